What follows belongs to an exercise in optimizing a design on an open flow for small area; a production flow would make more cautious choices. Only simulation tests tie the RTL to the original design; equivalence was not proved. The runs stand in the order in which they began. Some may have run side by side, so a run need not build on the results above it, and the first need not be the original design. Not every run is shown, and edits may drop behaviour that the tests do not exercise.

**design/flow/run.sh**
```bash
#!/bin/bash
# synth_recipe.tcl (not shown) runs the flow's synth.tcl, then flattens the netlist and writes it again
# the make line also repeats each setting of config.mk as NAME=value (left out here)
make -C /OpenROAD-flow-scripts/flow DESIGN_CONFIG=/design/flow/config.mk WORK_HOME=/design/flow/orfs CLKGATE_MAP_FILE= SYNTH_SCRIPT=/design/flow/synth_recipe.tcl finish
```
**design/flow/config.mk**
```make
export PLATFORM = sky130hd
export DESIGN_NAME = usb2_ulpi
export DESIGN_NICKNAME = usb2_ulpi
export VERILOG_FILES = /design/flow/design.v
export SDC_FILE = /design/flow/constraint.sdc
export NUM_CORES = 4
export LEC_CHECK = 0
export CAP_MARGIN = 20
export CORE_MARGIN = 2
export CORE_UTILIZATION = 40
export PLACE_DENSITY = 0.6
export SLEW_MARGIN = 20
```
**design/flow/constraint.sdc**
```tcl
create_clock -name core_clock -period 10.0 [get_ports {phy_clk}]
set_input_delay 2.0000 -clock core_clock [delete_from_list [all_inputs] [get_ports {phy_clk}]]
set_output_delay 2.0000 -clock core_clock [all_outputs]
set_load 0.01 [all_outputs]
```
**design/flow/design.v**
```verilog
module usb2_ulpi (
input	wire			reset_n,
output	wire			reset_local,
input	wire			opt_disable_all,
input	wire			opt_enable_hs,
input	wire			opt_ignore_vbus,
output	wire			stat_connected,
output	reg				stat_fs,
output	reg				stat_hs,
input	wire			phy_clk,
input	wire	[7:0]	phy_d_in,
output	wire	[7:0]	phy_d_out_mux,
output	wire			phy_d_oe,
input	wire			phy_dir,
output	wire			phy_stp,
input	wire			phy_nxt,
output	wire			pkt_out_act,
output	wire	[7:0]	pkt_out_byte,
output	wire			pkt_out_latch,
output	wire			pkt_in_cts,
output	wire			pkt_in_nxt,
input	wire	[7:0]	pkt_in_byte,
input	wire			pkt_in_latch,
input	wire			pkt_in_stp,
output	wire			se0_reset,
output	wire	[1:0]	dbg_linestate
);
	reg				reset_1, reset_2;
	reg				reset_ulpi;
	assign			reset_local = reset_n & reset_ulpi;
	reg				opt_enable_hs_1, opt_enable_hs_2;
	reg				opt_ignore_vbus_1, opt_ignore_vbus_2;
	reg				phy_dir_1;
	reg		[7:0]	phy_d_out;
	reg		[7:0]	phy_d_next;
	reg				phy_d_sel;
	assign	phy_d_out_mux 	= phy_d_sel ? pkt_in_byte : phy_d_out;
	assign	phy_d_oe = !phy_dir_1;
	reg				phy_stp_out;
	assign			phy_stp			= phy_stp_out ^ pkt_in_stp;
	reg		[7:0]	in_rx_cmd;
	reg				know_recv_packet;				 
	reg		[1:0]	last_line_state;
	wire	[1:0]	line_state	= in_rx_cmd[1:0];
	wire	[1:0]	vbus_state	= in_rx_cmd[3:2];
	wire	[1:0]	rx_event	= in_rx_cmd[5:4];
	wire			vbus_valid	= (vbus_state == 2'b11);
	reg				vbus_valid_1; 
	assign			stat_connected = vbus_valid;	 
	wire			rx_active	= (rx_event[0]);
	reg		[2:0]	tx_cmd_code;					 
	reg		[7:0]	tx_reg_addr;					 
	reg		[7:0]	tx_reg_data_rd;					 
	reg		[7:0]	tx_reg_data_wr;					 
	reg		[3:0]	tx_pid;							 
	parameter [2:0]	TX_CMD_XMIT_NOPID	= 3'b001,	 
					TX_CMD_XMIT_PID		= 3'b101,	
					TX_CMD_REGWR_IMM	= 3'b010,
					TX_CMD_REGWR_EXT	= 3'b110,
					TX_CMD_REGRD_IMM	= 3'b011,
					TX_CMD_REGRD_EXT	= 3'b111;
	assign	pkt_out_latch 	= pkt_out_act & phy_dir & phy_nxt;
	assign	pkt_out_byte 	= pkt_out_latch ? phy_d_in : 8'h0;
	assign	pkt_out_act 	= (rx_active | know_recv_packet) & phy_dir;
	assign	pkt_in_cts		= ~phy_dir & can_send;
	assign	pkt_in_nxt		= phy_nxt && (state == ST_PKT_1 || state == ST_PKT_2);
	reg				pkt_in_latch_defer;
	reg				can_send;
	reg		[3:0]	can_send_delay;
	reg		[6:0]	state;
	reg		[6:0]	state_next;
	parameter [6:0]	ST_RST_0			= 7'd0,
					ST_RST_1			= 7'd1,
					ST_RST_2			= 7'd2,
					ST_RST_3			= 7'd3,
					ST_RST_4			= 7'd4,
					ST_IDLE				= 7'd10,
					ST_RX_0				= 7'd20,
					ST_TXCMD_0			= 7'd30,
					ST_TXCMD_1			= 7'd31,
					ST_TXCMD_2			= 7'd32,
					ST_TXCMD_3			= 7'd33,
					ST_PKT_0			= 7'd40,
					ST_PKT_1			= 7'd41,
					ST_PKT_2			= 7'd42,
					ST_CHIRP_0			= 7'd50,
					ST_CHIRP_1			= 7'd51,
					ST_CHIRP_2			= 7'd52,
					ST_CHIRP_3			= 7'd53,
					ST_CHIRP_4			= 7'd54,
					ST_CHIRP_5			= 7'd55;
	reg		[7:0]	dc;
	reg		[11:0]	dc_wrap;
	wire			se0_bus_reset 	= (dc_wrap == 710); 
	assign			se0_reset		= se0_bus_reset;
	assign 			dbg_linestate = line_state;
always @(posedge phy_clk) begin
	{reset_2, reset_1} <= {reset_1, reset_n};
	{opt_enable_hs_2, opt_enable_hs_1} <= {opt_enable_hs_1, opt_enable_hs};
	{opt_ignore_vbus_2, opt_ignore_vbus_1} <= {opt_ignore_vbus_1, opt_ignore_vbus};
	vbus_valid_1 <= vbus_valid;
	phy_dir_1 <= phy_dir;
	dc <= dc + 1'b1;
	if(can_send) begin 
		if(can_send_delay < stat_hs ? 4'hF : 4'h0) 
			can_send_delay <= can_send_delay + 1'b1;
	end else begin
		can_send_delay <= 0;
	end
	phy_stp_out <= 1'b0;
	phy_d_out <= phy_d_next;
	if(pkt_in_latch) pkt_in_latch_defer <= 1;
	case(state)
	ST_RST_0: begin
		phy_d_out <= 8'h0;
		phy_d_next <= 8'h0;
		phy_stp_out <= 1'b0;
		phy_dir_1 <= 1'b1;
		stat_fs <= 1'b0;
		stat_hs <= 1'b0;
		can_send <= 1'b0;
		vbus_valid_1 <= 1'b0;
		dc <= 0;
		dc_wrap <= 0;
		pkt_in_latch_defer <= 0;
		if(opt_disable_all) 
			state <= ST_RST_0;
		else
			state <= ST_RST_1;
	end
	ST_RST_1: begin
		reset_ulpi <= 1;
		tx_cmd_code <= 		TX_CMD_REGWR_IMM;
		tx_reg_addr <= 		6'h4;
		tx_reg_data_wr <= {	2'b01, 		 
							1'b1, 		 
							2'b00, 		 
							1'b1,		 
							2'b01		 
		};
		if(dc == 255) dc_wrap <= dc_wrap + 1'b1;
		if(~phy_dir & dc_wrap == 2000) begin
			state <= ST_TXCMD_0;	
			state_next <= ST_RST_2;
		end
	end
	ST_RST_2: begin
		if(dc == 255) state <= ST_RST_0;
		if(phy_dir) state <= ST_RST_3;
	end
	ST_RST_3: begin
		if(phy_dir) state <= ST_RX_0;
		state_next <= ST_RST_4;
	end
	ST_RST_4: begin
		tx_cmd_code <= 		TX_CMD_REGWR_IMM;
		tx_reg_addr <= 		6'hA;
		tx_reg_data_wr <= 	8'h0;
		state <= ST_TXCMD_0;
		state_next <= ST_IDLE;
	end
	ST_IDLE: begin
		if(line_state == 2'b00) begin
			if(dc == 255) dc_wrap <= dc_wrap + 1'b1;
		end else begin
			dc_wrap <= 0;
		end
		know_recv_packet <= 0;
		if(phy_dir & ~phy_dir_1) begin
			can_send <= 0;
			know_recv_packet <= phy_nxt;
			dc <= 0;
			state <= ST_RX_0;
			state_next <= ST_IDLE;
		end else begin
			can_send <= 1;
			if(pkt_in_latch | pkt_in_latch_defer) begin	
				state <= ST_PKT_0;
			end else
			if(se0_bus_reset & opt_enable_hs_2) begin
				state <= ST_CHIRP_0;
			end
		end
	end
	ST_RX_0: begin
		if(~phy_nxt) in_rx_cmd <= phy_d_in;
		if(~phy_dir) begin
			state <= state_next;
		end
	end
	ST_TXCMD_0: begin
		if(~tx_cmd_code[2]) begin
			if(~tx_cmd_code[1]) 
				phy_d_next <= {tx_cmd_code[1:0], 6'b0};					 
			else 				
				phy_d_next <= {tx_cmd_code[1:0], tx_reg_addr[5:0]};		 
		end else begin
			if(~tx_cmd_code[1]) 
				phy_d_next <= {tx_cmd_code[1:0], 2'b0, tx_pid[3:0]};	 
			else 				
				phy_d_next <= {tx_cmd_code[1:0], 6'b101111};			 
		end
		if(phy_nxt) begin
			if(tx_cmd_code[0]) begin
				phy_d_out <= 0;
				state <= ST_TXCMD_2;
			end else begin
				phy_d_out <= tx_reg_data_wr;
				phy_d_next <= 0;
				state <= ST_TXCMD_1;	 
			end
		end
		if(~tx_cmd_code[1]) begin
			state <= state_next;
		end
	end
	ST_TXCMD_1: begin
		phy_stp_out <= 1'b1;
		state <= state_next;
	end
	ST_TXCMD_2: begin
		if(phy_dir) state <= ST_TXCMD_3;
	end 
	ST_TXCMD_3: begin
		tx_reg_data_rd <= phy_d_in;
		state <= state_next;
	end
	ST_PKT_0: begin
		tx_cmd_code <= TX_CMD_XMIT_PID;
		tx_pid <= pkt_in_byte[3:0];
		can_send <= 0;
		state <= ST_TXCMD_0;
		state_next <= ST_PKT_1;
	end
	ST_PKT_1: begin
		if(phy_nxt) begin
			state <= ST_PKT_2;
			phy_d_sel <= 1;
		end
	end
	ST_PKT_2: begin
		if(pkt_in_stp) begin
			phy_d_sel <= 0;
			phy_d_out <= 0;
			phy_d_next <= 0;
			pkt_in_latch_defer <= 0;
			state <= ST_IDLE;
		end
	end
	ST_CHIRP_0: begin
		tx_cmd_code <= 		TX_CMD_REGWR_IMM;
		tx_reg_addr <= 		6'h4;
		tx_reg_data_wr <= {	2'b01, 		 
							1'b0, 		 
							2'b10, 		 
							1'b0,		 
							2'b00		 
		};
		state <= ST_TXCMD_0;	
		state_next <= ST_CHIRP_1;
	end
	ST_CHIRP_1: begin
		tx_cmd_code <= 		TX_CMD_XMIT_NOPID;
		tx_reg_addr <= 		6'h4;
		dc_wrap <= 0;
		state <= ST_TXCMD_0;	
		state_next <= ST_CHIRP_2;
	end
	ST_CHIRP_2: begin
		if(phy_nxt) begin
			phy_d_out <= 8'h0;
			phy_d_next <= 8'h0;
			if(dc == 255) dc_wrap <= dc_wrap + 1'b1;
			if(dc_wrap == 600) begin
				phy_stp_out <= 1'b1;
				state <= ST_CHIRP_3;
			end
		end
	end
	ST_CHIRP_3: begin
		if(phy_dir & ~phy_dir_1) begin
			state <= ST_RX_0;
			state_next <= ST_CHIRP_4;
		end
	end
	ST_CHIRP_4: begin
		tx_cmd_code <= 		TX_CMD_REGWR_IMM;
		tx_reg_addr <= 		6'h4;
		tx_reg_data_wr <= {	2'b01, 		 
							1'b0, 		 
							2'b00, 		 
							1'b0,		 
							2'b00		 
		};
		if(~phy_dir && phy_d_in == 8'h0) state <= ST_TXCMD_0;	
		state_next <= ST_CHIRP_5;
	end
	ST_CHIRP_5: begin
		stat_hs <= 1'b1;
		state <= ST_IDLE;
	end
	default: state <= ST_RST_0;
	endcase
	if(~reset_2) begin
		state <= ST_RST_0;
		reset_ulpi <= 1'b0;
		in_rx_cmd <= 8'h0;
		know_recv_packet <= 1'b0;
		tx_cmd_code <= 3'h0;
		tx_reg_addr <= 8'h0;
		tx_reg_data_rd <= 8'h0;
		tx_reg_data_wr <= 8'h0;
		tx_pid <= 4'h0;
		phy_d_sel <= 1'b0;
		state_next <= ST_RST_0;
		can_send_delay <= 4'h0;
		last_line_state <= 2'b00;
	end
	if(~opt_ignore_vbus_2) begin
		if(~vbus_valid & vbus_valid_1) begin
			reset_ulpi <= 0;
			state <= ST_RST_0;
		end
	end
end
endmodule
```
==> impl_summary.txt, run 1 <==
----------------------------------------------------
[Clock network]
  Clock net sink count ... 81
  Source-to-sink clock delay at the later pin of the worst-skew pair ... 350 ps
  Max H-tree Level ... 3
  TritonCTS clock tree ... done
  Post-cts gate resize count ... 0
  Clk pin slew, worst setup/hold paths ... 60 ps
  Clock tree root driver cell ... clkbuf_16
  Maximum buffer depth of the clock tree ... 2
  Number of buffers inserted by post-CTS setup repair ... 0
  Cts hold-fix bufs ... 0
  Inserted Clock Buffers ... 9

[STA]
  Post-route setup TNS ... 0 ps
  Final setup viols ... 0
  Clock period minus worst slack ... 5770 ps
  Pins over their slew limit ... 0
  Fin. Hold Viols ... 0
  Worst clock skew ... 11.2 ps
  Slew at the pin closest to its max-slew limit ... 906 ps
  Hold_ws ... 328 ps
  Setup repair after global routing missed its margin ... false
  Relative slew slack ... 0.393
  Fmax achieved ... 173 MHz
  Period utilization ... 0.577

[Job]
  Number of max-cap violations ... 0

[Placed design]
  Number of buffers added on ports ... 52
  # placed instances ... 691
  Total cell area at the placement stage ... 0.00530 sq mm
  Gpl congestion ... 0.962
  DP Wirelength ... 10100 um

[Setup path]
  Setup CP Type ... input pin to output pin
  Highest cell delay on the worst timing path ... 540 ps
  CP Data Required Time ... 8000 ps
  Crit path launch type ... input pin
  Slowest cell on the critical path ... clkdlybuf4s50_1
  Arrival time of data at the critical path endpoint ... 3770 ps
  Critical Path End Type ... output pin
  Crit path top cell by count ... clkdlybuf4s50_1
  Max FO, Critical Path ... 17
  Worst path cell trace ... clkdlybuf4s50_1 > buf_4 > o21a_1 > and3_1 > clkdlybuf4s50_1

[Yosys]
  Synthesized cell area ... 0.00476 sq mm
  Library cell occupying the most area in the post-synthesis netlist ... dfxtp_1
  Mean instance size in the synthesized netlist ... 9.02 sq um
  Synth Flop Type ... dfxtp_1
  Count of distinct cell types in the synthesized netlist ... 73
  Proportion of synthesized chip area in sequential cells ... 0.387
  Area share of the largest cell type after synthesis ... 0.248
  Cell count after synthesis ... 527
  Register bit total from synthesis ... 81
  Synthesis warning total ... 1
  Post-synthesis async set-or-reset flop share ... 0
  Number of flops mapped to enable cells by yosys ... 22
  Cell types with the largest area share after synthesis ... dfxtp_1 (25%), edfxtp_1 (14%), nor2_1 (3.9%)

[Global route]
  Leftover overflow at the end of global routing ... 0
  Via count of the first global-routing pass ... 4148
  All-Layer GR Usage ... 0.228
  Initial antenna violation count ... 0
  Wire length of the first global-routing pass ... 22600 um
  Largest net degree at the start of global routing ... 32

[Layout]
  Count of filler cells inserted in the layout ... 1107
  Cell area after layout ... 0.00559 sq mm
  Area used by multi-input combinational logic ... 0.00267 sq mm
  Area used by sequential logic in the layout ... 0.00184 sq mm
  Final std cells w/o fill ... 707
  Share of layout cells above drive strength 1 ... 0.0904
  Post-layout nets ... 588
  Total inserted antenna cells ... 0
  Synthesis-to-layout area growth ... 17.6%

[Die]
  Initial Utilization ... 0.413
  Die span in x ... 113 um
  Floorplan core area ... 0.0115 sq mm
  Ports placed on the boundary ... 54
  Placement row count ... 39
  Die outline height ... 113 um
  DIE AREA ... 0.0128 sq mm

[Route]
  Detailed-router iteration count before antenna repair ... 15
  Number of vias per cell after detailed routing ... 6.08
  1st-iter DRT viols ... 329
  Final wirelength ... 14300 um
  Final routed DRC violation total ... 0
  DR vias ... 4300
  Antenna-violating nets left ... 0
  Routed len/inst ... 20.2 um

[Min path]
  Hold Crit Class ... flop to flop

[Run status]
  Status ... timing/DRC/antenna clean

----------------------------------------------------
-- stage by stage --
| stage | utilization | worst slack (ps) |
|---|---|---|
| 6_report | 0.486 | 4230 |
| 5_1_grt | 0.486 | 4120 |
| 4_1_cts | 0.486 | 4230 |
| 3_5_place_dp | 0.460 | 4230 |
| 3_3_place_gp | 0.460 | 4250 |
| 2_1_floorplan | - | 5050 |
-- metal layers --
layer / wire (um) / track usage / part of all wire / vias to the layer above
met3: 1060 / 0.0536 / 0.074 / 46
met5: 0 / 0 / 0 / -
met2: 6460 / 0.357 / 0.45 / 210
met4: 598 / 0.113 / 0.042 / 0
li1: - / - / - / 2004
met1: 6190 / 0.297 / 0.43 / 2040
-- layout make-up --
cell class                      count  share of cell area
Inverter                           11             0.00738
Sequential cell                    81               0.329
Clock inverter                      6              0.0119
Tap cell                          143              0.0320
Timing Repair Buffer               58               0.101
Clock buffer                       10              0.0409
Multi-Input combinational cell    398               0.477
-- registers in the layout (all words and copies together) (netlist names), 2 cells and up --
name            flops
dc                  8
dc_wrap            12
in_rx_cmd           5
phy_d_next          8
phy_d_out           8
state               7
state_next          6
tx_cmd_code         3
tx_pid              4
tx_reg_addr         2
tx_reg_data_wr      3
-- cell usage in the layout (no fill, tap or decap), drive strengths merged, types with 4 or more instances in the layout --
master | synthesis | layout
nor4 | 6 | 6
a22o | 5 | 5
o211ai | 8 | 8
a21boi | 11 | 11
and3 | 17 | 17
mux2i | 15 | 15
xor2 | 10 | 10
a21o | 4 | 4
a211oi | 5 | 5
clkbuf | 15 | 10
nor3 | 24 | 24
ha | 4 | 4
mux2 | 9 | 9
nor2b | 15 | 15
xnor2 | 8 | 8
o21ai | 22 | 22
nand2b | 10 | 10
inv | 11 | 13
o41a | 6 | 6
nand3 | 25 | 25
or2 | 4 | 4
buf | 23 | 6
clkdlybuf4s50 | 0 | 52
o22ai | 5 | 5
a211o | 4 | 4
and2 | 7 | 7
dfxtp | 59 | 59
edfxtp | 22 | 22
nand4 | 8 | 8
nand2 | 43 | 43
nor2 | 49 | 49
or3 | 7 | 7
a21oi | 13 | 13
-- synthesized netlist by cell type, types with 5 or more instances --
cell type / count
dfxtp_1: 59
nor2_1: 49
nand2_1: 43
nand3_1: 25
edfxtp_1: 22
o21ai_0: 22
nor3_1: 20
and3_1: 17
mux2i_1: 15
nor2b_1: 15
buf_2: 13
clkbuf_1: 13
a21oi_1: 12
a21boi_0: 11
inv_1: 11
nand2b_1: 10
xor2_1: 10
mux2_2: 9
nand4_1: 8
o211ai_1: 8
xnor2_1: 8
and2_1: 6
buf_4: 6
o41a_1: 6
a22o_1: 5
nor4_1: 5
or3_1: 5
-- cells by family after synthesis --
logic type                 share of synthesized area
and+or+nand+nor                                0.280
buffers and inverters                         0.0521
xor gates and xnor gates                      0.0331
muxes                                         0.0529
AOI/OAI and AO/OA                              0.183
adders and majority gates                     0.0105
DFF                                            0.387
other                                       0.000789
-- final timing paths --
path / cells past startpoint / end / from / slack [ps]
setup / recovery: 5 / pkt_out_byte[7] / phy_dir / 4230
hold reg to reg: 0 / opt_ignore_vbus_2$_DFF_P_ / opt_ignore_vbus_1$_DFF_P_ / 330
setup reg to reg: 5 / phy_d_out[4]$_DFF_P_ / state[4]$_DFF_P_ / 7000
hold / removal: 0 / opt_ignore_vbus_2$_DFF_P_ / opt_ignore_vbus_1$_DFF_P_ / 330
-- critical path: cells and delay by family --
family / cells / cell delay (ps)
simple gates: 1 / 200
compound gates: 1 / 330
buf+inv: 3 / 1230
Power of run 1 is not shown: the default activity estimate is doubtful for this run.
==> run 2: changes to the inputs <==
==> design/flow/design.v (replaced) <==
module usb2_ulpi (
input	wire			reset_n,
output	wire			reset_local,
input	wire			opt_disable_all,
input	wire			opt_enable_hs,
input	wire			opt_ignore_vbus,
output	wire			stat_connected,
output	wire			stat_fs,
output	reg				stat_hs,
input	wire			phy_clk,
input	wire	[7:0]	phy_d_in,
output	wire	[7:0]	phy_d_out_mux,
output	wire			phy_d_oe,
input	wire			phy_dir,
output	wire			phy_stp,
input	wire			phy_nxt,
output	wire			pkt_out_act,
output	wire	[7:0]	pkt_out_byte,
output	wire			pkt_out_latch,
output	wire			pkt_in_cts,
output	wire			pkt_in_nxt,
input	wire	[7:0]	pkt_in_byte,
input	wire			pkt_in_latch,
input	wire			pkt_in_stp,
output	wire			se0_reset,
output	wire	[1:0]	dbg_linestate
);
	localparam		DCW = 8;			 
	localparam		WW = 12;			 
	localparam		N_DEB = 2000;		 
	localparam		N_SE0 = 710;		 
	localparam		N_CHIRP = 600;		 
	localparam [4:0]
		S_RST_0		= 5'd0,
		S_RST_1		= 5'd1,
		S_RST_2		= 5'd2,
		S_RST_3		= 5'd3,
		S_RST_4		= 5'd4,
		S_IDLE		= 5'd5,
		S_PKT_0		= 5'd6,
		S_PKT_1		= 5'd7,
		S_PKT_2		= 5'd8,
		S_CHIRP_0	= 5'd9,
		S_CHIRP_1	= 5'd10,
		S_CHIRP_2	= 5'd11,
		S_CHIRP_3	= 5'd12,
		S_CHIRP_4	= 5'd13,
		S_CHIRP_5	= 5'd14,
		S_X_PID		= 5'd15,	 
		S_X_NOPID	= 5'd16,	 
		S_RX_R4		= 5'd17,	 
		S_RX_I		= 5'd18,	 
		S_RX_C4		= 5'd19,	 
		S_W_RST		= 5'd24,	 
		S_W_A		= 5'd25,	 
		S_W_C0		= 5'd26,	 
		S_W_C4		= 5'd27,	 
		S_S_RST		= 5'd28,	 
		S_S_A		= 5'd29,
		S_S_C0		= 5'd30,
		S_S_C4		= 5'd31;
	localparam [2:0]
		K_00		= 3'd0,
		K_84		= 3'd1,
		K_8A		= 3'd2,
		K_40		= 3'd3,
		K_4P		= 3'd4,
		K_65		= 3'd5,
		K_50		= 3'd6;
	reg				reset_1, reset_2;
	reg				reset_ulpi;
	reg				opt_enable_hs_1, opt_enable_hs_2;
	reg				opt_ignore_vbus_1, opt_ignore_vbus_2;
	reg				phy_dir_1;
	reg		[2:0]	phy_d_k;
	reg				phy_d_f;
	reg				phy_d_sel;
	reg				phy_stp_out;
	reg		[1:0]	line_state;
	reg				vbus_valid;
	reg				rx_active;
	reg				vbus_valid_1;
	reg				know_recv_packet;
	reg		[3:0]	tx_pid;
	reg				pkt_in_latch_defer;
	reg				can_send;
	reg		[4:0]	state;
	reg		[DCW-1:0]	dc;
	reg		[WW-1:0]	dc_wrap;
	wire			dc_max = &dc;
	wire			dir_rise = phy_dir & ~phy_dir_1;
	wire			st_w = (state[4:2] == 3'b110);
	wire			st_s = (state[4:2] == 3'b111);
	wire			st_pkt = (state == S_PKT_1) | (state == S_PKT_2);
	assign	reset_local		= reset_n & reset_ulpi;
	assign	stat_connected	= vbus_valid;
	assign	stat_fs			= 1'b0;
	assign	dbg_linestate	= line_state;
	assign	se0_reset		= (dc_wrap == N_SE0);
	assign	phy_d_oe		= !phy_dir_1;
	assign	phy_stp			= phy_stp_out ^ pkt_in_stp;
	assign	pkt_out_act		= (rx_active | know_recv_packet) & phy_dir;
	assign	pkt_out_latch	= pkt_out_act & phy_nxt;
	assign	pkt_out_byte	= pkt_out_latch ? phy_d_in : 8'h0;
	assign	pkt_in_cts		= ~phy_dir & can_send;
	assign	pkt_in_nxt		= phy_nxt & st_pkt;
	reg		[7:0]	phy_d_out;
	always @(*) begin
		case (phy_d_k)
		K_84:		phy_d_out = 8'h84;
		K_8A:		phy_d_out = 8'h8A;
		K_40:		phy_d_out = 8'h40;
		K_4P:		phy_d_out = {4'h4, tx_pid};
		K_65:		phy_d_out = 8'h65;
		K_50:		phy_d_out = 8'h50;
		default:	phy_d_out = 8'h00;
		endcase
	end
	assign	phy_d_out_mux	= phy_d_sel ? pkt_in_byte : phy_d_out;
	reg		[2:0]	k_next;
	always @(*) begin
		k_next = K_00;
		case (state)
		S_W_RST:	k_next = phy_nxt ? K_65 : phy_d_f ? K_84 : K_00;
		S_W_A:		k_next = phy_nxt ? K_00 : phy_d_f ? K_8A : K_00;
		S_W_C0:		k_next = phy_nxt ? K_50 : phy_d_f ? K_84 : K_00;
		S_W_C4:		k_next = phy_nxt ? K_40 : phy_d_f ? K_84 : K_00;
		S_PKT_1:	k_next = K_4P;
		S_PKT_2:	k_next = pkt_in_stp ? K_00 : K_4P;
		S_CHIRP_2:	k_next = (phy_nxt | phy_d_f) ? K_00 : K_40;
		default:	k_next = K_00;
		endcase
	end
	reg		[4:0]	st_next;
	always @(*) begin
		st_next = state;
		case (state)
		S_RST_0:	st_next = opt_disable_all ? S_RST_0 : S_RST_1;
		S_RST_1:	if (~phy_dir & (dc_wrap == N_DEB)) st_next = S_W_RST;
		S_RST_2:	if (phy_dir) st_next = S_RST_3; else if (dc_max) st_next = S_RST_0;
		S_RST_3:	if (phy_dir) st_next = S_RX_R4;
		S_RST_4:	st_next = S_W_A;
		S_IDLE: begin
			if (dir_rise) st_next = S_RX_I;
			else if (pkt_in_latch | pkt_in_latch_defer) st_next = S_PKT_0;
			else if (se0_reset & opt_enable_hs_2) st_next = S_CHIRP_0;
		end
		S_RX_R4:	if (~phy_dir) st_next = S_RST_4;
		S_RX_I:		if (~phy_dir) st_next = S_IDLE;
		S_RX_C4:	if (~phy_dir) st_next = S_CHIRP_4;
		S_W_RST, S_W_A, S_W_C0, S_W_C4:
					if (phy_nxt) st_next = {3'b111, state[1:0]};
		S_S_RST:	st_next = S_RST_2;
		S_S_A:		st_next = S_IDLE;
		S_S_C0:		st_next = S_CHIRP_1;
		S_S_C4:		st_next = S_CHIRP_5;
		S_PKT_0:	st_next = S_X_PID;
		S_X_PID:	st_next = S_PKT_1;
		S_PKT_1:	if (phy_nxt) st_next = S_PKT_2;
		S_PKT_2:	if (pkt_in_stp) st_next = S_IDLE;
		S_CHIRP_0:	st_next = S_W_C0;
		S_CHIRP_1:	st_next = S_X_NOPID;
		S_X_NOPID:	st_next = S_CHIRP_2;
		S_CHIRP_2:	if (phy_nxt & (dc_wrap == N_CHIRP)) st_next = S_CHIRP_3;
		S_CHIRP_3:	if (dir_rise) st_next = S_RX_C4;
		S_CHIRP_4:	if (~phy_dir & (phy_d_in == 8'h0)) st_next = S_W_C4;
		S_CHIRP_5:	st_next = S_IDLE;
		default:	st_next = S_RST_0;
		endcase
	end
	wire	st_rst0 = (state == S_RST_0);
	wire	st_idle = (state == S_IDLE);
	wire	st_rx = (state == S_RX_R4) | (state == S_RX_I) | (state == S_RX_C4);
	wire	vbus_drop = ~opt_ignore_vbus_2 & ~vbus_valid & vbus_valid_1;
always @(posedge phy_clk) begin
	{reset_2, reset_1} <= {reset_1, reset_n};
	{opt_enable_hs_2, opt_enable_hs_1} <= {opt_enable_hs_1, opt_enable_hs};
	{opt_ignore_vbus_2, opt_ignore_vbus_1} <= {opt_ignore_vbus_1, opt_ignore_vbus};
	vbus_valid_1 <= vbus_valid & ~st_rst0;
	phy_dir_1 <= phy_dir | st_rst0;
	if (st_rst0 | (st_idle & dir_rise))
		dc <= 0;
	else
		dc <= dc + 1'b1;
	phy_stp_out <= st_s | ((state == S_CHIRP_2) & phy_nxt & (dc_wrap == N_CHIRP));
	phy_d_k <= st_rst0 ? K_00 : k_next;
	phy_d_f <= st_w | ((state == S_CHIRP_2) & (phy_d_f | phy_nxt));
	if (st_rst0 | ((state == S_PKT_2) & pkt_in_stp))
		pkt_in_latch_defer <= 1'b0;
	else if (pkt_in_latch)
		pkt_in_latch_defer <= 1'b1;
	if (st_rst0 | (state == S_PKT_0))
		can_send <= 1'b0;
	else if (st_idle)
		can_send <= ~dir_rise;
	if (st_rst0)
		stat_hs <= 1'b0;
	else if (state == S_CHIRP_5)
		stat_hs <= 1'b1;
	if (state == S_PKT_0)
		tx_pid <= pkt_in_byte[3:0];
	if (st_rst0 | (state == S_CHIRP_1) | (st_idle & (line_state != 2'b00)))
		dc_wrap <= 0;
	else if (dc_max & ((state == S_RST_1) | st_idle | ((state == S_CHIRP_2) & phy_nxt)))
		dc_wrap <= dc_wrap + 1'b1;
	state <= st_next;
	if (~reset_2) begin
		state <= S_RST_0;
		reset_ulpi <= 1'b0;
		line_state <= 2'b00;
		vbus_valid <= 1'b0;
		rx_active <= 1'b0;
		know_recv_packet <= 1'b0;
		phy_d_sel <= 1'b0;
	end else begin
		if (state == S_RST_1) reset_ulpi <= 1'b1;
		if (st_rx & ~phy_nxt) begin
			line_state <= phy_d_in[1:0];
			vbus_valid <= &phy_d_in[3:2];
			rx_active <= phy_d_in[4];
		end
		if (st_idle) know_recv_packet <= dir_rise & phy_nxt;
		if ((state == S_PKT_1) & phy_nxt) phy_d_sel <= 1'b1;
		else if ((state == S_PKT_2) & pkt_in_stp) phy_d_sel <= 1'b0;
	end
	if (vbus_drop) begin
		reset_ulpi <= 1'b0;
		state <= S_RST_0;
	end
end
endmodule
==> impl_summary.txt, run 2 <==
----------------------------------------------------
[Run status]
  Status ... timing/DRC/antenna clean (unchanged)

[Die]
  Die span in x ... 89.7 um (was 113 um)
  Ports placed on the boundary ... 54 (unchanged)
  Placement row count ... 31 (was 39)
  Initial Utilization ... 0.409 (was 0.413)
  Floorplan core area ... 0.00718 sq mm (was 0.0115 sq mm)
  DIE AREA ... 0.00804 sq mm (was 0.0128 sq mm)
  Die outline height ... 89.7 um (was 113 um)

[Placed design]
  Gpl congestion ... 0.866 (was 0.962)
  DP Wirelength ... 5440 um (was 10100 um)
  Number of buffers added on ports ... 52 (unchanged)

[Clock network]
  Maximum buffer depth of the clock tree ... 2 (unchanged)
  Post-cts gate resize count ... 0 (unchanged)
  Clock net sink count ... 52 (was 81)
  Max H-tree Level ... 2 (was 3)
  TritonCTS clock tree ... done (unchanged)
  Inserted Clock Buffers ... 5 (was 9)
  Clock tree root driver cell ... clkbuf_8 (was clkbuf_16)
  Source-to-sink clock delay at the later pin of the worst-skew pair ... 310 ps (was 350 ps)
  Clk pin slew, worst setup/hold paths ... 100 ps (was 60 ps)
  Cts hold-fix bufs ... 0 (unchanged)
  Number of buffers inserted by post-CTS setup repair ... 0 (unchanged)

[STA]
  Relative slew slack ... 0.344 (was 0.393)
  Post-route setup TNS ... 0 ps (unchanged)
  Fmax achieved ... 172 MHz (was 173 MHz)
  Hold_ws ... 335 ps (was 328 ps)
  Fin. Hold Viols ... 0 (unchanged)
  Setup repair after global routing missed its margin ... false (unchanged)
  Final setup viols ... 0 (unchanged)
  Pins over their slew limit ... 0 (unchanged)
  Clock period minus worst slack ... 5820 ps (was 5770 ps)
  Slew at the pin closest to its max-slew limit ... 976 ps (was 906 ps)
  Period utilization ... 0.582 (was 0.577)
  Worst clock skew ... 4.53 ps (was 11.2 ps)

[Yosys]
  Register bit total from synthesis ... 52 (was 81)
  Synthesized cell area ... 0.00294 sq mm (was 0.00476 sq mm)
  Synth Flop Type ... dfxtp_1 (unchanged)
  Cell types with the largest area share after synthesis ... dfxtp_1 (33%), nor2_1 (5.8%), edfxtp_1 (4.1%) (was dfxtp_1 (25%), edfxtp_1 (14%), nor2_1 (3.9%))
  Cell count after synthesis ... 366 (was 527)
  Post-synthesis async set-or-reset flop share ... 0 (unchanged)
  Number of flops mapped to enable cells by yosys ... 4 (was 22)
  Proportion of synthesized chip area in sequential cells ... 0.368 (was 0.387)
  Dominant cell by count in the synthesized netlist ... dfxtp_1 (unchanged)
  Mean instance size in the synthesized netlist ... 8.02 sq um (was 9.02 sq um)
  Library cell occupying the most area in the post-synthesis netlist ... dfxtp_1 (unchanged)
  Synthesis warning total ... 1 (unchanged)
  Count of distinct cell types in the synthesized netlist ... 57 (was 73)
  Leading post-synthesis cells by instance count ... dfxtp_1 (48), nor2_1 (45), nand2_1 (31), a21oi_1 (23), clkbuf_1 (17) (was dfxtp_1 (59), nor2_1 (49), nand2_1 (43), nand3_1 (25))
  Area share of the largest cell type after synthesis ... 0.327 (was 0.248)

[Route]
  Detailed-router iteration count before antenna repair ... 4 (was 15)
  Number of vias per cell after detailed routing ... 5.34 (was 6.08)
  DR vias ... 2702 (was 4300)
  Final wirelength ... 7380 um (was 14300 um)
  Final routed DRC violation total ... 0 (unchanged)
  1st-iter DRT viols ... 236 (was 329)
  Routed len/inst ... 14.6 um (was 20.2 um)
  Antenna-violating nets left ... 0 (unchanged)

[Layout]
  Commonest non-fill, non-tap cells in the layout ... clkdlybuf4s50_1 (52), dfxtp_1 (48), nor2_1 (45) (was dfxtp_1 (59), clkdlybuf4s50_1 (52), nor2_1 (49))
  Reg with most FFs ... dc_wrap (unchanged)
  Most frequent standard cell in the layout excluding fill and tap cells ... clkdlybuf4s50_1 (was dfxtp_1)
  Max FFs per register ... 12 (unchanged)
  Synthesis-to-layout area growth ... 23.0% (was 17.6%)
  Post-layout nets ... 435 (was 588)
  Regs by FF count ... dc_wrap x12, dc x8, state x5
  Total inserted antenna cells ... 0 (unchanged)
  Share of layout cells above drive strength 1 ... 0.0418 (was 0.0904)

[Setup path]
  Crit path launch type ... input pin (unchanged)
  Arrival time of data at the critical path endpoint ... 3820 ps (was 3770 ps)
  CP Data Required Time ... 8000 ps (about the same)
  Setup CP Type ... input pin to output pin (unchanged)
  Critical Path End Type ... output pin (unchanged)
  Max FO, Critical Path ... 22 (was 17)

[Global route]
  Largest net degree at the start of global routing ... 32 (unchanged)
  All-Layer GR Usage ... 0.189 (was 0.228)
  Leftover overflow at the end of global routing ... 0 (unchanged)
  Met3 track demand over resource ... 0.0274 (was 0.0536)
  Initial antenna violation count ... 0 (unchanged)
  Via count of the first global-routing pass ... 2394 (was 4148)
  Top Usage Layer GRT ... met2 (unchanged)
  GR Util met1 ... 0.274 (was 0.297)
  Global Route met2 Usage ... 0.290 (was 0.357)
  Wire length of the first global-routing pass ... 11900 um (was 22600 um)

[Min path]
  Hold Crit Class ... flop to flop (unchanged)

[Job]
  Number of max-cap violations ... 0 (unchanged)

----------------------------------------------------
-- run 2: cell types whose count changed in the layout (fill, tap and decap cells not counted), sizes merged, moves of 6 or more --
cell and delta:
mux2 -9, o41a -6, nand2 -12, nand3 -11, nor3 -11, edfxtp -18, dfxtp -11, mux2i -8
a21boi -9, a21oi +10
-- run 2: through the flow --
stage / utilization / worst slack (ps) / std cells / area, sq um
2_1_floorplan: - / 5200 / 366 / 2940
3_3_place_gp: 0.490 / 4200 / 498 / 3510
3_5_place_dp: 0.490 / 4130 / 498 / 3510
4_1_cts: 0.503 / 4120 / 506 / 3610
5_1_grt: 0.503 / 4050 / 506 / 3610
6_report: 0.503 / 4180 / 506 / 3610
-- run 2: final cells by class --
| cell class | instances | area [sq um] |
|---|---|---|
| clock inverters | 3 | 27.5 |
| well taps | 99 | 124 |
| flip-flops and latches | 52 | 1080 |
| fillers | 716 | 3560 |
| repair buffers | 55 | 543 |
| clock buffers | 5 | 68.8 |
| inverters | 11 | 41.3 |
| multi-input cells | 281 | 1730 |
-- run 2: worst max-delay path: stages --
cell,delay [ps]
clkdlybuf4s50_1,950
a21boi_0,290
clkdlybuf4s50_1,570
-- run 2: final timing paths --
check | start | endpoint | slack (ps) | cells past startpoint
max | phy_nxt | pkt_in_nxt | 4180 | 3
min | opt_ignore_vbus_1$_DFF_P_ | opt_ignore_vbus_2$_DFF_P_ | 340 | 0
max reg2reg | state[4]$_SDFFE_PP0P_ | state[0]$_SDFFE_PP0P_ | 7450 | 6
min reg2reg | opt_ignore_vbus_1$_DFF_P_ | opt_ignore_vbus_2$_DFF_P_ | 340 | 0
-- run 2: routing by layer --
layer,vias to the layer above,share of wire
met2,70,0.45
met5,-,0
met3,9,0.052
met1,1237,0.48
met4,0,0.012
li1,1386,-
-- run 2: kinds of logic (layout without fill, tap and decap cells) --
| logic type | count (synthesis) | after routing | share of synthesized area |
|---|---|---|---|
| AND/OR/NAND/NOR | 170 | 170 | 0.306 |
| AO/OA/AOI/OAI | 81 | 81 | 0.186 |
| flip-flops | 52 | 52 | 0.368 |
| buffers and inverters | 33 | 74 | 0.0443 |
| XOR/XNOR | 18 | 18 | 0.0537 |
| multiplexers | 7 | 7 | 0.0239 |
| adder cells (fa/ha/maj) | 4 | 4 | 0.0170 |
| other | 1 | 1 | 0.00128 |
Power of run 2 is not shown: the default activity estimate is doubtful for this run.
==> run 3: changes to the inputs <==
==> design/flow/flow/run.sh (new file) <==
#!/bin/bash
# Standard ORFS layout, with buf_1 as the port buffer cell.
set -euo pipefail
bash standard.sh "BUFFER_PORTS_ARGS=-buffer_cell sky130_fd_sc_hd__buf_1" finish > standard_flow.log 2>&1
==> design/flow/standard.sh (new file) <==
#!/bin/bash
# synth_recipe.tcl (not shown) runs the flow's synth.tcl, then flattens the netlist and writes it again
# the make line also repeats each setting of config.mk as NAME=value (left out here)
make -C /OpenROAD-flow-scripts/flow DESIGN_CONFIG=/design/flow/config.mk WORK_HOME=/design/flow/orfs CLKGATE_MAP_FILE= SYNTH_SCRIPT=/design/flow/synth_recipe.tcl "${@:-finish}"
removed: design/flow/run.sh
==> impl_summary.txt, run 3 <==
----------------------------------------------------
[Die]
  Floorplan core area ... 0.00718 sq mm (unchanged)
  Initial Utilization ... 0.409 (unchanged)
  Ports placed on the boundary ... 54 (unchanged)
  DIE AREA ... 0.00804 sq mm (unchanged)
  Placement row count ... 31 (unchanged)
  Die outline height ... 89.7 um (unchanged)
  Die span in x ... 89.7 um (unchanged)

[Min path]
  Hold Crit Class ... flop to flop (unchanged)
  Launch point of the worst hold path ... opt_enable_hs_1$_DFF_P_ (was opt_ignore_vbus_1$_DFF_P_)
  Worst min-delay path endpoint ... opt_enable_hs_2$_DFF_P_ (was opt_ignore_vbus_2$_DFF_P_)
  Hold Path Cell Cnt ... 0 (unchanged)

[Placed design]
  Gpl congestion ... 0.887 (was 0.866)
  Number of buffers added on ports ... 52 (unchanged)
  Setup WS pre-CTS ... 4910 ps (was 4130 ps)
  DP Wirelength ... 5150 um (was 5440 um)

[Yosys]
  Dominant cell by count in the synthesized netlist ... dfxtp_1 (unchanged)
  Synthesized cell area ... 0.00294 sq mm (unchanged)
  Post-synthesis async set-or-reset flop share ... 0 (unchanged)
  Synth Flop Type ... dfxtp_1 (unchanged)
  Number of flops mapped to enable cells by yosys ... 4 (unchanged)
  Cell count after synthesis ... 366 (unchanged)
  Leading post-synthesis cells by instance count ... dfxtp_1 (48), nor2_1 (45), nand2_1 (31), a21oi_1 (23), clkbuf_1 (17) (unchanged)
  Cell types with the largest area share after synthesis ... dfxtp_1 (33%), nor2_1 (5.8%), edfxtp_1 (4.1%) (unchanged)
  Synthesis warning total ... 1 (unchanged)
  Mean instance size in the synthesized netlist ... 8.02 sq um (unchanged)
  Proportion of synthesized chip area in sequential cells ... 0.368 (unchanged)
  Library cell occupying the most area in the post-synthesis netlist ... dfxtp_1 (unchanged)
  Area share of the largest cell type after synthesis ... 0.327 (unchanged)
  Count of distinct cell types in the synthesized netlist ... 57 (unchanged)
  Register bit total from synthesis ... 52 (unchanged)

[Route]
  Final wirelength ... 7200 um (was 7380 um)
  Detailed-router iteration count before antenna repair ... 5 (was 4)
  Number of vias per cell after detailed routing ... 5.38 (was 5.34)
  Final routed DRC violation total ... 0 (unchanged)
  Antenna-violating nets left ... 0 (unchanged)
  1st-iter DRT viols ... 312 (was 236)
  Routed len/inst ... 14.1 um (was 14.6 um)
  DR vias ... 2736 (was 2702)

[Setup path]
  Crit path launch type ... input pin (unchanged)
  Critical Path End Type ... output pin (unchanged)
  Reg2reg path depth ... 5 (was 6)
  Arrival time of data at the critical path endpoint ... 3070 ps (was 3820 ps)
  R2r startpoint ... state[0]$_SDFFE_PP0P_ (was state[4]$_SDFFE_PP0P_)
  Capturing point of the worst reg2reg path ... dc_wrap[1]$_SDFFE_PP0P_ (was state[0]$_SDFFE_PP0P_)
  Setup CP Type ... input pin to output pin (unchanged)
  Max FO, Critical Path ... 10 (was 22)
  CP Data Required Time ... 8000 ps (about the same)
  Setup slack, reg-to-reg ... 7560 ps (was 7450 ps)

[Layout]
  Share of layout cells above drive strength 1 ... 0.0463 (was 0.0418)
  Commonest non-fill, non-tap cells in the layout ... buf_1 (52), dfxtp_1 (48), nor2_1 (45) (was clkdlybuf4s50_1 (52), dfxtp_1 (48), nor2_1 (45))
  Post-layout nets ... 438 (was 435)
  Regs by FF count ... dc_wrap x12, dc x8, state x5 (unchanged)
  Total inserted antenna cells ... 0 (unchanged)
  Synthesis-to-layout area growth ... 12.3% (was 23.0%)
  Reg with most FFs ... dc_wrap (unchanged)
  Max FFs per register ... 12 (unchanged)
  Most frequent standard cell in the layout excluding fill and tap cells ... buf_1 (was clkdlybuf4s50_1)

[Clock network]
  Maximum buffer depth of the clock tree ... 2 (unchanged)
  Inserted Clock Buffers ... 5 (unchanged)
  Clock tree root driver cell ... clkbuf_8 (unchanged)
  Number of buffers inserted by post-CTS setup repair ... 0 (unchanged)
  TritonCTS clock tree ... done (unchanged)
  Post-cts gate resize count ... 0 (unchanged)
  Cts hold-fix bufs ... 0 (unchanged)
  Clk pin slew, worst setup/hold paths ... 90 ps (was 100 ps)
  Source-to-sink clock delay at the later pin of the worst-skew pair ... 320 ps (was 310 ps)
  Max H-tree Level ... 2 (unchanged)
  Clock net sink count ... 52 (unchanged)

[STA]
  Period utilization ... 0.507 (was 0.582)
  Slew at the pin closest to its max-slew limit ... 782 ps (was 976 ps)
  Clock period minus worst slack ... 5070 ps (was 5820 ps)
  Final setup viols ... 0 (unchanged)
  Fmax achieved ... 197 MHz (was 172 MHz)
  Pins over their slew limit ... 0 (unchanged)
  Relative slew slack ... 0.465 (was 0.344)
  Worst clock skew ... 11.3 ps (was 4.53 ps)
  Fin. Hold Viols ... 0 (unchanged)
  Post-route setup TNS ... 0 ps (unchanged)
  Setup repair after global routing missed its margin ... false (unchanged)
  Final worst slack ... 4930 ps (was 4180 ps)

[Global route]
  Leftover overflow at the end of global routing ... 0 (unchanged)
  Largest net degree at the start of global routing ... 32 (unchanged)
  All-Layer GR Usage ... 0.184 (was 0.189)
  Initial antenna violation count ... 0 (unchanged)
  Wire length of the first global-routing pass ... 11600 um (was 11900 um)
  Via count of the first global-routing pass ... 2366 (was 2394)

[Run status]
  Status ... timing/DRC/antenna clean (unchanged)

[Job]
  Number of max-cap violations ... 0 (unchanged)

----------------------------------------------------
run 3: layout make-up:
class / instances / area [sq um]
clock buffer: 6 / 72.6
sequential: 52 / 1080
timing repair buffer: 58 / 238
fill: 719 / 3880
clock inverter: 2 / 16.3
tap: 99 / 124
inverter: 11 / 41.3
multi-input combinational: 281 / 1730
run 3: cell families after synthesis:
kind of cell / synth area share
multiplexers: 0.0239
AND/OR/NAND/NOR: 0.306
flip-flops: 0.368
adder cells (fa/ha/maj): 0.0170
XOR/XNOR: 0.0537
other: 0.00128
AO/OA/AOI/OAI: 0.186
buffers and inverters: 0.0443
run 3: metal layers:
layer | vias up | global-route usage | wire length, um
li1 | 1389 | - | -
met1 | 1241 | 0.267 | 3510
met2 | 97 | 0.273 | 3190
met3 | 9 | 0.0356 | 390
met4 | 0 | 0.0583 | 101
met5 | - | 0 | 0
run 3: metrics by stage:
stage / instance area, sq um / std cells / hold WS (ps) / utilization
5_1_grt: 3300 / 509 / 343 / 0.460
6_report: 3300 / 509 / 328 / 0.460
3_3_place_gp: 3200 / 500 / 311 / 0.447
4_1_cts: 3290 / 508 / 335 / 0.459
2_1_floorplan: 2940 / 366 / 310 / -
3_5_place_dp: 3200 / 500 / 318 / 0.447
run 3: how the worst max path moves through the flow:
stage | start | end | slack, ps | cells after the start
after global routing | phy_dir | pkt_out_byte[6] | 4760 | 4
after detailed placement | phy_dir | pkt_out_byte[6] | 4910 | 4
after CTS | phy_dir | pkt_out_byte[6] | 4900 | 4
after floorplan | phy_nxt | pkt_in_nxt | 5200 | 3
after global placement | phy_dir | pkt_out_byte[6] | 4970 | 4
final | phy_dir | pkt_out_byte[6] | 4930 | 4
run 3: critical path: stages:
cell	delay, ps
buf_1	390
o21a_1	340
and3_1	190
buf_1	160
Power of run 3 is not shown: the default activity estimate is doubtful for this run.
==> run 4: changes to the inputs <==
--- a/design/flow/design.v
+++ b/design/flow/design.v
@@ -26,6 +26,7 @@
 output	wire	[1:0]	dbg_linestate
 );
 	localparam		DCW = 8;			 
+	localparam [DCW-1:0] DC_TAPS = 8'b10111000;	 
 	localparam		WW = 12;			 
 	localparam		N_DEB = 2000;		 
 	localparam		N_SE0 = 710;		 
@@ -87,7 +88,18 @@
 	reg		[4:0]	state;
 	reg		[DCW-1:0]	dc;
 	reg		[WW-1:0]	dc_wrap;
-	wire			dc_max = &dc;
+	wire			dc_z = ~|dc[DCW-2:0];
+	wire			dc_fb = ^(dc & DC_TAPS) ^ dc_z;
+	wire			dc_max = dc[DCW-1] & dc_z;
+	wire	[WW:0]	wr_c;
+	wire			wr_en;
+	assign	wr_c[0] = wr_en;
+	genvar gi;
+	generate
+		for (gi = 0; gi < WW; gi = gi + 1) begin : g_wr
+			assign wr_c[gi+1] = wr_c[gi] & dc_wrap[gi];
+		end
+	endgenerate
 	wire			dir_rise = phy_dir & ~phy_dir_1;
 	wire			st_w = (state[4:2] == 3'b110);
 	wire			st_s = (state[4:2] == 3'b111);
@@ -171,6 +183,7 @@
 	wire	st_rst0 = (state == S_RST_0);
 	wire	st_idle = (state == S_IDLE);
 	wire	st_rx = (state == S_RX_R4) | (state == S_RX_I) | (state == S_RX_C4);
+	assign	wr_en = dc_max & ((state == S_RST_1) | st_idle | ((state == S_CHIRP_2) & phy_nxt));
 	wire	vbus_drop = ~opt_ignore_vbus_2 & ~vbus_valid & vbus_valid_1;
 always @(posedge phy_clk) begin
 	{reset_2, reset_1} <= {reset_1, reset_n};
@@ -181,7 +194,7 @@
 	if (st_rst0 | (st_idle & dir_rise))
 		dc <= 0;
 	else
-		dc <= dc + 1'b1;
+		dc <= {dc[DCW-2:0], dc_fb};
 	phy_stp_out <= st_s | ((state == S_CHIRP_2) & phy_nxt & (dc_wrap == N_CHIRP));
 	phy_d_k <= st_rst0 ? K_00 : k_next;
 	phy_d_f <= st_w | ((state == S_CHIRP_2) & (phy_d_f | phy_nxt));
@@ -201,8 +214,8 @@
 		tx_pid <= pkt_in_byte[3:0];
 	if (st_rst0 | (state == S_CHIRP_1) | (st_idle & (line_state != 2'b00)))
 		dc_wrap <= 0;
-	else if (dc_max & ((state == S_RST_1) | st_idle | ((state == S_CHIRP_2) & phy_nxt)))
-		dc_wrap <= dc_wrap + 1'b1;
+	else
+		dc_wrap <= dc_wrap ^ wr_c[WW-1:0];
 	state <= st_next;
 	if (~reset_2) begin
 		state <= S_RST_0;
--- a/design/flow/config.mk
+++ b/design/flow/config.mk
@@ -8,5 +8,6 @@
 export CAP_MARGIN = 20
 export CORE_MARGIN = 2
 export CORE_UTILIZATION = 40
+export CTS_BUF_LIST = sky130_fd_sc_hd__clkbuf_8
 export PLACE_DENSITY = 0.6
 export SLEW_MARGIN = 20
==> impl_summary.txt, run 4 <==
----------------------------------------------------
[Run status]
  Status ... timing/DRC/antenna clean (unchanged)

[Yosys]
  Dominant cell by count in the synthesized netlist ... dfxtp_1 (unchanged)
  Cell count after synthesis ... 328 (was 366)
  Post-synthesis async set-or-reset flop share ... 0 (unchanged)
  Number of flops mapped to enable cells by yosys ... 4 (unchanged)
  Leading post-synthesis cells by instance count ... dfxtp_1 (48), nand2_1 (27), nor2_1 (27), nor2b_1 (22), o21ai_0 (16) (was dfxtp_1 (48), nor2_1 (45), nand2_1 (31), a21oi_1 (23), clkbuf_1 (17))
  Count of distinct cell types in the synthesized netlist ... 61 (was 57)
  Library cell occupying the most area in the post-synthesis netlist ... dfxtp_1 (unchanged)
  Cell types with the largest area share after synthesis ... dfxtp_1 (34%), ha_1 (5.3%), nor2b_1 (4.9%) (was dfxtp_1 (33%), nor2_1 (5.8%), edfxtp_1 (4.1%))
  Area share of the largest cell type after synthesis ... 0.340 (was 0.327)
  Synthesis warning total ... 1 (unchanged)
  Mean instance size in the synthesized netlist ... 8.61 sq um (was 8.02 sq um)
  Synthesized cell area ... 0.00282 sq mm (was 0.00294 sq mm)
  Proportion of synthesized chip area in sequential cells ... 0.383 (was 0.368)
  Synth Flop Type ... dfxtp_1 (unchanged)
  Register bit total from synthesis ... 52 (unchanged)

[Clock network]
  Clock net sink count ... 52 (unchanged)
  Post-cts gate resize count ... 0 (unchanged)
  Number of buffers inserted by post-CTS setup repair ... 0 (unchanged)
  Inserted Clock Buffers ... 5 (unchanged)
  Max H-tree Level ... 2 (unchanged)
  Cts hold-fix bufs ... 0 (unchanged)
  Clock tree root driver cell ... clkbuf_8 (unchanged)
  Source-to-sink clock delay at the later pin of the worst-skew pair ... 310 ps (was 320 ps)
  Clk pin slew, worst setup/hold paths ... 90 ps (about the same)
  TritonCTS clock tree ... done (unchanged)
  Maximum buffer depth of the clock tree ... 2 (unchanged)

[Global route]
  All-Layer GR Usage ... 0.179 (was 0.184)
  Via count of the first global-routing pass ... 2270 (was 2366)
  Initial antenna violation count ... 0 (unchanged)
  Wire length of the first global-routing pass ... 10900 um (was 11600 um)
  Leftover overflow at the end of global routing ... 0 (unchanged)
  Largest net degree at the start of global routing ... 28 (was 32)

[Die]
  DIE AREA ... 0.00775 sq mm (was 0.00804 sq mm)
  Ports placed on the boundary ... 54 (unchanged)
  Initial Utilization ... 0.413 (was 0.409)
  Placement row count ... 30 (was 31)
  Floorplan core area ... 0.00683 sq mm (was 0.00718 sq mm)
  Die outline height ... 88.0 um (was 89.7 um)
  Die span in x ... 88.0 um (was 89.7 um)

[Route]
  Number of vias per cell after detailed routing ... 5.30 (was 5.38)
  DR vias ... 2480 (was 2736)
  1st-iter DRT viols ... 242 (was 312)
  Routed len/inst ... 13.8 um (was 14.1 um)
  Antenna-violating nets left ... 0 (unchanged)
  Final routed DRC violation total ... 0 (unchanged)
  Detailed-router iteration count before antenna repair ... 4 (was 5)
  Final wirelength ... 6480 um (was 7200 um)

[Min path]
  Hold Crit Class ... flop to flop (unchanged)

[Setup path]
  CP Data Required Time ... 8000 ps (about the same)
  Setup slack, reg-to-reg ... 6300 ps (was 7560 ps)
  Crit path launch type ... input pin (unchanged)
  Setup CP Type ... input pin to output pin (unchanged)
  Critical Path End Type ... output pin (unchanged)
  Max FO, Critical Path ... 22 (was 10)
  Arrival time of data at the critical path endpoint ... 3010 ps (was 3070 ps)

[STA]
  Fin. Hold Viols ... 0 (unchanged)
  Period utilization ... 0.501 (was 0.507)
  Worst clock skew ... 8.00 ps (was 11.3 ps)
  Relative slew slack ... 0.456 (was 0.465)
  Final setup viols ... 0 (unchanged)
  Slew at the pin closest to its max-slew limit ... 815 ps (was 782 ps)
  Fmax achieved ... 199 MHz (was 197 MHz)
  Pins over their slew limit ... 0 (unchanged)
  Post-route setup TNS ... 0 ps (unchanged)
  Setup repair after global routing missed its margin ... false (unchanged)
  Clock period minus worst slack ... 5010 ps (was 5070 ps)
  Final worst slack ... 4990 ps (was 4930 ps)

[Job]
  Number of max-cap violations ... 0 (unchanged)

[Placed design]
  Setup WS pre-CTS ... 4910 ps (about the same)
  Number of buffers added on ports ... 52 (unchanged)
  Gpl congestion ... 0.894 (was 0.887)
  DP Wirelength ... 4750 um (was 5150 um)

[Layout]
  Share of layout cells above drive strength 1 ... 0.0591 (was 0.0463)
  Total inserted antenna cells ... 0 (unchanged)
  Synthesis-to-layout area growth ... 12.5% (was 12.3%)
  Most frequent standard cell in the layout excluding fill and tap cells ... buf_1 (unchanged)
  Reg with most FFs ... dc_wrap (unchanged)
  Regs by FF count ... dc_wrap x12, dc x8, state x5 (unchanged)
  Post-layout nets ... 408 (was 438)
  Commonest non-fill, non-tap cells in the layout ... buf_1 (52), dfxtp_1 (48), nor2_1 (27), nand2_1 (27), nor2b_1 (22) (was buf_1 (52), dfxtp_1 (48), nor2_1 (45))
  Max FFs per register ... 12 (unchanged)

----------------------------------------------------
[run 4: cell count changes after synthesis, moves of 5 or more]
cell     previous run  this run
xor2_1              9         2
nor2b_1            10        22
inv_1              11         5
and2_1              5        13
nand4_1             8         0
nor4_1              3         8
nor2_1             45        27
a21oi_1            23        15
ha_1                4        12
[run 4: layer usage]
layer	track usage	vias to the layer above	wire length, um
met5	0	-	0
met4	0.0744	0	147
met3	0.0320	11	419
met2	0.282	88	2910
met1	0.243	1125	3000
li1	-	1256	-
[run 4: layout make-up]
cell class,instances,area (sq um)
flip-flops and latches,52,1080
repair buffers,56,225
inverters,6,22.5
multi-input cells,250,1630
clock buffers,6,82.6
well taps,96,120
clock inverters,2,15.0
fillers,710,3660
[run 4: path summary, 6_finish.rpt]
check | startpoint | endpoint | cells after the start
min | opt_ignore_vbus_1$_DFF_P_ | opt_ignore_vbus_2$_DFF_P_ | 0
max | phy_nxt | pkt_in_nxt | 3
min reg2reg | opt_ignore_vbus_1$_DFF_P_ | opt_ignore_vbus_2$_DFF_P_ | 0
max reg2reg | state[0]$_SDFFE_PP0P_ | dc_wrap[10]$_SDFF_PP0_ | 14
[run 4: kinds of logic after synthesis]
family,synth area share
simple gates,0.316
compound gates,0.163
flops,0.383
buf+inv,0.0403
fa+ha+maj,0.0532
xor+xnor,0.0217
mux,0.0217
other cells,0.00133
[run 4: critical path: stages]
cell     delay, ps
buf_1          560
nor3b_1        270
buf_1          170
[run 4: per-stage QoR]
stage / utilization / hold WS [ps] / std cells / instance area, sq um
6_report: 0.465 / 334 / 468 / 3180
5_1_grt: 0.465 / 342 / 468 / 3180
4_1_cts: 0.465 / 335 / 468 / 3180
3_5_place_dp: 0.451 / 312 / 460 / 3080
3_3_place_gp: 0.451 / 311 / 460 / 3080
2_1_floorplan: - / 310 / 328 / 2820
Power of run 4 is not shown: the default activity estimate is doubtful for this run.
==> run 5: changes to the inputs <==
==> design/flow/flow/run.sh (replaced) <==
#!/bin/bash
# Standard ORFS layout (standard.sh), with two changes:
#  - port buffers use the smallest buffer cell (buf_1),
#  - CTS does not add dummy load cells.
set -euo pipefail
bash standard.sh \
  "BUFFER_PORTS_ARGS=-buffer_cell sky130_fd_sc_hd__buf_1" \
  "CTS_ARGS=-sink_clustering_enable -repair_clock_nets -dont_use_dummy_load" \
  finish > standard_flow.log 2>&1
--- a/design/flow/config.mk
+++ b/design/flow/config.mk
@@ -8,6 +8,5 @@
 export CAP_MARGIN = 20
 export CORE_MARGIN = 2
 export CORE_UTILIZATION = 40
-export CTS_BUF_LIST = sky130_fd_sc_hd__clkbuf_8
 export PLACE_DENSITY = 0.6
 export SLEW_MARGIN = 20
==> impl_summary.txt, run 5 <==
----------------------------------------------------
[Route]
  Detailed-router iteration count before antenna repair ... 4 (unchanged)
  Antenna-violating nets left ... 0 (unchanged)
  1st-iter DRT viols ... 228 (was 242)
  Final routed DRC violation total ... 0 (unchanged)
  Final wirelength ... 6460 um (was 6480 um)
  Number of vias per cell after detailed routing ... 5.31 (was 5.30)
  Routed len/inst ... 13.9 um (was 13.8 um)
  DR vias ... 2469 (was 2480)

[Clock network]
  Maximum buffer depth of the clock tree ... 2 (unchanged)
  Max H-tree Level ... 2 (unchanged)
  Source-to-sink clock delay at the later pin of the worst-skew pair ... 310 ps (about the same)
  Clock tree root driver cell ... clkbuf_8 (unchanged)
  TritonCTS clock tree ... done (unchanged)
  Inserted Clock Buffers ... 5 (unchanged)
  Clock net sink count ... 52 (unchanged)
  Cts hold-fix bufs ... 0 (unchanged)
  Number of buffers inserted by post-CTS setup repair ... 0 (unchanged)
  Clk pin slew, worst setup/hold paths ... 70 ps (was 90 ps)
  Post-cts gate resize count ... 0 (unchanged)

[STA]
  Worst clock skew ... 15.4 ps (was 8.00 ps)
  Relative slew slack ... 0.443 (was 0.456)
  Pins over their slew limit ... 0 (unchanged)
  Setup repair after global routing missed its margin ... false (unchanged)
  Period utilization ... 0.502 (was 0.501)
  Final worst slack ... 4980 ps (was 4990 ps)
  Slew at the pin closest to its max-slew limit ... 834 ps (was 815 ps)
  Fin. Hold Viols ... 0 (unchanged)
  Fmax achieved ... 199 MHz (about the same)
  Post-route setup TNS ... 0 ps (unchanged)
  Final setup viols ... 0 (unchanged)
  Clock period minus worst slack ... 5020 ps (was 5010 ps)

[Min path]
  Hold Path Cell Cnt ... 0 (unchanged)
  Launch point of the worst hold path ... opt_ignore_vbus_1$_DFF_P_ (unchanged)
  Hold Crit Class ... flop to flop (unchanged)
  Worst min-delay path endpoint ... opt_ignore_vbus_2$_DFF_P_ (unchanged)

[Die]
  Die span in x ... 88.0 um (unchanged)
  Initial Utilization ... 0.413 (unchanged)
  Placement row count ... 30 (unchanged)
  DIE AREA ... 0.00775 sq mm (unchanged)
  Ports placed on the boundary ... 54 (unchanged)
  Floorplan core area ... 0.00683 sq mm (unchanged)
  Die outline height ... 88.0 um (unchanged)

[Setup path]
  Capturing point of the worst reg2reg path ... dc_wrap[10]$_SDFF_PP0_ (unchanged)
  CP Data Required Time ... 8000 ps (about the same)
  Critical Path End Type ... output pin (unchanged)
  Setup slack, reg-to-reg ... 6300 ps (about the same)
  Crit path launch type ... input pin (unchanged)
  Setup CP Type ... input pin to output pin (unchanged)
  Max FO, Critical Path ... 22 (unchanged)
  Arrival time of data at the critical path endpoint ... 3020 ps (was 3010 ps)
  Reg2reg path depth ... 16 (was 14)
  R2r startpoint ... state[1]$_SDFFE_PP0P_ (was state[0]$_SDFFE_PP0P_)

[Global route]
  Global Route met2 Usage ... 0.286 (was 0.282)
  GR Util met1 ... 0.244 (was 0.243)
  All-Layer GR Usage ... 0.179 (unchanged)
  Initial antenna violation count ... 0 (unchanged)
  Wire length of the first global-routing pass ... 10800 um (was 10900 um)
  Via count of the first global-routing pass ... 2257 (was 2270)
  Top Usage Layer GRT ... met2 (unchanged)
  Leftover overflow at the end of global routing ... 0 (unchanged)
  Met3 track demand over resource ... 0.0311 (was 0.0320)
  Largest net degree at the start of global routing ... 28 (unchanged)

[Layout]
  Max FFs per register ... 12 (unchanged)
  Post-layout nets ... 408 (unchanged)
  Regs by FF count ... dc_wrap x12, dc x8, state x5 (unchanged)
  Final std cells w/o fill ... 465 (was 468)
  Synthesis-to-layout area growth ... 11.4% (was 12.5%)
  Share of layout cells above drive strength 1 ... 0.0515 (was 0.0591)
  Reg with most FFs ... dc_wrap (unchanged)
  Total inserted antenna cells ... 0 (unchanged)
  Most frequent standard cell in the layout excluding fill and tap cells ... buf_1 (unchanged)
  Commonest non-fill, non-tap cells in the layout ... buf_1 (52), dfxtp_1 (48), nor2_1 (27), nand2_1 (27), nor2b_1 (22) (unchanged)

[Yosys]
  Leading post-synthesis cells by instance count ... dfxtp_1 (48), nand2_1 (27), nor2_1 (27), nor2b_1 (22), o21ai_0 (16) (unchanged)
  Synthesized cell area ... 0.00282 sq mm (unchanged)
  Cell types with the largest area share after synthesis ... dfxtp_1 (34%), ha_1 (5.3%), nor2b_1 (4.9%) (unchanged)
  Synth Flop Type ... dfxtp_1 (unchanged)
  Count of distinct cell types in the synthesized netlist ... 61 (unchanged)
  Register bit total from synthesis ... 52 (unchanged)
  Library cell occupying the most area in the post-synthesis netlist ... dfxtp_1 (unchanged)
  Post-synthesis async set-or-reset flop share ... 0 (unchanged)
  Dominant cell by count in the synthesized netlist ... dfxtp_1 (unchanged)
  Area share of the largest cell type after synthesis ... 0.340 (unchanged)
  Proportion of synthesized chip area in sequential cells ... 0.383 (unchanged)
  Number of flops mapped to enable cells by yosys ... 4 (unchanged)
  Synthesis warning total ... 1 (unchanged)
  Mean instance size in the synthesized netlist ... 8.61 sq um (unchanged)
  Cell count after synthesis ... 328 (unchanged)

[Job]
  Number of max-cap violations ... 0 (unchanged)

[Placed design]
  Setup WS pre-CTS ... 4910 ps (unchanged)
  # placed instances ... 460 (unchanged)
  DP Wirelength ... 4750 um (unchanged)
  Gpl congestion ... 0.894 (unchanged)
  Number of buffers added on ports ... 52 (unchanged)

[Run status]
  Status ... timing/DRC/antenna clean (unchanged)

----------------------------------------------------
## run 5: stage by stage
step                hold WS [ps]  utilization  area (sq um)
finish                       330        0.461          3150
floorplan                    310            -          2820
global placement             311        0.451          3080
CTS                          331        0.461          3150
global route                 341        0.461          3150
detailed placement           312        0.451          3080
## run 5: cell families after synthesis
| group | after synthesis | synth area share |
|---|---|---|
| compound gates | 66 | 0.163 |
| xor+xnor | 7 | 0.0217 |
| fa+ha+maj | 12 | 0.0532 |
| buf+inv | 26 | 0.0403 |
| flops | 52 | 0.383 |
| mux | 6 | 0.0217 |
| other cells | 1 | 0.00133 |
| simple gates | 158 | 0.316 |
## run 5: layout make-up
type / instances / area [sq um]
Clock buffer: 5 / 68.8
Fill cell: 711 / 3680
Inverter: 6 / 22.5
Multi-Input combinational cell: 250 / 1630
Sequential cell: 52 / 1080
Tap cell: 96 / 120
Timing Repair Buffer: 56 / 225
## run 5: critical path: stages
cell	delay [ps]
buf_1	570
nor3b_1	270
buf_1	170
## run 5: worst max path at each step
stage / startpoint / to / slack, ps / cells after the start
2_1_floorplan: phy_nxt / pkt_in_nxt / 5200 / 3
3_3_place_gp: phy_nxt / dc_wrap[10]$_SDFF_PP0_ / 4970 / 16
3_5_place_dp: phy_nxt / dc_wrap[10]$_SDFF_PP0_ / 4910 / 16
4_1_cts: phy_nxt / pkt_in_nxt / 4980 / 3
5_1_grt: phy_nxt / pkt_out_byte[7] / 4900 / 3
6_report: phy_nxt / pkt_in_nxt / 4980 / 3
## run 5: routing by layer
layer,up-vias,wire length [um]
met5,-,0
met4,0,126
met3,11,464
met2,103,2850
met1,1114,3020
li1,1241,-
Power of run 5 is not shown: the default activity estimate is doubtful for this run.
==> run 6: changes to the inputs <==
--- a/design/flow/design.v
+++ b/design/flow/design.v
@@ -33,25 +33,25 @@
 	localparam		N_CHIRP = 600;		 
 	localparam [4:0]
 		S_RST_0		= 5'd0,
-		S_RST_1		= 5'd1,
+		S_RST_1		= 5'd18,
 		S_RST_2		= 5'd2,
-		S_RST_3		= 5'd3,
-		S_RST_4		= 5'd4,
-		S_IDLE		= 5'd5,
-		S_PKT_0		= 5'd6,
-		S_PKT_1		= 5'd7,
-		S_PKT_2		= 5'd8,
+		S_RST_3		= 5'd5,
+		S_RST_4		= 5'd12,
+		S_IDLE		= 5'd3,
+		S_PKT_0		= 5'd19,
+		S_PKT_1		= 5'd14,
+		S_PKT_2		= 5'd17,
 		S_CHIRP_0	= 5'd9,
 		S_CHIRP_1	= 5'd10,
 		S_CHIRP_2	= 5'd11,
-		S_CHIRP_3	= 5'd12,
+		S_CHIRP_3	= 5'd4,
 		S_CHIRP_4	= 5'd13,
-		S_CHIRP_5	= 5'd14,
+		S_CHIRP_5	= 5'd7,
 		S_X_PID		= 5'd15,	 
 		S_X_NOPID	= 5'd16,	 
-		S_RX_R4		= 5'd17,	 
-		S_RX_I		= 5'd18,	 
-		S_RX_C4		= 5'd19,	 
+		S_RX_R4		= 5'd8,	 
+		S_RX_I		= 5'd1,	 
+		S_RX_C4		= 5'd6,	 
 		S_W_RST		= 5'd24,	 
 		S_W_A		= 5'd25,	 
 		S_W_C0		= 5'd26,	 
@@ -63,10 +63,10 @@
 	localparam [2:0]
 		K_00		= 3'd0,
 		K_84		= 3'd1,
-		K_8A		= 3'd2,
+		K_8A		= 3'd5,
 		K_40		= 3'd3,
 		K_4P		= 3'd4,
-		K_65		= 3'd5,
+		K_65		= 3'd2,
 		K_50		= 3'd6;
 	reg				reset_1, reset_2;
 	reg				reset_ulpi;
@@ -101,8 +101,8 @@
 		end
 	endgenerate
 	wire			dir_rise = phy_dir & ~phy_dir_1;
-	wire			st_w = (state[4:2] == 3'b110);
-	wire			st_s = (state[4:2] == 3'b111);
+	wire			st_w = (state == S_W_RST) | (state == S_W_A) | (state == S_W_C0) | (state == S_W_C4);
+	wire			st_s = (state == S_S_RST) | (state == S_S_A) | (state == S_S_C0) | (state == S_S_C4);
 	wire			st_pkt = (state == S_PKT_1) | (state == S_PKT_2);
 	assign	reset_local		= reset_n & reset_ulpi;
 	assign	stat_connected	= vbus_valid;
@@ -160,8 +160,10 @@
 		S_RX_R4:	if (~phy_dir) st_next = S_RST_4;
 		S_RX_I:		if (~phy_dir) st_next = S_IDLE;
 		S_RX_C4:	if (~phy_dir) st_next = S_CHIRP_4;
-		S_W_RST, S_W_A, S_W_C0, S_W_C4:
-					if (phy_nxt) st_next = {3'b111, state[1:0]};
+		S_W_RST:	if (phy_nxt) st_next = S_S_RST;
+		S_W_A:		if (phy_nxt) st_next = S_S_A;
+		S_W_C0:		if (phy_nxt) st_next = S_S_C0;
+		S_W_C4:		if (phy_nxt) st_next = S_S_C4;
 		S_S_RST:	st_next = S_RST_2;
 		S_S_A:		st_next = S_IDLE;
 		S_S_C0:		st_next = S_CHIRP_1;
==> design/flow/flow/run.sh (replaced) <==
#!/bin/bash
# Own layout flow:
#  1. the standard synthesis, unchanged (standard.sh synth).
#  2. The combinational logic of that netlist is re-mapped by ABC with an
#     area-oriented script (flow/reabc.abc); the flip-flops are kept as
#     black boxes, so every register keeps its name and cell type.
#  3. The rest of the standard ORFS flow (standard.sh finish), with port
#     buffers of the smallest buffer cell (buf_1) and no CTS dummy loads.
# Each tool's output goes to a log file of its own in this folder.
set -euo pipefail
W=$(pwd)
R=$W/orfs/results/$FLOW_PLATFORM/usb2_ulpi/base
LIB=$FLOW_HOME/platforms/$FLOW_PLATFORM/lib/sky130_fd_sc_hd__tt_025C_1v80.lib
YOSYS=$FLOW_HOME/../tools/install/yosys/bin/yosys
[[ -x $YOSYS ]] || YOSYS=yosys
DONT_USE="sky130_fd_sc_hd__lpflow_bleeder_1 sky130_fd_sc_hd__lpflow_clkbufkapwr_1 sky130_fd_sc_hd__lpflow_clkbufkapwr_16 sky130_fd_sc_hd__lpflow_clkbufkapwr_2 sky130_fd_sc_hd__lpflow_clkbufkapwr_4 sky130_fd_sc_hd__lpflow_clkbufkapwr_8 sky130_fd_sc_hd__lpflow_clkinvkapwr_1 sky130_fd_sc_hd__lpflow_clkinvkapwr_16 sky130_fd_sc_hd__lpflow_clkinvkapwr_2 sky130_fd_sc_hd__lpflow_clkinvkapwr_4 sky130_fd_sc_hd__lpflow_clkinvkapwr_8 sky130_fd_sc_hd__lpflow_decapkapwr_12 sky130_fd_sc_hd__lpflow_decapkapwr_3 sky130_fd_sc_hd__lpflow_decapkapwr_4 sky130_fd_sc_hd__lpflow_decapkapwr_6 sky130_fd_sc_hd__lpflow_decapkapwr_8 sky130_fd_sc_hd__lpflow_inputiso0n_1 sky130_fd_sc_hd__lpflow_inputiso0p_1 sky130_fd_sc_hd__lpflow_inputiso1n_1 sky130_fd_sc_hd__lpflow_inputiso1p_1 sky130_fd_sc_hd__lpflow_inputisolatch_1 sky130_fd_sc_hd__lpflow_isobufsrc_1 sky130_fd_sc_hd__lpflow_isobufsrc_16 sky130_fd_sc_hd__lpflow_isobufsrc_2 sky130_fd_sc_hd__lpflow_isobufsrc_4 sky130_fd_sc_hd__lpflow_isobufsrc_8 sky130_fd_sc_hd__lpflow_isobufsrckapwr_16 sky130_fd_sc_hd__lpflow_lsbuf_lh_hl_isowell_tap_1 sky130_fd_sc_hd__lpflow_lsbuf_lh_hl_isowell_tap_2 sky130_fd_sc_hd__lpflow_lsbuf_lh_hl_isowell_tap_4 sky130_fd_sc_hd__lpflow_lsbuf_lh_isowell_4 sky130_fd_sc_hd__lpflow_lsbuf_lh_isowell_tap_1 sky130_fd_sc_hd__lpflow_lsbuf_lh_isowell_tap_2 sky130_fd_sc_hd__lpflow_lsbuf_lh_isowell_tap_4 sky130_fd_sc_hd__probe_p_8 sky130_fd_sc_hd__probec_p_8 "
DU_ARGS=""
for c in $DONT_USE; do DU_ARGS="$DU_ARGS -dont_use $c"; done

bash standard.sh synth > standard_synth.log 2>&1
cp $R/1_2_yosys.v $W/1_2_yosys_standard.v

$YOSYS -p "read_liberty -ignore_miss_func $LIB; read_verilog $W/1_2_yosys_standard.v; hierarchy -top $FLOW_TOP; blackbox sky130_fd_sc_hd__*df* sky130_fd_sc_hd__*dl* sky130_fd_sc_hd__*sdf*; flatten; opt -purge; abc -liberty $LIB $DU_ARGS -script $W/flow/reabc.abc; hilomap -singleton -hicell sky130_fd_sc_hd__conb_1 HI -locell sky130_fd_sc_hd__conb_1 LO; opt_clean -purge; stat -liberty $LIB; write_verilog -noattr $W/1_2_yosys_reabc.v" > reabc_yosys.log 2>&1
cp $W/1_2_yosys_reabc.v $R/1_2_yosys.v
touch $R/1_2_yosys.v

bash standard.sh \
  "BUFFER_PORTS_ARGS=-buffer_cell sky130_fd_sc_hd__buf_1" \
  "CTS_ARGS=-sink_clustering_enable -repair_clock_nets -dont_use_dummy_load" \
  finish > standard_finish.log 2>&1
==> design/flow/flow/reabc.abc (new file) <==
strash
&get -n
&deepsyn -T 20
&put
map -a
topo
==> impl_summary.txt, run 6 <==
----------------------------------------------------
[Run status]
  Status ... timing/DRC/antenna clean (unchanged)

[Layout]
  Regs by FF count ... dc_wrap x12, dc x8, state x5 (unchanged)
  Area used by multi-input combinational logic ... 0.00103 sq mm (was 0.00163 sq mm)
  Post-layout nets ... 432 (was 408)
  Total inserted antenna cells ... 0 (unchanged)
  Commonest non-fill, non-tap cells in the layout ... clkinv_1 (76), nor2_1 (74), buf_1 (52) (was buf_1 (52), dfxtp_1 (48), nor2_1 (27), nand2_1 (27), nor2b_1 (22))
  Final std cells w/o fill ... 480 (was 465)
  Cell area after layout ... 0.00276 sq mm (was 0.00315 sq mm)
  Synthesis-to-layout area growth ... 14.9% (was 11.4%)
  Max FFs per register ... 12 (unchanged)
  Share of layout cells above drive strength 1 ... 0.0148 (was 0.0515)
  Count of filler cells inserted in the layout ... 630 (was 711)
  Reg with most FFs ... dc_wrap (unchanged)
  Area used by sequential logic in the layout ... 0.00108 sq mm (unchanged)
  Most frequent standard cell in the layout excluding fill and tap cells ... clkinv_1 (was buf_1)

[Min path]
  Hold Crit Class ... flop to flop (unchanged)
  Hold Path Cell Cnt ... 0 (unchanged)

[Route]
  Final routed DRC violation total ... 0 (unchanged)
  Number of vias per cell after detailed routing ... 4.87 (was 5.31)
  Final wirelength ... 5900 um (was 6460 um)
  1st-iter DRT viols ... 118 (was 228)
  DR vias ... 2339 (was 2469)
  Detailed-router iteration count before antenna repair ... 4 (unchanged)
  Antenna-violating nets left ... 0 (unchanged)
  Routed len/inst ... 12.3 um (was 13.9 um)

[Placed design]
  Total cell area at the placement stage ... 0.00269 sq mm (was 0.00308 sq mm)
  Number of buffers added on ports ... 52 (unchanged)
  DP Wirelength ... 4770 um (was 4750 um)
  # placed instances ... 475 (was 460)
  Gpl congestion ... 0.895 (was 0.894)

[Global route]
  Global Route met2 Usage ... 0.311 (was 0.286)
  Via count of the first global-routing pass ... 2081 (was 2257)
  Leftover overflow at the end of global routing ... 0 (unchanged)
  Largest net degree at the start of global routing ... 16 (was 28)
  Initial antenna violation count ... 0 (unchanged)
  Wire length of the first global-routing pass ... 9600 um (was 10800 um)
  Met3 track demand over resource ... 0.0396 (was 0.0311)
  All-Layer GR Usage ... 0.187 (was 0.179)
  GR Util met1 ... 0.242 (was 0.244)
  Top Usage Layer GRT ... met2 (unchanged)

[Clock network]
  Post-cts gate resize count ... 0 (unchanged)
  Cts hold-fix bufs ... 0 (unchanged)
  Maximum buffer depth of the clock tree ... 2 (unchanged)
  TritonCTS clock tree ... done (unchanged)
  Max H-tree Level ... 2 (unchanged)
  Clock tree root driver cell ... clkbuf_8 (unchanged)
  Source-to-sink clock delay at the later pin of the worst-skew pair ... 300 ps (was 310 ps)
  Inserted Clock Buffers ... 5 (unchanged)
  Clk pin slew, worst setup/hold paths ... 90 ps (was 70 ps)
  Clock net sink count ... 52 (unchanged)
  Number of buffers inserted by post-CTS setup repair ... 0 (unchanged)

[Setup path]
  Setup CP Type ... input pin to output pin (unchanged)
  Arrival time of data at the critical path endpoint ... 3170 ps (was 3020 ps)
  Reg2reg path depth ... 21 (was 16)
  Crit path launch type ... input pin (unchanged)
  CP Data Required Time ... 8000 ps (about the same)
  Max FO, Critical Path ... 9 (was 22)
  Critical Path End Type ... output pin (unchanged)

[Die]
  Die span in x ... 81.5 um (was 88.0 um)
  DIE AREA ... 0.00664 sq mm (was 0.00775 sq mm)
  Die outline height ... 81.5 um (was 88.0 um)
  Ports placed on the boundary ... 54 (unchanged)
  Placement row count ... 28 (was 30)
  Floorplan core area ... 0.00585 sq mm (was 0.00683 sq mm)
  Initial Utilization ... 0.410 (was 0.413)

[Yosys]
  Mean instance size in the synthesized netlist ... 6.90 sq um (was 8.61 sq um)
  Synthesis warning total ... 1 (unchanged)
  Synthesized cell area ... 0.00240 sq mm (was 0.00282 sq mm)
  Cell count after synthesis ... 348 (was 328)

[STA]
  Relative slew slack ... 0.330 (was 0.443)
  Setup repair after global routing missed its margin ... false (unchanged)
  Post-route setup TNS ... 0 ps (unchanged)
  Fin. Hold Viols ... 0 (unchanged)
  Worst clock skew ... 18.8 ps (was 15.4 ps)
  Fmax achieved ... 193 MHz (was 199 MHz)
  Final setup viols ... 0 (unchanged)
  Period utilization ... 0.517 (was 0.502)
  Clock period minus worst slack ... 5170 ps (was 5020 ps)
  Slew at the pin closest to its max-slew limit ... 994 ps (was 834 ps)
  Pins over their slew limit ... 0 (unchanged)

[Job]
  Number of max-cap violations ... 0 (unchanged)

----------------------------------------------------
run 6: final cells by class:
class	count	area share
flip-flops and latches	52	0.392
multi-input cells	220	0.375
inverters	76	0.103
repair buffers	52	0.0707
well taps	75	0.0340
clock buffers	5	0.0249
run 6: layer usage:
metal	vias to the layer above	wire [um]
li1	1251	-
met1	1035	2710
met2	44	2860
met3	9	238
met4	0	85
met5	-	0
run 6: path summary, 6_finish.rpt:
| path | from | to | slack (ps) |
|---|---|---|---|
| setup / recovery | phy_dir | pkt_out_byte[2] | 4830 |
| hold reg to reg | opt_ignore_vbus_1$_DFF_P_ | opt_ignore_vbus_2$_DFF_P_ | 330 |
| hold / removal | opt_ignore_vbus_1$_DFF_P_ | opt_ignore_vbus_2$_DFF_P_ | 330 |
| setup reg to reg | state[0]$_SDFFE_PP0P_ | dc_wrap[11]$_SDFF_PP0_ | 6320 |
run 6: metrics by stage:
stage / hold slack (ps) / worst slack (ps) / util
after floorplan: 310 / 5230 / -
after global placement: 311 / 4890 / 0.460
after detailed placement: 318 / 4830 / 0.460
after CTS: 341 / 4830 / 0.472
after global routing: 345 / 4620 / 0.472
final: 330 / 4830 / 0.472
run 6: critical path, cell delays in order:
cell      delay [ps]
buf_1            200
clkinv_1         250
nor2_1           180
nand2_1          200
nor2_1           160
buf_1            170
Power of run 6 is not shown: the default activity estimate is doubtful for this run.
==> run 7: changes to the inputs <==
==> design/flow/flow/reabc.abc (replaced) <==
strash
&get -n
&deepsyn -T 90
&put
dch
amap
topo
==> impl_summary.txt, run 7 <==
----------------------------------------------------
[Route]
  Detailed-routed wire length on met2 ... 2390 um (was 2860 um)
  Final wirelength ... 5650 um (was 5900 um)
  Antenna-violating nets left ... 0 (unchanged)
  Final routed DRC violation total ... 0 (unchanged)
  Uppermost routed layer ... met4 (unchanged)
  Metal3 WL ... 421 um (was 238 um)
  Detailed-router iteration count before antenna repair ... 7 (was 4)
  DR vias ... 2262 (was 2339)
  Routed len/inst ... 13.3 um (was 12.3 um)
  1st-iter DRT viols ... 166 (was 118)
  Wire length on met1 ... 2740 um (was 2710 um)
  Number of vias per cell after detailed routing ... 5.31 (was 4.87)

[Die]
  Initial Utilization ... 0.416 (was 0.410)
  DIE AREA ... 0.00638 sq mm (was 0.00664 sq mm)
  Die span in x ... 79.9 um (was 81.5 um)
  Ports placed on the boundary ... 54 (unchanged)
  Die outline height ... 79.9 um (was 81.5 um)
  Placement row count ... 27 (was 28)
  Floorplan core area ... 0.00554 sq mm (was 0.00585 sq mm)

[Min path]
  Hold Crit Class ... flop to flop (unchanged)
  Hold Path Cell Cnt ... 0 (unchanged)
  Worst min-delay path endpoint ... opt_ignore_vbus_2$_DFF_P_ (unchanged)
  Launch point of the worst hold path ... opt_ignore_vbus_1$_DFF_P_ (unchanged)

[STA]
  Fmax achieved ... 194 MHz (was 193 MHz)
  Pins over their slew limit ... 0 (unchanged)
  Fin. Hold Viols ... 0 (unchanged)
  Worst clock skew ... 15.8 ps (was 18.8 ps)
  Slew at the pin closest to its max-slew limit ... 963 ps (was 994 ps)
  Post-route setup TNS ... 0 ps (unchanged)
  Clock period minus worst slack ... 5160 ps (was 5170 ps)
  Final setup viols ... 0 (unchanged)
  Period utilization ... 0.516 (was 0.517)
  Relative slew slack ... 0.350 (was 0.330)
  Setup repair after global routing missed its margin ... false (unchanged)

[Setup path]
  Setup CP Type ... input pin to output pin (unchanged)
  CP Data Required Time ... 8000 ps (about the same)
  Setup slack, reg-to-reg ... 6030 ps (was 6320 ps)
  Max FO, Critical Path ... 8 (was 9)
  Arrival time of data at the critical path endpoint ... 3160 ps (was 3170 ps)
  Crit path launch type ... input pin (unchanged)
  Critical Path End Type ... output pin (unchanged)
  Reg2reg path depth ... 18 (was 21)
  Capturing point of the worst reg2reg path ... dc_wrap[11]$_SDFF_PP0_ (unchanged)
  R2r startpoint ... state[3]$_SDFFE_PP0P_ (was state[0]$_SDFFE_PP0P_)

[Run status]
  Status ... timing/DRC/antenna clean (unchanged)

[Clock network]
  Cts hold-fix bufs ... 0 (unchanged)
  Clock tree root driver cell ... clkbuf_8 (unchanged)
  Source-to-sink clock delay at the later pin of the worst-skew pair ... 300 ps (about the same)
  Inserted Clock Buffers ... 5 (unchanged)
  Maximum buffer depth of the clock tree ... 2 (unchanged)
  Clock net sink count ... 52 (unchanged)
  Max H-tree Level ... 2 (unchanged)
  Post-cts gate resize count ... 0 (unchanged)
  Number of buffers inserted by post-CTS setup repair ... 0 (unchanged)
  Clk pin slew, worst setup/hold paths ... 70 ps (was 90 ps)
  TritonCTS clock tree ... done (unchanged)

[Layout]
  Most frequent standard cell in the layout excluding fill and tap cells ... nor2_1 (was clkinv_1)
  Regs by FF count ... dc_wrap x12, dc x8, state x5 (unchanged)
  Share of layout cells above drive strength 1 ... 0.0169 (was 0.0148)
  Synthesis-to-layout area growth ... 15.7% (was 14.9%)
  Commonest non-fill, non-tap cells in the layout ... nor2_1 (60), buf_1 (52), clkinv_1 (48), dfxtp_1 (48), o21ai_0 (20) (was clkinv_1 (76), nor2_1 (74), buf_1 (52))
  Reg with most FFs ... dc_wrap (unchanged)
  Max FFs per register ... 12 (unchanged)
  Total inserted antenna cells ... 0 (unchanged)
  Post-layout nets ... 381 (was 432)

[Yosys]
  Cell count after synthesis ... 296 (was 348)
  Synthesis warning total ... 1 (unchanged)
  Mean instance size in the synthesized netlist ... 7.79 sq um (was 6.90 sq um)
  Synthesized cell area ... 0.00230 sq mm (was 0.00240 sq mm)

[Global route]
  Via count of the first global-routing pass ... 2043 (was 2081)
  Leftover overflow at the end of global routing ... 0 (unchanged)
  Largest net degree at the start of global routing ... 16 (unchanged)
  Initial antenna violation count ... 0 (unchanged)
  All-Layer GR Usage ... 0.191 (was 0.187)
  Wire length of the first global-routing pass ... 9590 um (was 9600 um)

[Placed design]
  Gpl congestion ... 0.914 (was 0.895)
  DP Wirelength ... 4480 um (was 4770 um)
  Number of buffers added on ports ... 52 (unchanged)

[Job]
  Number of max-cap violations ... 0 (unchanged)

----------------------------------------------------
[run 7: final cells by class]
class,instances,area [sq um]
tap,72,90.1
fill,591,2870
inverter,48,180
sequential,52,1080
clock buffer,5,68.8
multi-input combinational,196,1040
timing repair buffer,53,203
[run 7: how the worst max path moves through the flow]
| stage | slack (ps) | endpoint | depth (start not counted) | startpoint |
|---|---|---|---|---|
| after floorplan | 5230 | pkt_out_byte[0] | 4 | phy_nxt |
| after global placement | 4920 | pkt_out_byte[4] | 6 | phy_nxt |
| after detailed placement | 4850 | pkt_out_byte[4] | 6 | phy_nxt |
| after CTS | 4850 | pkt_out_byte[4] | 6 | phy_nxt |
| after global routing | 4720 | pkt_out_byte[4] | 6 | phy_nxt |
| final | 4840 | pkt_out_byte[4] | 6 | phy_nxt |
[run 7: routing by layer]
| layer | up-vias | global-route usage |
|---|---|---|
| met5 | - | 0 |
| met4 | 0 | 0.0627 |
| met3 | 8 | 0.0543 |
| met2 | 92 | 0.283 |
| met1 | 1008 | 0.268 |
| li1 | 1154 | - |
[run 7: per-stage QoR]
step,area [sq um],utilization,hold WS [ps],setup WS [ps],instances
finish,2670,0.481,331,4840,426
global route,2670,0.481,339,4720,426
CTS,2670,0.481,336,4850,426
detailed placement,2600,0.469,314,4850,421
global placement,2600,0.469,310,4920,421
floorplan,2300,-,310,5230,296
[run 7: worst max-delay path, stage by stage]
cell and delay [ps]:
buf_1 200, clkinv_1 260, nor2_1 210, clkinv_1 180, nor2_1 140, buf_1 160
Power of run 7 is not shown: the default activity estimate is doubtful for this run.
==> run 8: changes to the inputs <==
==> design/flow/flow/run.sh (replaced) <==
#!/bin/bash
# Own layout flow:
#  1. the standard synthesis, unchanged (standard.sh synth).
#  2. The combinational logic of that netlist is re-synthesized by ABC for
#     area (flow/reabc.abc: &deepsyn, then dch + amap), from NRUNS random
#     seeds in parallel; the smallest result is kept. The flip-flops are
#     black boxes during this step, so every register keeps its name and
#     cell type.
#  3. The rest of the standard ORFS flow (standard.sh finish), with port
#     buffers of the smallest buffer cell (buf_1) and no CTS dummy loads.
# Each tool's output goes to a log file of its own in this folder.
set -euo pipefail
W=$(pwd)
R=$W/orfs/results/$FLOW_PLATFORM/usb2_ulpi/base
LIB=$FLOW_HOME/platforms/$FLOW_PLATFORM/lib/sky130_fd_sc_hd__tt_025C_1v80.lib
YOSYS=$FLOW_HOME/../tools/install/yosys/bin/yosys
[[ -x $YOSYS ]] || YOSYS=yosys
DONT_USE="sky130_fd_sc_hd__lpflow_bleeder_1 sky130_fd_sc_hd__lpflow_clkbufkapwr_1 sky130_fd_sc_hd__lpflow_clkbufkapwr_16 sky130_fd_sc_hd__lpflow_clkbufkapwr_2 sky130_fd_sc_hd__lpflow_clkbufkapwr_4 sky130_fd_sc_hd__lpflow_clkbufkapwr_8 sky130_fd_sc_hd__lpflow_clkinvkapwr_1 sky130_fd_sc_hd__lpflow_clkinvkapwr_16 sky130_fd_sc_hd__lpflow_clkinvkapwr_2 sky130_fd_sc_hd__lpflow_clkinvkapwr_4 sky130_fd_sc_hd__lpflow_clkinvkapwr_8 sky130_fd_sc_hd__lpflow_decapkapwr_12 sky130_fd_sc_hd__lpflow_decapkapwr_3 sky130_fd_sc_hd__lpflow_decapkapwr_4 sky130_fd_sc_hd__lpflow_decapkapwr_6 sky130_fd_sc_hd__lpflow_decapkapwr_8 sky130_fd_sc_hd__lpflow_inputiso0n_1 sky130_fd_sc_hd__lpflow_inputiso0p_1 sky130_fd_sc_hd__lpflow_inputiso1n_1 sky130_fd_sc_hd__lpflow_inputiso1p_1 sky130_fd_sc_hd__lpflow_inputisolatch_1 sky130_fd_sc_hd__lpflow_isobufsrc_1 sky130_fd_sc_hd__lpflow_isobufsrc_16 sky130_fd_sc_hd__lpflow_isobufsrc_2 sky130_fd_sc_hd__lpflow_isobufsrc_4 sky130_fd_sc_hd__lpflow_isobufsrc_8 sky130_fd_sc_hd__lpflow_isobufsrckapwr_16 sky130_fd_sc_hd__lpflow_lsbuf_lh_hl_isowell_tap_1 sky130_fd_sc_hd__lpflow_lsbuf_lh_hl_isowell_tap_2 sky130_fd_sc_hd__lpflow_lsbuf_lh_hl_isowell_tap_4 sky130_fd_sc_hd__lpflow_lsbuf_lh_isowell_4 sky130_fd_sc_hd__lpflow_lsbuf_lh_isowell_tap_1 sky130_fd_sc_hd__lpflow_lsbuf_lh_isowell_tap_2 sky130_fd_sc_hd__lpflow_lsbuf_lh_isowell_tap_4 sky130_fd_sc_hd__probe_p_8 sky130_fd_sc_hd__probec_p_8 "
DU_ARGS=""
for c in $DONT_USE; do DU_ARGS="$DU_ARGS -dont_use $c"; done
NRUNS=4
DEEPSYN_T=120

bash standard.sh synth > standard_synth.log 2>&1
cp $R/1_2_yosys.v $W/1_2_yosys_standard.v

for s in $(seq 1 $NRUNS); do
  sed -e "s/@SEED@/$s/" -e "s/@T@/$DEEPSYN_T/" $W/flow/reabc.abc > $W/reabc_$s.abc
  $YOSYS -p "read_liberty -ignore_miss_func $LIB; read_verilog $W/1_2_yosys_standard.v; hierarchy -top $FLOW_TOP; blackbox sky130_fd_sc_hd__*df* sky130_fd_sc_hd__*dl* sky130_fd_sc_hd__*sdf*; flatten; opt -purge; abc -liberty $LIB $DU_ARGS -script $W/reabc_$s.abc; hilomap -singleton -hicell sky130_fd_sc_hd__conb_1 HI -locell sky130_fd_sc_hd__conb_1 LO; opt_clean -purge; tee -o $W/reabc_stat_$s.txt stat -liberty $LIB; write_verilog -noattr $W/1_2_yosys_reabc_$s.v" > reabc_yosys_$s.log 2>&1 &
done
wait
best=""; best_a=""
for s in $(seq 1 $NRUNS); do
  a=$(awk '/Chip area/ {print $NF}' $W/reabc_stat_$s.txt 2>/dev/null || true)
  [[ -n "$a" && -s $W/1_2_yosys_reabc_$s.v ]] || continue
  if [[ -z "$best_a" ]] || awk -v a=$a -v b=$best_a 'BEGIN{exit !(a<b)}'; then best=$s; best_a=$a; fi
done
echo "reabc: seed $best, area $best_a" > reabc_choice.log
if [[ -n "$best" ]]; then
  cp $W/1_2_yosys_reabc_$best.v $R/1_2_yosys.v
  touch $R/1_2_yosys.v
fi

bash standard.sh \
  "BUFFER_PORTS_ARGS=-buffer_cell sky130_fd_sc_hd__buf_1" \
  "CTS_ARGS=-sink_clustering_enable -repair_clock_nets -dont_use_dummy_load" \
  finish > standard_finish.log 2>&1
==> design/flow/flow/reabc.abc (replaced) <==
strash
&get -n
&deepsyn -S @SEED@ -T @T@
&put
dch
amap
topo
==> impl_summary.txt, run 8 <==
----------------------------------------------------
[Run status]
  Status ... timing/DRC/antenna clean (unchanged)

[Job]
  Number of max-cap violations ... 0 (unchanged)

[Clock network]
  Number of buffers inserted by post-CTS setup repair ... 0 (unchanged)
  Cts hold-fix bufs ... 0 (unchanged)
  Max H-tree Level ... 2 (unchanged)
  Clock tree root driver cell ... clkbuf_8 (unchanged)
  Maximum buffer depth of the clock tree ... 2 (unchanged)
  Post-cts gate resize count ... 0 (unchanged)
  Clock net sink count ... 52 (unchanged)
  Inserted Clock Buffers ... 5 (unchanged)
  Source-to-sink clock delay at the later pin of the worst-skew pair ... 300 ps (about the same)
  TritonCTS clock tree ... done (unchanged)
  Clk pin slew, worst setup/hold paths ... 70 ps (about the same)

[Layout]
  Total inserted antenna cells ... 0 (unchanged)
  Count of filler cells inserted in the layout ... 558 (was 591)
  Regs by FF count ... dc_wrap x12, dc x8, state x5 (unchanged)
  Post-layout nets ... 384 (was 381)
  Commonest non-fill, non-tap cells in the layout ... nor2_1 (58), buf_1 (52), clkinv_1 (49) (was nor2_1 (60), buf_1 (52), clkinv_1 (48), dfxtp_1 (48), o21ai_0 (20))
  Max FFs per register ... 12 (unchanged)
  Share of layout cells above drive strength 1 ... 0.0168 (was 0.0169)
  Synthesis-to-layout area growth ... 15.8% (was 15.7%)
  Most frequent standard cell in the layout excluding fill and tap cells ... nor2_1 (unchanged)
  Reg with most FFs ... dc_wrap (unchanged)

[Route]
  Detailed-router iteration count before antenna repair ... 5 (was 7)
  Final wirelength ... 5680 um (was 5650 um)
  1st-iter DRT viols ... 142 (was 166)
  Number of vias per cell after detailed routing ... 5.17 (was 5.31)
  DR vias ... 2218 (was 2262)
  Antenna-violating nets left ... 0 (unchanged)
  Routed len/inst ... 13.2 um (was 13.3 um)
  Final routed DRC violation total ... 0 (unchanged)

[Die]
  DIE AREA ... 0.00636 sq mm (was 0.00638 sq mm)
  Die span in x ... 79.7 um (was 79.9 um)
  Ports placed on the boundary ... 54 (unchanged)
  Die outline height ... 79.7 um (was 79.9 um)
  Floorplan core area ... 0.00551 sq mm (was 0.00554 sq mm)
  Initial Utilization ... 0.416 (about the same)
  Placement row count ... 27 (unchanged)

[Yosys]
  Cell count after synthesis ... 299 (was 296)
  Mean instance size in the synthesized netlist ... 7.67 sq um (was 7.79 sq um)
  Synthesis warning total ... 1 (unchanged)
  Synthesized cell area ... 0.00229 sq mm (was 0.00230 sq mm)

[STA]
  Setup repair after global routing missed its margin ... false (unchanged)
  Post-route setup TNS ... 0 ps (unchanged)
  Period utilization ... 0.530 (was 0.516)
  Final setup viols ... 0 (unchanged)
  Worst clock skew ... 8.17 ps (was 15.8 ps)
  Fmax achieved ... 189 MHz (was 194 MHz)
  Pins over their slew limit ... 0 (unchanged)
  Slew at the pin closest to its max-slew limit ... 550 ps (was 963 ps)
  Fin. Hold Viols ... 0 (unchanged)
  Clock period minus worst slack ... 5300 ps (was 5160 ps)
  Relative slew slack ... 0.632 (was 0.350)

[Placed design]
  DP Wirelength ... 4540 um (was 4480 um)
  Gpl congestion ... 0.937 (was 0.914)
  Number of buffers added on ports ... 52 (unchanged)

[Setup path]
  Setup CP Type ... input pin to output pin (unchanged)
  CP Data Required Time ... 8000 ps (about the same)
  Critical Path End Type ... output pin (unchanged)
  Crit path launch type ... input pin (unchanged)
  Max FO, Critical Path ... 9 (was 8)
  Arrival time of data at the critical path endpoint ... 3300 ps (was 3160 ps)
  Setup slack, reg-to-reg ... 6220 ps (was 6030 ps)

[Global route]
  Wire length of the first global-routing pass ... 9290 um (was 9590 um)
  Leftover overflow at the end of global routing ... 0 (unchanged)
  Initial antenna violation count ... 0 (unchanged)
  Via count of the first global-routing pass ... 2015 (was 2043)
  Largest net degree at the start of global routing ... 15 (was 16)
  All-Layer GR Usage ... 0.190 (was 0.191)

[Min path]
  Hold Crit Class ... flop to flop (unchanged)

----------------------------------------------------
run 8: cell type report:
cell class | instances | area [sq um] | area share
sequential | 52 | 1080 | 0.407
multi-input combinational | 198 | 1030 | 0.387
timing repair buffer | 53 | 203 | 0.0763
inverter | 49 | 184 | 0.0693
tap | 72 | 90.1 | 0.0339
clock buffer | 5 | 68.8 | 0.0259
run 8: layer usage:
metal / share of wire / track usage / vias up
li1: - / - / 1146
met1: 0.46 / 0.238 / 970
met2: 0.45 / 0.311 / 87
met3: 0.060 / 0.0430 / 15
met4: 0.024 / 0.0845 / 0
met5: 0 / 0 / -
run 8: metrics by stage:
step | setup WS [ps] | instances | area (sq um) | hold WS, ps | utilization
after detailed placement | 4740 | 424 | 2590 | 315 | 0.470
after global routing | 4540 | 429 | 2660 | 342 | 0.482
after CTS | 4730 | 429 | 2660 | 333 | 0.482
after global placement | 4800 | 424 | 2590 | 310 | 0.470
final | 4700 | 429 | 2660 | 331 | 0.482
after floorplan | 5220 | 299 | 2290 | 310 | -
run 8: worst max-delay path, cell delays in order:
cell and delay [ps]:
buf_1 300, clkinv_1 320, nor2_1 220, clkinv_1 170, nor2_1 130, buf_1 150
run 8: path summary, 6_finish.rpt:
| path | from | end | cells past startpoint |
|---|---|---|---|
| setup / recovery | phy_nxt | pkt_out_byte[4] | 6 |
| hold / removal | opt_ignore_vbus_1$_DFF_P_ | opt_ignore_vbus_2$_DFF_P_ | 0 |
| setup reg to reg | state[1]$_SDFFE_PP0P_ | dc_wrap[11]$_SDFF_PP0_ | 17 |
| hold reg to reg | opt_ignore_vbus_1$_DFF_P_ | opt_ignore_vbus_2$_DFF_P_ | 0 |
Power of run 8 is not shown: the default activity estimate is doubtful for this run.
==> run 9: changes to the inputs <==
==> design/flow/flow/run.sh (replaced) <==
#!/bin/bash
# Own layout flow:
#  1. the standard synthesis, unchanged (standard.sh synth).
#  2. The combinational logic of that netlist is re-synthesized by ABC for
#     area (flow/reabc_*.abc: &deepsyn, then dch + amap), with several
#     random seeds and mapper settings, 4 runs at a time; the smallest
#     result is kept. The flip-flops are
#     black boxes during this step, so every register keeps its name and
#     cell type.
#  3. The rest of the standard ORFS flow (standard.sh finish), with port
#     buffers of the smallest buffer cell (buf_1) and no CTS dummy loads.
# Each tool's output goes to a log file of its own in this folder.
set -euo pipefail
W=$(pwd)
R=$W/orfs/results/$FLOW_PLATFORM/usb2_ulpi/base
LIB=$FLOW_HOME/platforms/$FLOW_PLATFORM/lib/sky130_fd_sc_hd__tt_025C_1v80.lib
YOSYS=$FLOW_HOME/../tools/install/yosys/bin/yosys
[[ -x $YOSYS ]] || YOSYS=yosys
DONT_USE="sky130_fd_sc_hd__lpflow_bleeder_1 sky130_fd_sc_hd__lpflow_clkbufkapwr_1 sky130_fd_sc_hd__lpflow_clkbufkapwr_16 sky130_fd_sc_hd__lpflow_clkbufkapwr_2 sky130_fd_sc_hd__lpflow_clkbufkapwr_4 sky130_fd_sc_hd__lpflow_clkbufkapwr_8 sky130_fd_sc_hd__lpflow_clkinvkapwr_1 sky130_fd_sc_hd__lpflow_clkinvkapwr_16 sky130_fd_sc_hd__lpflow_clkinvkapwr_2 sky130_fd_sc_hd__lpflow_clkinvkapwr_4 sky130_fd_sc_hd__lpflow_clkinvkapwr_8 sky130_fd_sc_hd__lpflow_decapkapwr_12 sky130_fd_sc_hd__lpflow_decapkapwr_3 sky130_fd_sc_hd__lpflow_decapkapwr_4 sky130_fd_sc_hd__lpflow_decapkapwr_6 sky130_fd_sc_hd__lpflow_decapkapwr_8 sky130_fd_sc_hd__lpflow_inputiso0n_1 sky130_fd_sc_hd__lpflow_inputiso0p_1 sky130_fd_sc_hd__lpflow_inputiso1n_1 sky130_fd_sc_hd__lpflow_inputiso1p_1 sky130_fd_sc_hd__lpflow_inputisolatch_1 sky130_fd_sc_hd__lpflow_isobufsrc_1 sky130_fd_sc_hd__lpflow_isobufsrc_16 sky130_fd_sc_hd__lpflow_isobufsrc_2 sky130_fd_sc_hd__lpflow_isobufsrc_4 sky130_fd_sc_hd__lpflow_isobufsrc_8 sky130_fd_sc_hd__lpflow_isobufsrckapwr_16 sky130_fd_sc_hd__lpflow_lsbuf_lh_hl_isowell_tap_1 sky130_fd_sc_hd__lpflow_lsbuf_lh_hl_isowell_tap_2 sky130_fd_sc_hd__lpflow_lsbuf_lh_hl_isowell_tap_4 sky130_fd_sc_hd__lpflow_lsbuf_lh_isowell_4 sky130_fd_sc_hd__lpflow_lsbuf_lh_isowell_tap_1 sky130_fd_sc_hd__lpflow_lsbuf_lh_isowell_tap_2 sky130_fd_sc_hd__lpflow_lsbuf_lh_isowell_tap_4 sky130_fd_sc_hd__probe_p_8 sky130_fd_sc_hd__probec_p_8 "
DU_ARGS=""
for c in $DONT_USE; do DU_ARGS="$DU_ARGS -dont_use $c"; done
DEEPSYN_T=60
RUNS="1:a 2:a 3:a 4:a 1:m 2:m 3:m 4:m"

bash standard.sh synth > standard_synth.log 2>&1
cp $R/1_2_yosys.v $W/1_2_yosys_standard.v

run_one() {
  local id=$1 seed=${1%%:*} map=${1##*:}
  local tag=${seed}_${map}
  sed -e "s/@SEED@/$seed/" -e "s/@T@/$DEEPSYN_T/" $W/flow/reabc_$map.abc > $W/reabc_$tag.abc
  $YOSYS -p "read_liberty -ignore_miss_func $LIB; read_verilog $W/1_2_yosys_standard.v; hierarchy -top $FLOW_TOP; blackbox sky130_fd_sc_hd__*df* sky130_fd_sc_hd__*dl* sky130_fd_sc_hd__*sdf*; flatten; opt -purge; abc -liberty $LIB $DU_ARGS -script $W/reabc_$tag.abc; hilomap -singleton -hicell sky130_fd_sc_hd__conb_1 HI -locell sky130_fd_sc_hd__conb_1 LO; opt_clean -purge; tee -o $W/reabc_stat_$tag.txt stat -liberty $LIB; write_verilog -noattr $W/1_2_yosys_reabc_$tag.v" > reabc_yosys_$tag.log 2>&1 || true
}
n=0
for r in $RUNS; do
  run_one $r &
  n=$((n+1)); if [[ $n -eq 4 ]]; then wait; n=0; fi
done
wait
best=""; best_a=""
for r in $RUNS; do
  tag=${r%%:*}_${r##*:}
  a=$(awk '/Chip area/ {print $NF}' $W/reabc_stat_$tag.txt 2>/dev/null || true)
  [[ -n "$a" && -s $W/1_2_yosys_reabc_$tag.v ]] || continue
  if [[ -z "$best_a" ]] || awk -v a=$a -v b=$best_a 'BEGIN{exit !(a<b)}'; then best=$tag; best_a=$a; fi
done
echo "reabc: seed $best, area $best_a" > reabc_choice.log
if [[ -n "$best" ]]; then
  cp $W/1_2_yosys_reabc_$best.v $R/1_2_yosys.v
  touch $R/1_2_yosys.v
fi

bash standard.sh \
  "BUFFER_PORTS_ARGS=-buffer_cell sky130_fd_sc_hd__buf_1" \
  "CTS_ARGS=-sink_clustering_enable -repair_clock_nets -dont_use_dummy_load" \
  finish > standard_finish.log 2>&1
==> design/flow/flow/reabc_a.abc (new file) <==
strash
&get -n
&deepsyn -S @SEED@ -T @T@
&put
dch
amap
topo
==> design/flow/flow/reabc_m.abc (new file) <==
strash
&get -n
&deepsyn -S @SEED@ -T @T@
&put
dch
amap -m
topo
removed: design/flow/flow/reabc.abc
==> impl_summary.txt, run 9 <==
----------------------------------------------------
[Setup path]
  Setup CP Type ... input pin to output pin (unchanged)
  Crit path launch type ... input pin (unchanged)
  CP Data Required Time ... 8000 ps (about the same)
  Slowest cell on the critical path ... buf_1 (was clkinv_1)
  Max FO, Critical Path ... 9 (unchanged)
  Worst path cell trace ... buf_1 > clkinv_1 > nor2_1 > clkinv_1 > nor2_1 > buf_1 (unchanged)
  Setup slack, reg-to-reg ... 6100 ps (was 6220 ps)
  Arrival time of data at the critical path endpoint ... 3250 ps (was 3300 ps)
  Delay-heaviest family, CP ... buffers and inverters (unchanged)
  Total buffers and inverters traversed by the critical path ... 4 (unchanged)
  Highest cell delay on the worst timing path ... 290 ps (was 320 ps)
  Critical Path End Type ... output pin (unchanged)

[Die]
  Placement row count ... 27 (unchanged)
  Ports placed on the boundary ... 54 (unchanged)
  DIE AREA ... 0.00635 sq mm (was 0.00636 sq mm)
  Floorplan core area ... 0.00551 sq mm (unchanged)
  Die span in x ... 79.7 um (about the same)
  Initial Utilization ... 0.416 (about the same)
  Die outline height ... 79.7 um (about the same)

[Route]
  Uppermost routed layer ... met4 (unchanged)
  Detailed-router iteration count before antenna repair ... 4 (was 5)
  Routed len/inst ... 12.7 um (was 13.2 um)
  1st-iter DRT viols ... 89 (was 142)
  Final routed DRC violation total ... 0 (unchanged)
  Final wirelength ... 5450 um (was 5680 um)
  Detailed-routed wire length on met2 ... 2320 um (was 2580 um)
  Wire length on met1 ... 2620 um (was 2630 um)
  Metal3 WL ... 370 um (was 343 um)
  DR vias ... 2228 (was 2218)
  Number of vias per cell after detailed routing ... 5.19 (was 5.17)
  Antenna-violating nets left ... 0 (unchanged)

[STA]
  Slew at the pin closest to its max-slew limit ... 733 ps (was 550 ps)
  Clock period minus worst slack ... 5250 ps (was 5300 ps)
  Post-route setup TNS ... 0 ps (unchanged)
  Period utilization ... 0.525 (was 0.530)
  Fmax achieved ... 190 MHz (was 189 MHz)
  Worst clock skew ... 6.22 ps (was 8.17 ps)
  Pins over their slew limit ... 0 (unchanged)
  Final setup viols ... 0 (unchanged)
  Setup repair after global routing missed its margin ... false (unchanged)
  Fin. Hold Viols ... 0 (unchanged)
  Relative slew slack ... 0.510 (was 0.632)

[Yosys]
  Synthesized cell area ... 0.00229 sq mm (about the same)
  Cell count after synthesis ... 299 (unchanged)
  Mean instance size in the synthesized netlist ... 7.67 sq um (about the same)
  Synthesis warning total ... 1 (unchanged)

[Placed design]
  Gpl congestion ... 0.898 (was 0.937)
  DP Wirelength ... 4300 um (was 4540 um)
  Number of buffers added on ports ... 52 (unchanged)

[Layout]
  Post-layout nets ... 384 (unchanged)
  Most frequent standard cell in the layout excluding fill and tap cells ... nor2_1 (unchanged)
  Area used by sequential logic in the layout ... 0.00108 sq mm (unchanged)
  Total inserted antenna cells ... 0 (unchanged)
  Synthesis-to-layout area growth ... 15.8% (about the same)
  Count of filler cells inserted in the layout ... 566 (was 558)
  Commonest non-fill, non-tap cells in the layout ... nor2_1 (56), buf_1 (52), clkinv_1 (50) (was nor2_1 (58), buf_1 (52), clkinv_1 (49))
  Area used by multi-input combinational logic ... 0.00102 sq mm (was 0.00103 sq mm)
  Max FFs per register ... 12 (unchanged)
  Reg with most FFs ... dc_wrap (unchanged)
  Regs by FF count ... dc_wrap x12, dc x8, state x5 (unchanged)
  Share of layout cells above drive strength 1 ... 0.0168 (unchanged)

[Clock network]
  Max H-tree Level ... 2 (unchanged)
  Clock tree root driver cell ... clkbuf_8 (unchanged)
  Maximum buffer depth of the clock tree ... 2 (unchanged)
  TritonCTS clock tree ... done (unchanged)
  Post-cts gate resize count ... 0 (unchanged)
  Clock net sink count ... 52 (unchanged)
  Clk pin slew, worst setup/hold paths ... 80 ps (was 70 ps)
  Inserted Clock Buffers ... 5 (unchanged)
  Source-to-sink clock delay at the later pin of the worst-skew pair ... 300 ps (about the same)
  Number of buffers inserted by post-CTS setup repair ... 0 (unchanged)
  Cts hold-fix bufs ... 0 (unchanged)

[Global route]
  Initial antenna violation count ... 0 (unchanged)
  Via count of the first global-routing pass ... 1963 (was 2015)
  All-Layer GR Usage ... 0.175 (was 0.190)
  Wire length of the first global-routing pass ... 8660 um (was 9290 um)
  Largest net degree at the start of global routing ... 15 (unchanged)
  Leftover overflow at the end of global routing ... 0 (unchanged)

[Run status]
  Status ... timing/DRC/antenna clean (unchanged)

[Job]
  Number of max-cap violations ... 0 (unchanged)

[Min path]
  Hold Crit Class ... flop to flop (unchanged)

----------------------------------------------------
==> run 9: worst paths after layout <==
kind	from	to	depth (start not counted)
setup / recovery	phy_nxt	pkt_out_byte[2]	6
hold / removal	reset_1$_DFF_P_	reset_2$_DFF_P_	0
setup reg to reg	state[1]$_SDFFE_PP0P_	dc_wrap[11]$_SDFF_PP0_	17
hold reg to reg	reset_1$_DFF_P_	reset_2$_DFF_P_	0
==> run 9: layout make-up <==
| class | instances | area share |
|---|---|---|
| Sequential cell | 52 | 0.407 |
| Clock buffer | 5 | 0.0259 |
| Multi-Input combinational cell | 197 | 0.386 |
| Timing Repair Buffer | 53 | 0.0764 |
| Tap cell | 72 | 0.0339 |
| Inverter | 50 | 0.0707 |
==> run 9: metal layers <==
layer	vias to the layer above	GRT usage
met5	-	0
met4	0	0.0793
met3	15	0.0441
met2	87	0.277
met1	972	0.224
li1	1154	-
==> run 9: stage by stage <==
| step | setup slack [ps] | cell area [sq um] | hold WS, ps | instances | util |
|---|---|---|---|---|---|
| 3_5_place_dp | 4760 | 2580 | 321 | 424 | 0.469 |
| 2_1_floorplan | 5240 | 2290 | 310 | 299 | - |
| 4_1_cts | 4760 | 2650 | 341 | 429 | 0.482 |
| 5_1_grt | 4510 | 2650 | 343 | 429 | 0.482 |
| 3_3_place_gp | 4800 | 2580 | 313 | 424 | 0.469 |
| 6_report | 4750 | 2650 | 337 | 429 | 0.482 |
==> run 9: worst register-to-register path: cells and delay by family (launching register included) <==
kind                   cells  cell delay (ps)
AO/OA/AOI/OAI              2              540
buffers and inverters      2              350
flip-flops                 1              450
AND/OR/NAND/NOR           13             2470
Power of run 9 is not shown: the default activity estimate is doubtful for this run.
==> run 10: changes to the inputs <==
--- a/design/flow/design.v
+++ b/design/flow/design.v
@@ -33,7 +33,7 @@
 	localparam		N_CHIRP = 600;		 
 	localparam [4:0]
 		S_RST_0		= 5'd0,
-		S_RST_1		= 5'd18,
+		S_RST_1		= 5'd8,
 		S_RST_2		= 5'd2,
 		S_RST_3		= 5'd5,
 		S_RST_4		= 5'd12,
@@ -49,7 +49,7 @@
 		S_CHIRP_5	= 5'd7,
 		S_X_PID		= 5'd15,	 
 		S_X_NOPID	= 5'd16,	 
-		S_RX_R4		= 5'd8,	 
+		S_RX_R4		= 5'd18,	 
 		S_RX_I		= 5'd1,	 
 		S_RX_C4		= 5'd6,	 
 		S_W_RST		= 5'd24,	 
--- a/design/flow/flow/run.sh
+++ b/design/flow/flow/run.sh
@@ -2,11 +2,10 @@
 # Own layout flow:
 #  1. the standard synthesis, unchanged (standard.sh synth).
 #  2. The combinational logic of that netlist is re-synthesized by ABC for
-#     area (flow/reabc_*.abc: &deepsyn, then dch + amap), with several
-#     random seeds and mapper settings, 4 runs at a time; the smallest
-#     result is kept. The flip-flops are
-#     black boxes during this step, so every register keeps its name and
-#     cell type.
+#     area (flow/reabc_a.abc: &deepsyn, then dch + amap), with several
+#     random seeds, 4 runs at a time; the smallest result is kept. The
+#     flip-flops are black boxes during this step, so every register keeps
+#     its name and cell type.
 #  3. The rest of the standard ORFS flow (standard.sh finish), with port
 #     buffers of the smallest buffer cell (buf_1) and no CTS dummy loads.
 # Each tool's output goes to a log file of its own in this folder.
@@ -20,7 +19,7 @@
 DU_ARGS=""
 for c in $DONT_USE; do DU_ARGS="$DU_ARGS -dont_use $c"; done
 DEEPSYN_T=60
-RUNS="1:a 2:a 3:a 4:a 1:m 2:m 3:m 4:m"
+RUNS="1:a 2:a 3:a 4:a 5:a 6:a 7:a 8:a 9:a 10:a 11:a 12:a"
 
 bash standard.sh synth > standard_synth.log 2>&1
 cp $R/1_2_yosys.v $W/1_2_yosys_standard.v
removed: design/flow/flow/reabc_m.abc
==> impl_summary.txt, run 10 <==
----------------------------------------------------
[Run status]
  Status ... timing/DRC/antenna clean (unchanged)

[Global route]
  Leftover overflow at the end of global routing ... 0 (unchanged)
  Top Usage Layer GRT ... met2 (unchanged)
  Wire length of the first global-routing pass ... 9430 um (was 8660 um)
  Met3 track demand over resource ... 0.0373 (was 0.0441)
  Global Route met2 Usage ... 0.318 (was 0.277)
  Largest net degree at the start of global routing ... 16 (was 15)
  GR Util met1 ... 0.239 (was 0.224)
  Via count of the first global-routing pass ... 2043 (was 1963)
  Initial antenna violation count ... 0 (unchanged)
  All-Layer GR Usage ... 0.189 (was 0.175)

[Clock network]
  Clk pin slew, worst setup/hold paths ... 80 ps (about the same)
  Source-to-sink clock delay at the later pin of the worst-skew pair ... 310 ps (was 300 ps)
  Clock net sink count ... 52 (unchanged)
  Cts hold-fix bufs ... 0 (unchanged)
  TritonCTS clock tree ... done (unchanged)
  Max H-tree Level ... 2 (unchanged)
  Maximum buffer depth of the clock tree ... 2 (unchanged)
  Number of buffers inserted by post-CTS setup repair ... 0 (unchanged)
  Clock tree root driver cell ... clkbuf_8 (unchanged)
  Post-cts gate resize count ... 0 (unchanged)
  Inserted Clock Buffers ... 5 (unchanged)

[Layout]
  Total inserted antenna cells ... 0 (unchanged)
  Reg with most FFs ... dc_wrap (unchanged)
  Synthesis-to-layout area growth ... 15.8% (about the same)
  Post-layout nets ... 381 (was 384)
  Final std cells w/o fill ... 426 (was 429)
  Share of layout cells above drive strength 1 ... 0.0169 (was 0.0168)
  Most frequent standard cell in the layout excluding fill and tap cells ... nor2_1 (unchanged)
  Max FFs per register ... 12 (unchanged)
  Regs by FF count ... dc_wrap x12, dc x8, state x5 (unchanged)
  Commonest non-fill, non-tap cells in the layout ... nor2_1 (59), buf_1 (52), dfxtp_1 (48) (was nor2_1 (56), buf_1 (52), clkinv_1 (50))

[STA]
  Worst clock skew ... 14.9 ps (was 6.22 ps)
  Fmax achieved ... 191 MHz (was 190 MHz)
  Setup repair after global routing missed its margin ... false (unchanged)
  Period utilization ... 0.523 (was 0.525)
  Final worst slack ... 4770 ps (was 4750 ps)
  Final setup viols ... 0 (unchanged)
  Slew at the pin closest to its max-slew limit ... 763 ps (was 733 ps)
  Clock period minus worst slack ... 5230 ps (was 5250 ps)
  Fin. Hold Viols ... 0 (unchanged)
  Pins over their slew limit ... 0 (unchanged)
  Post-route setup TNS ... 0 ps (unchanged)
  Relative slew slack ... 0.488 (was 0.510)

[Route]
  DR vias ... 2283 (was 2228)
  1st-iter DRT viols ... 196 (was 89)
  Routed len/inst ... 13.5 um (was 12.7 um)
  Antenna-violating nets left ... 0 (unchanged)
  Final routed DRC violation total ... 0 (unchanged)
  Number of vias per cell after detailed routing ... 5.36 (was 5.19)
  Final wirelength ... 5770 um (was 5450 um)
  Detailed-router iteration count before antenna repair ... 6 (was 4)

[Placed design]
  DP Wirelength ... 4470 um (was 4300 um)
  Gpl congestion ... 0.971 (was 0.898)
  # placed instances ... 421 (was 424)
  Number of buffers added on ports ... 52 (unchanged)
  Setup WS pre-CTS ... 4740 ps (was 4760 ps)

[Setup path]
  Arrival time of data at the critical path endpoint ... 3230 ps (was 3250 ps)
  Highest cell delay on the worst timing path ... 330 ps (was 290 ps)
  Max FO, Critical Path ... 10 (was 9)
  Slowest cell on the critical path ... buf_1 (unchanged)
  Critical Path End Type ... output pin (unchanged)
  CP Data Required Time ... 8000 ps (about the same)
  Crit path launch type ... input pin (unchanged)
  Setup CP Type ... input pin to output pin (unchanged)
  Worst path cell trace ... buf_1 > clkinv_1 > nor2_1 > clkinv_1 > nor2_1 > buf_1 (unchanged)

[Die]
  Floorplan core area ... 0.00551 sq mm (unchanged)
  Initial Utilization ... 0.415 (was 0.416)
  Ports placed on the boundary ... 54 (unchanged)
  Placement row count ... 27 (unchanged)
  Die outline height ... 79.6 um (was 79.7 um)
  Die span in x ... 79.6 um (was 79.7 um)
  DIE AREA ... 0.00633 sq mm (was 0.00635 sq mm)

[Min path]
  Hold Crit Class ... flop to flop (unchanged)

[Yosys]
  Synthesis warning total ... 1 (unchanged)
  Cell count after synthesis ... 296 (was 299)
  Synthesized cell area ... 0.00228 sq mm (was 0.00229 sq mm)
  Mean instance size in the synthesized netlist ... 7.71 sq um (was 7.67 sq um)

[Job]
  Number of max-cap violations ... 0 (unchanged)

----------------------------------------------------
## run 10: final cells by class
class | instances | area [sq um]
Fill cell | 555 | 2860
Multi-Input combinational cell | 198 | 1030
Tap cell | 72 | 90.1
Timing Repair Buffer | 53 | 203
Clock buffer | 5 | 68.8
Inverter | 46 | 173
Sequential cell | 52 | 1080
## run 10: final timing paths
check	start	end	slack [ps]	depth (start not counted)
setup / recovery	phy_nxt	pkt_out_byte[4]	4770	6
hold / removal	opt_enable_hs_1$_DFF_P_	opt_enable_hs_2$_DFF_P_	330	0
setup reg to reg	state[3]$_SDFFE_PP0P_	dc_wrap[11]$_SDFF_PP0_	6280	17
hold reg to reg	opt_enable_hs_1$_DFF_P_	opt_enable_hs_2$_DFF_P_	330	0
## run 10: critical path, delay by kind of cell
kind,cells,cell delay [ps]
buffers and inverters,4,920
AND/OR/NAND/NOR,2,310
## run 10: metrics by stage
stage | cell area (sq um) | util | hold WS, ps
after floorplan | 2280 | - | 310
after global placement | 2580 | 0.468 | 312
after detailed placement | 2580 | 0.468 | 315
after CTS | 2650 | 0.480 | 336
after global routing | 2650 | 0.480 | 349
final | 2650 | 0.480 | 334
## run 10: per-layer routing
metal | wire length (um) | vias to the layer above
met1 | 2610 | 1007
met5 | 0 | -
met4 | 100 | 0
li1 | - | 1153
met3 | 412 | 9
met2 | 2640 | 114
Power of run 10 is not shown: the default activity estimate is doubtful for this run.

static timing again, ports no longer ideal:
Ports are ideal in the flow. The routed layouts listed here were re-timed in OpenROAD. Step 1 (the two cells are an assumption about what drives the block):
set clk [get_ports {phy_clk}]
set_driving_cell -lib_cell sky130_fd_sc_hd__clkbuf_16 $clk
set_driving_cell -lib_cell sky130_fd_sc_hd__buf_2 [delete_from_list [all_inputs] $clk]
Step 2, shift: input delay + t, output delay - t, t = (earliest + latest rising clock arrival at the registers) / 2. This alone moves slack from input paths to output paths. Slacks: no drivers / after step 1 / after step 2; pairs: no drivers / after step 1.
run	t, ns	setup WS [ns]	worst hold slack (ns)	cell pins on the clock port's net
run 1	0.387	4.226 / 4.203 / 4.203	0.328 / 0.328 / 0.328	1
run 2	0.341	4.183 / 4.157 / 4.157	0.335 / 0.335 / 0.335	1
run 3	0.337	4.925 / 4.899 / 4.899	0.328 / 0.328 / 0.328	1
run 4	0.334	4.987 / 4.963 / 4.929	0.334 / 0.334 / 0.334	1
run 5	0.332	4.984 / 4.960 / 4.922	0.330 / 0.330 / 0.330	1
run 6	0.327	4.829 / 4.808 / 4.808	0.330 / 0.330 / 0.330	1
run 7	0.325	4.843 / 4.820 / 4.820	0.331 / 0.331 / 0.331	1
run 8	0.320	4.699 / 4.674 / 4.674	0.331 / 0.331 / 0.331	1
run 9	0.325	4.745 / 4.720 / 4.720	0.337 / 0.337 / 0.337	1
run 10	0.326	4.773 / 4.749 / 4.749	0.334 / 0.334 / 0.334	1
After both steps every run listed still meets setup and hold. For run 5, which loses most, drivers alone change the setup slack by -0.024 ns; drivers and shift together by -0.062 ns.
